Source: an optimization exercise on an open RTL-to-GDS flow (aim: small area). Production flows keep margins and buffers that such runs may drop.
Function was checked by simulation only, so behaviour that the tests miss may differ from the original.
Order is by start time. A run may have started before the one above it ended, and the first run may already hold edits.
Some runs may be left out. An edit can pass the tests and still lose a function that they never use.

$ cat flow/design.v
module mult_32x32 (a, b, c, clk, en, reset);
input  [31:0] a;
input  [31:0] b;
output [31:0] c;
input  clk;
input  en;
input  reset;
reg [31:0] c;
reg [61:0] temp;
reg        mark;
always @(posedge clk)
begin
  if (!reset) begin
    mark <= 1'b0;
    temp <= 62'd0;
    c    <= 32'd0;
  end else if (!en) begin
    if (a == 32'd0)
      mark <= 1'b0;
    else if (b == 32'd0)
      mark <= 1'b0;
    else
      mark <= a[31] ^ b[31];
    temp <= a[30:0] * b[30:0];
    c    <= {mark, temp[46:16]};
  end
end
endmodule
module Integrator (data_in, data_out, clk, en, reset);
input  [31:0] data_in;
output [31:0] data_out;
input  clk;
input  en;
input  reset;
reg [31:0] data_out;
reg        mark;
reg [30:0] temp;
always @(*)
begin
  if ((data_out[31] ^ data_in[31]) == 1'b0) begin
    mark = data_in[31];
    temp = data_in[30:0] + data_out[30:0];
  end else if (data_in[30:0] > data_out[30:0]) begin
    mark = data_in[31];
    temp = data_in[30:0] - data_out[30:0];
  end else if (data_in[30:0] < data_out[30:0]) begin
    mark = data_out[31];
    temp = data_out[30:0] - data_in[30:0];
  end else begin
    mark = 1'b0;
    temp = 31'd0;
  end
end
always @(posedge clk)
begin
  if (!reset)
    data_out <= 32'd0;
  else if (!en)
    data_out <= {mark, temp};
end
endmodule
module net_state_ctrl(clk,en,reset,en00,en01,en02,en03,en04,
							en05,en06,en07,en08,en09,en10,addder);
input clk,en,reset;
output en00,en01,en02,en03,en04,en05,en06,en07,en08,en09,en10;
output [6:0] addder;
reg [10:0] state;
reg [6:0] addder;
always @ (posedge clk)
begin
	if (!reset)
		addder<=0;
	else if (!en)
		begin
			if(addder==21)
				addder<=1;
			else
				addder<=addder+1'b1;
			end
	else addder<=0;
	end
assign {en00,en01,en02,en03,en04,en05,en06,en07,
		en08,en09,en10}=state;
always @ (addder)
begin
	case (addder)
	7'd1	:	state = 11'b011_111_111_11;
	7'd2, 7'd3	:	state = 11'b101_111_111_11;
	7'd4, 7'd5	:	state = 11'b110_111_111_11;
	7'd6, 7'd7	:	state = 11'b111_011_111_11;
	7'd8, 7'd9, 7'd10	:	state = 11'b111_101_111_11;
	7'd11	:	state = 11'b111_110_111_11;
	7'd12, 7'd13	:	state = 11'b111_111_011_11;
	7'd14, 7'd15	:	state = 11'b111_111_101_11;
	7'd16, 7'd17	:	state = 11'b111_111_110_11;
	7'd18, 7'd19	:	state = 11'b111_111_111_01;
	7'd20, 7'd21	:	state = 11'b111_111_111_10;
	default :	state = 11'b111_111_111_11;
	endcase
end
endmodule
module pdnn_update (clk, reset, en, h, g1, g2, g3, g4, x1, x2, u, v);
input clk;
input reset;
input en;
input  [31:0] h;
input  [31:0] g1, g2, g3, g4;
output [31:0] x1, x2, u, v;
wire en00, en01, en02, en03, en04, en05, en06, en07, en08, en09, en10;
wire [6:0] addder;
wire [31:0] z61, z62, z63, z64;
mult_32x32 m81 (.a(g1), .b(h), .c(z61), .clk(clk), .en(en10), .reset(reset));
mult_32x32 m82 (.a(g2), .b(h), .c(z62), .clk(clk), .en(en10), .reset(reset));
mult_32x32 m83 (.a(g3), .b(h), .c(z63), .clk(clk), .en(en10), .reset(reset));
mult_32x32 m84 (.a(g4), .b(h), .c(z64), .clk(clk), .en(en10), .reset(reset));
Integrator Integrator_1 (.data_in(z61), .data_out(x1), .en(en00), .clk(clk), .reset(reset));
Integrator Integrator_2 (.data_in(z62), .data_out(x2), .en(en00), .clk(clk), .reset(reset));
Integrator Integrator_3 (.data_in(z63), .data_out(u),  .en(en00), .clk(clk), .reset(reset));
Integrator Integrator_4 (.data_in(z64), .data_out(v),  .en(en00), .clk(clk), .reset(reset));
net_state_ctrl ctr1 (.clk(clk), .en(en), .reset(reset), .en00(en00),
	.en01(en01), .en02(en02), .en03(en03), .en04(en04),
	.en05(en05), .en06(en06), .en07(en07), .en08(en08),
	.en09(en09), .en10(en10), .addder(addder));
endmodule
$ cat flow/run.sh
#!/bin/bash
# synth_recipe.tcl (not shown) runs the flow's synth.tcl, then flattens the netlist and writes it again
# the make line also repeats each setting of config.mk as NAME=value (left out here)
make -C /OpenROAD-flow-scripts/flow DESIGN_CONFIG=/design/flow/config.mk WORK_HOME=/design/flow/orfs CLKGATE_MAP_FILE= SYNTH_SCRIPT=/design/flow/synth_recipe.tcl finish
$ cat flow/config.mk
export PLATFORM = sky130hd
export DESIGN_NAME = pdnn_update
export DESIGN_NICKNAME = pdnn_update
export VERILOG_FILES = /design/flow/design.v
export SDC_FILE = /design/flow/constraint.sdc
export NUM_CORES = 4
export LEC_CHECK = 0
export CAP_MARGIN = 20
export CORE_MARGIN = 2
export CORE_UTILIZATION = 40
export SLEW_MARGIN = 20
$ cat flow/constraint.sdc
create_clock -name core_clock -period 20.0 [get_ports {clk}]
set_input_delay 4.0000 -clock core_clock [delete_from_list [all_inputs] [get_ports {clk}]]
set_output_delay 4.0000 -clock core_clock [all_outputs]
set_load 0.01 [all_outputs]
==> run summary, run 1 <==
status = finished clean
drt total wl = 454000 um
Iter 0 DRT Violations = 8943
Die Wd = 587 um
global routing usage on met3 = 5.00%
CP required = 20540 ps
Synth Flop Type = dfxtp_1
share of layout cells above drive strength 1 = 2.87%
Hold EP = m84.c[14]
GRT overflow = 0
Bufs on Longest Clock Path = 3
WS Path Type = in2reg
Netlist cell types = 84
leading area contributor after synthesis = fa_1
Final Cell Area = 0.144 mm2
chip height = 587 um
CP arrival = 12840 ps
post-route ant nets = 0
# resized after CTS = 0
DR vias/cell = 5.40
Fin. Hold Viols = 0
min-delay worst type = reg2reg
Synth Register Bits = 391
fin crit period = 12290 ps
internal reg-to-reg setup slack = 14940 ps
Max Cap Viol = 0
Tcrit/Tclk final = 61.5%
Synth Instances = 15900
Final Setup Violations = 0
vias in the first global route = 113000
DRC = 0
post-route setup TNS = 0 ps
Post-synth EDFFs = 0
critical path launch point type = input pin
synthesized net count = 20000
io pins = 291
Syn Std Cell Area = 0.136 mm2
Initial Utilization = 40.1%
M2 GR Usage = 41.8%
Hold Buf Count CTS = 0
Num CTS Buffers = 54
Worst Hold Launch = m84.temp[30]
FFs w/ async S/R, synth = 0%
post-DP HPWL = 339000 um
first-pass GRT wire length = 699000 um
YS warnings = 3
Routed WL per cell = 22.7 um
initial antenna violation count = 38
met1 Track Usage GR = 36.5%
FP Rows = 214
core area = 0.339 mm2
sequential share of the synthesized area = 5.76%
Initial DRT Pass Iterations = 7
Port Buf Inserts = 290
H-tree Lvls = 2
nets@finish = 19600
Clk Latency, worst-skew pair = 720 ps
Post-CTS Setup Repair Bufs = 0
global placement routability congestion = 0.922
All-Layer GR Usage = 26.4%
busiest grt layer = met2
Max Slew Vio Count = 0
Worst Path Max Fanout = 39
final worst clock skew = 51.8 ps
clk slew on worst S/H paths = 60 ps
Mapped Avg Cell Area = 8.56 um2
reg2reg end = Integrator_3.data_out[19]
CTS tree = yes
Root Buffer = clkbuf_16
largest net degree at the start of global routing = 173
Worst Hold Depth = 2
RSZ-0062 raised after global routing = false
via count = 108000
f_max = 81.3 MHz
worst reg2reg path startpoint = Integrator_3.data_out[3]
Area after DPL = 0.142 mm2
Slew headroom = 24.5%
FF-to-FF path depth = 13
CTS Sinks = 391
Worst Tran Pin Value = 1120 ps
post-synth top area share = 43.4%
CP endpoint kind = flop
P&R area growth vs syn = 6.30%
largest cells by area after synthesis = fa_1 (43%), ha_1 (9.6%), inv_1 (8.6%), and2_1 (7.9%), nand2_1 (6.5%)
die footprint = 0.344 mm2
area by class of cell:
cell class / instances / area, um2
flip-flops and latches: 391 / 7830
multi-input cells: 11300 / 113000
clock inverters: 28 / 435
repair buffers: 526 / 4640
diodes: 8 / 20.0
fillers: 34300 / 195000
clock buffers: 69 / 1500
well taps: 4536 / 5680
inverters: 3132 / 11800
flip-flops by register name, indices dropped and copies added, names as in the netlist, 32 cells and up:
signal	count
Integrator_1.data_out	32
m83.c	32
m81.c	32
m82.c	32
m84.c	32
Integrator_3.data_out	32
Integrator_4.data_out	32
Integrator_2.data_out	32
Yosys cell counts (74+ instances only):
cell      number
a21oi_1      729
clkbuf_1     965
a21o_1       170
fa_1        2948
inv_1       3125
o21ai_0      340
nand4_1       74
nand2_1     2353
nor2_1       363
a221oi_1      94
a211oi_1      91
nand3_1       80
xor2_1       103
and2_1      1711
dfxtp_1      391
ha_1        1043
xnor2_1      273
o21bai_1     116
nor3_1       104
worst max-delay path by stage:
stage / from / endpoint / slack (ps) / cells after the start
6_report: h[23] / m81.temp[40] / 7710 / 28
5_1_grt: h[23] / m81.temp[40] / 7400 / 28
4_1_cts: h[23] / m81.temp[40] / 7860 / 28
3_5_place_dp: h[23] / m81.temp[40] / 7140 / 28
3_3_place_gp: h[23] / m81.temp[40] / 7190 / 28
2_1_floorplan: h[4] / m84.temp[46] / 8180 / 30
worst max-delay path, stage by stage:
cell	delay (ps)
buf_4	460
buf_4	740
buf_4	450
nand2_1	130
fa_1	520
inv_1	50
fa_1	490
inv_1	50
fa_1	530
inv_1	50
fa_1	490
fa_1	540
fa_1	440
fa_1	540
fa_1	430
ha_1	390
a21o_1	190
a21oi_1	150
o22ai_1	100
nor3_1	240
nand2_1	80
nor3_1	510
o31ai_1	260
a221oi_1	420
o21bai_1	100
a21oi_1	180
xor2_1	170
o21ai_0	80
cell families after synthesis:
group	Yosys count	share of synthesized area [%]
AO/OA/AOI/OAI	2045	9.68
buffers and inverters	4143	11.5
flip-flops	391	5.76
adder cells (fa/ha/maj)	3991	53.0
AND/OR/NAND/NOR	4931	17.6
XOR/XNOR	376	2.42
multiplexers	6	0.0442
layer usage:
metal,part of all wire (%),vias up
li1,-,47300
met1,42,55700
met2,45,4464
met3,9.0,751
met4,3.7,28
met5,0.042,-
per-stage QoR:
stage                     std cells  util (%)  hold WS, ps  setup slack, ps
after global routing          20000      42.6          442             7400
final                         20000      42.6          411             7710
after global placement        19900      42.0          435             7190
after CTS                     20000      42.6          399             7860
after floorplan               15900         -          415             8180
after detailed placement      19900      42.0          442             7140
placed cells by master (no fill, tap or decap), types with 20 or more instances in the layout:
cell type / synthesis / routed
inv_1: 3125 / 3125
fa_1: 2948 / 2948
nand2_1: 2353 / 2351
and2_1: 1711 / 1711
ha_1: 1043 / 1043
a21oi_1: 729 / 729
dfxtp_1: 391 / 391
nor2_1: 363 / 359
o21ai_0: 340 / 338
xnor2_1: 273 / 269
buf_4: 1 / 262
clkdlybuf4s50_1: 0 / 252
a21o_1: 170 / 170
o21bai_1: 116 / 116
nor3_1: 104 / 104
xor2_1: 103 / 99
a221oi_1: 94 / 94
a211oi_1: 91 / 91
nand3_1: 80 / 79
nand4_1: 74 / 74
nor4_1: 56 / 56
clkbuf_16: 0 / 55
a31oi_1: 50 / 50
o21a_1: 47 / 47
a221o_1: 47 / 47
o221ai_1: 42 / 42
o22ai_1: 41 / 41
nand2b_1: 40 / 40
o211ai_1: 40 / 40
nor2b_1: 38 / 38
o31ai_1: 32 / 32
or3_1: 31 / 31
and3_1: 26 / 25
a22oi_1: 21 / 21
or2_2: 20 / 20
Power of run 1 is left out: the tool's default activity adds up to more than one toggle a clock period on the data nets, which glitch-free logic cannot reach.
==> run 2, diff against run 1 <==
==> flow/design.v (replaced) <==
module mult_32x32 (a, b, c);
input  [31:0] a;
input  [31:0] b;
output [31:0] c;
wire [46:0] p = a[30:0] * b[30:0];
wire mark = (a == 32'd0 || b == 32'd0) ? 1'b0 : (a[31] ^ b[31]);
assign c = {mark, p[46:16]};
endmodule
module Integrator (c, acc, y);
input  [31:0] c;
input  [31:0] acc;
output [31:0] y;
wire        sub = c[31] ^ acc[31];
wire [31:0] s   = {1'b0, c[30:0]} + {1'b0, acc[30:0] ^ {31{sub}}};
wire [30:0] inc = s[30:0] + 31'd1;
wire        eq  = sub & (&s[30:0]);
assign y = !sub  ? {c[31], s[30:0]} :
           s[31] ? {c[31], inc} :
                   {acc[31] & ~eq, ~s[30:0]};
endmodule
module net_state_ctrl (clk, en, reset, cnt);
input clk, en, reset;
output reg [6:0] cnt;
always @(posedge clk)
begin
  if (!reset)
    cnt <= 7'd0;
  else if (en)
    cnt <= 7'd0;
  else if (cnt == 7'd21)
    cnt <= 7'd1;
  else
    cnt <= cnt + 7'd1;
end
endmodule
module pdnn_update (clk, reset, en, h, g1, g2, g3, g4, x1, x2, u, v);
input clk;
input reset;
input en;
input  [31:0] h;
input  [31:0] g1, g2, g3, g4;
output [31:0] x1, x2, u, v;
localparam IDLE = 4'd0, A1 = 4'd1, A2 = 4'd2, A3 = 4'd3,
           B1 = 4'd4, B2 = 4'd5, B3 = 4'd6, B4 = 4'd7, B5 = 4'd8, B6 = 4'd9;
wire [6:0] cnt;
net_state_ctrl ctr1 (.clk(clk), .en(en), .reset(reset), .cnt(cnt));
wire e20 = (cnt == 7'd20);
wire e21 = (cnt == 7'd21);
wire e01 = (cnt == 7'd1);
reg [3:0]  ph;
reg [31:0] t1, t2, t3, t4, c1, c2, c3, c4, ht, hc;
reg [31:0] a1, a2, a3, a4;
reg        pend4;
reg [31:0] ma, mb;
always @(*)
begin
  ma = t1;
  mb = ht;
  case (ph)
    A1: ma = t2;
    A2: ma = t3;
    A3: ma = t4;
    B1: begin ma = c3; mb = hc; end
    B2: begin ma = c4; mb = hc; end
    B3: ma = t1;
    B4: ma = t2;
    B5: ma = t3;
    B6: ma = t4;
    default: begin ma = g1; mb = h; end
  endcase
end
wire [31:0] mp;
mult_32x32 m81 (.a(ma), .b(mb), .c(mp));
wire [31:0] c3s = (ph == B1) ? mp : c3;
wire [31:0] c4s = (ph == B2) ? mp : c4;
wire [31:0] s1, s2, s3, s4;
Integrator Integrator_1 (.c(c1),  .acc(a1), .y(s1));
Integrator Integrator_2 (.c(c2),  .acc(a2), .y(s2));
Integrator Integrator_3 (.c(c3s), .acc(a3), .y(s3));
Integrator Integrator_4 (.c(c4s), .acc(a4), .y(s4));
assign x1 = a1;
assign x2 = a2;
assign u  = a3;
assign v  = pend4 ? s4 : a4;
always @(posedge clk)
begin
  if (!reset) begin
    ph <= IDLE;
    t1 <= 32'd0; t2 <= 32'd0; t3 <= 32'd0; t4 <= 32'd0;
    c1 <= 32'd0; c2 <= 32'd0; c3 <= 32'd0; c4 <= 32'd0;
    ht <= 32'd0; hc <= 32'd0;
    a1 <= 32'd0; a2 <= 32'd0; a3 <= 32'd0; a4 <= 32'd0;
    pend4 <= 1'b0;
  end else begin
    if (e01) begin
      a1 <= s1; a2 <= s2; a3 <= s3;
    end
    pend4 <= e01;
    if (pend4)
      a4 <= s4;
    if (e20) begin
      c1 <= t1; c2 <= t2; c3 <= t3; c4 <= t4;
      t1 <= mp; t2 <= g2; t3 <= g3; t4 <= g4; ht <= h;
      ph <= A1;
    end else if (e21) begin
      c1 <= t1; c2 <= mp; c3 <= t3; c4 <= t4; hc <= ht;
      t1 <= g1; t2 <= g2; t3 <= g3; t4 <= g4; ht <= h;
      ph <= B1;
    end else begin
      case (ph)
        A1: begin t2 <= mp; ph <= A2; end
        A2: begin t3 <= mp; ph <= A3; end
        A3: begin t4 <= mp; ph <= IDLE; end
        B1: begin c3 <= mp; ph <= B2; end
        B2: begin c4 <= mp; ph <= B3; end
        B3: begin t1 <= mp; ph <= B4; end
        B4: begin t2 <= mp; ph <= B5; end
        B5: begin t3 <= mp; ph <= B6; end
        B6: begin t4 <= mp; ph <= IDLE; end
        default: ph <= IDLE;
      endcase
    end
  end
end
endmodule
==> run 2 against run 1 <==
  * Critical path type is now in2out
  * Setup slack lost 7400 ps
  * Sequential share of layout area increased by 8.3 points
  * Fmax fell by 38%
  * Still clean on timing, DRC and antenna
  * Non-clock buffer count grew 227
  * Largest cell class unchanged
  * Via count fell by 49%
  * Area after synthesis fell by 58%
  * Register-to-register slack got worse by 10000 ps
  * Global-route usage rose by 6.3 points
  * Clock-buffer cell count up 9
==> run summary, run 2 <==
CP max stage cell = a2111o_2 (was buf_4)
Fin. Hold Viols = 0 (unchanged)
Bufs on Longest Clock Path = 3 (unchanged)
io pins = 291 (unchanged)
H-tree Lvls = 2 (unchanged)
Worst Tran Pin Value = 1150 ps (was 1120 ps)
Crit path top cell by count = fa_1 (unchanged)
post-synth top area share = 25.9% (was 43.4%)
first-pass GRT wire length = 355000 um (was 699000 um)
GRT overflow = 0 (unchanged)
clk slew on worst S/H paths = 70 ps (was 60 ps)
drt total wl = 244000 um (was 454000 um)
Final Instance Count excl. Fillers = 9536 (was 20000)
nets@finish = 8790 (was 19600)
via count = 54900 (was 108000)
leading area contributor after synthesis = fa_1 (unchanged)
RSZ-0062 raised after global routing = true (was false)
Iter 0 DRT Violations = 5895 (was 8943)
share of layout cells above drive strength 1 = 9.58% (was 2.87%)
vias in the first global route = 53200 (was 113000)
Die Wd = 381 um (was 587 um)
YS warnings = 2 (was 3)
P&R area growth vs syn = 17.5% (was 6.30%)
complex-gate fraction of the synthesized area = 16.7% (was 9.68%)
largest cells by area after synthesis = fa_1 (26%), dfxtp_1 (16%), nand2_1 (7.6%), ha_1 (6.6%), nor2_1 (5.3%) (was fa_1 (43%), ha_1 (9.6%), inv_1 (8.6%), and2_1 (7.9%), nand2_1 (6.5%))
Slew headroom = 23.3% (was 24.5%)
Synth Flop Type = dfxtp_1 (unchanged)
min-delay worst type = reg2reg (unchanged)
Num CTS Buffers = 55 (was 54)
Worst Path Max Fanout = 12 (was 39)
FP Rows = 138 (was 214)
CP peak stage delay = 630 ps (was 740 ps)
f_max = 50.7 MHz (was 81.3 MHz)
status = finished clean (unchanged)
final worst clock skew = 70.7 ps (was 51.8 ps)
Initial Utilization = 40.3% (was 40.1%)
placed cell count = 9408 (was 19900)
CTS tree = yes (unchanged)
critical path launch point type = input pin (unchanged)
xor and xnor area share after synthesis = 6.20% (was 2.42%)
WS Path Type = in2out (was in2reg)
post-DP HPWL = 194000 um (was 339000 um)
Post-synth EDFFs = 0 (unchanged)
CTS Sinks = 460 (was 391)
core area = 0.141 mm2 (was 0.339 mm2)
CP arrival = 15730 ps (was 12840 ps)
post-route ant nets = 0 (unchanged)
global placement routability congestion = 1.04 (was 0.922)
DRC = 0 (unchanged)
commonest cells after routing, fill and taps aside = nand2_1 (1147), nor2_1 (798), inv_1 (778) (was inv_1 (3125), fa_1 (2948), nand2_1 (2351))
most common cell in the netlist = nand2_1 (was inv_1)
Tcrit/Tclk final = 98.7% (was 61.5%)
synthesized net count = 8425 (was 20000)
All-Layer GR Usage = 32.7% (was 26.4%)
Max Cap Viol = 0 (unchanged)
DR vias/cell = 5.76 (was 5.40)
CP endpoint kind = primary output (was flop)
FFs w/ async S/R, synth = 0% (unchanged)
Initial DRT Pass Iterations = 6 (was 7)
Final Setup Violations = 0 (unchanged)
Clk Latency, worst-skew pair = 680 ps (was 720 ps)
sequential share of the synthesized area = 16.2% (was 5.76%)
largest net degree at the start of global routing = 97 (was 173)
Port Buf Inserts = 290 (unchanged)
Max Slew Vio Count = 0 (unchanged)
initial antenna violation count = 35 (was 38)
Hold Buf Count CTS = 0 (unchanged)
Synth Register Bits = 460 (was 391)
Synth Instances = 7224 (was 15900)
Netlist cell types = 116 (was 84)
die footprint = 0.146 mm2 (was 0.344 mm2)
largest family of logic cells by synthesized area = adder cells (unchanged)
post-synthesis mux area share = 0.773% (was 0.0442%)
Routed WL per cell = 25.5 um (was 22.7 um)
Root Buffer = clkbuf_16 (unchanged)
simple-gate portion of the synthesized area = 19.3% (was 17.6%)
Commonest cells post-synth = nand2_1 (1153), nor2_1 (804), inv_1 (779) (was inv_1 (3125), fa_1 (2948), nand2_1 (2353))
chip height = 381 um (was 587 um)
CP required = 16000 ps (was 20540 ps)
Synth Area in Adders = 32.5% (was 53.0%)
commonest non-fill, non-tap cell in the layout = nand2_1 (was inv_1)
Mapped Avg Cell Area = 7.89 um2 (was 8.56 um2)
Syn Std Cell Area = 0.0570 mm2 (was 0.136 mm2)
fin crit period = 19730 ps (was 12290 ps)
[run 2: path summary, 6_finish.rpt]
path,startpoint,end,slack [ps],cells past startpoint
min,ht[3],hc[3],430,2
max reg2reg,ph[2],a3[28],4760,47
min reg2reg,ht[3],hc[3],430,2
max,g1[25],v[29],270,45
[run 2: layout make-up]
class	count	area, um2
antenna	12	30.0
clock buffer	78	1610
clock inverter	24	384
fill	13900	74400
inverter	783	2950
multi-input combinational	5536	43600
sequential	460	9220
tap	1890	2360
timing repair buffer	753	6850
[run 2: timing repair]
item,in CTS,in global routing
pin swaps,4,27
cloned,0,1
setup endpoints to repair,31,31
resized for setup,21,89
hold endpoints to repair,0,0
setup buffers,1,12
[run 2: per-layer routing]
metal  GRT usage [%]  routed length [um]  part of all wire, %
met5               0                 259                 0.11
met4            14.1               12600                  5.2
met1            44.9               99900                   41
met2            49.1              104000                   43
met3            7.55               26600                   11
[run 2: kinds of logic (layout without fill, tap and decap cells)]
| family | Yosys count | after routing |
|---|---|---|
| other | 0 | 12 |
| AND/OR/NAND/NOR | 2531 | 2531 |
| multiplexers | 42 | 42 |
| XOR/XNOR | 400 | 400 |
| buffers and inverters | 1228 | 1638 |
| flip-flops | 460 | 460 |
| AO/OA/AOI/OAI | 1524 | 1524 |
| adder cells (fa/ha/maj) | 1039 | 1039 |
[run 2: through the flow]
| step | setup WS [ps] | util [%] | instance area, um2 | TNS [ps] | hold slack, ps |
|---|---|---|---|---|---|
| floorplan | 727 | - | 57000 | 0 | 436 |
| global placement | -279 | 45.6 | 64400 | -2540 | 443 |
| detailed placement | -335 | 45.6 | 64400 | -4860 | 447 |
| CTS | -32.2 | 47.0 | 66500 | -32.2 | 420 |
| global route | -142 | 47.4 | 67000 | -314 | 472 |
| finish | 268 | 47.4 | 67000 | 0 | 432 |
[run 2: worst max-delay path: cells and delay by family]
kind,cells,cell delay (ps)
AO/OA/AOI/OAI,16,3490
XOR/XNOR,1,310
adder cells (fa/ha/maj),10,4780
buffers and inverters,10,2220
AND/OR/NAND/NOR,8,880
Power of run 2 is left out for the same reason.
--- run 3: outline of the changes from run 2 ---
flow/design.v: 125 -> 1920 lines; modules unchanged: 1
  mult_32x32: edited, 8 -> 1612 lines, shown in part
  Integrator: edited, 12 -> 19 lines
  Integrator_fast: new, 164 lines
  pdnn_update: edited, 90 -> 110 lines
==> module mult_32x32, changes in run 3, first 36 of 1609 lines <==
@@ -4,3 +4,1607 @@
 output [31:0] c;
-wire [46:0] p = a[30:0] * b[30:0];
+wire one1 = b[0] ^ 1'b0;
+wire two2 = (b[1] & ~b[0] & ~1'b0) | (~b[1] & b[0] & 1'b0);
+wire neg3 = b[1];
+wire pp4 = ((one1 & a[0])) ^ neg3;
+wire pp5 = ((one1 & a[1]) | (two2 & a[0])) ^ neg3;
+wire pp6 = ((one1 & a[2]) | (two2 & a[1])) ^ neg3;
+wire pp7 = ((one1 & a[3]) | (two2 & a[2])) ^ neg3;
+wire pp8 = ((one1 & a[4]) | (two2 & a[3])) ^ neg3;
+wire pp9 = ((one1 & a[5]) | (two2 & a[4])) ^ neg3;
+wire pp10 = ((one1 & a[6]) | (two2 & a[5])) ^ neg3;
+wire pp11 = ((one1 & a[7]) | (two2 & a[6])) ^ neg3;
+wire pp12 = ((one1 & a[8]) | (two2 & a[7])) ^ neg3;
+wire pp13 = ((one1 & a[9]) | (two2 & a[8])) ^ neg3;
+wire pp14 = ((one1 & a[10]) | (two2 & a[9])) ^ neg3;
+wire pp15 = ((one1 & a[11]) | (two2 & a[10])) ^ neg3;
+wire pp16 = ((one1 & a[12]) | (two2 & a[11])) ^ neg3;
+wire pp17 = ((one1 & a[13]) | (two2 & a[12])) ^ neg3;
+wire pp18 = ((one1 & a[14]) | (two2 & a[13])) ^ neg3;
+wire pp19 = ((one1 & a[15]) | (two2 & a[14])) ^ neg3;
+wire pp20 = ((one1 & a[16]) | (two2 & a[15])) ^ neg3;
+wire pp21 = ((one1 & a[17]) | (two2 & a[16])) ^ neg3;
+wire pp22 = ((one1 & a[18]) | (two2 & a[17])) ^ neg3;
+wire pp23 = ((one1 & a[19]) | (two2 & a[18])) ^ neg3;
+wire pp24 = ((one1 & a[20]) | (two2 & a[19])) ^ neg3;
+wire pp25 = ((one1 & a[21]) | (two2 & a[20])) ^ neg3;
+wire pp26 = ((one1 & a[22]) | (two2 & a[21])) ^ neg3;
+wire pp27 = ((one1 & a[23]) | (two2 & a[22])) ^ neg3;
+wire pp28 = ((one1 & a[24]) | (two2 & a[23])) ^ neg3;
+wire pp29 = ((one1 & a[25]) | (two2 & a[24])) ^ neg3;
+wire pp30 = ((one1 & a[26]) | (two2 & a[25])) ^ neg3;
+wire pp31 = ((one1 & a[27]) | (two2 & a[26])) ^ neg3;
+wire pp32 = ((one1 & a[28]) | (two2 & a[27])) ^ neg3;
+wire pp33 = ((one1 & a[29]) | (two2 & a[28])) ^ neg3;
==> module Integrator as of run 3 <==
module Integrator (c, acc, y);
input  [31:0] c;
input  [31:0] acc;
output [31:0] y;
wire sub = c[31] ^ acc[31];
wire [30:0] b = acc[30:0] ^ {31{sub}};
wire [30:0] p = c[30:0] ^ b;
wire [30:0] g = c[30:0] & b;
wire [31:0] k0, pp;
assign k0[0] = 1'b0;
assign pp[0] = 1'b1;
assign k0[31:1] = g | (p & k0[30:0]);
assign pp[31:1] = p & pp[30:0];
wire [30:0] s0 = p ^ k0[30:0];
wire cout = k0[31];
wire eq = sub & ~cout & pp[31];
wire [30:0] fl = {31{sub}} & ({31{~cout}} | (pp[30:0] & ~k0[30:0]));
assign y = {(sub & ~cout) ? (acc[31] & ~eq) : c[31], s0 ^ fl};
endmodule
==> module Integrator_fast as of run 3 <==
module Integrator_fast (c, acc, y);
input  [31:0] c;
input  [31:0] acc;
output [31:0] y;
wire sub = c[31] ^ acc[31];
wire [30:0] b = acc[30:0] ^ {31{sub}};
wire [30:0] p = c[30:0] ^ b;
wire [30:0] g = c[30:0] & b;
wire gg1 = g[1] | (p[1] & g[0]);
wire pp2 = p[1] & p[0];
wire gg3 = g[3] | (p[3] & g[2]);
wire pp4 = p[3] & p[2];
wire gg5 = g[5] | (p[5] & g[4]);
wire pp6 = p[5] & p[4];
wire gg7 = g[7] | (p[7] & g[6]);
wire pp8 = p[7] & p[6];
wire gg9 = g[9] | (p[9] & g[8]);
wire pp10 = p[9] & p[8];
wire gg11 = g[11] | (p[11] & g[10]);
wire pp12 = p[11] & p[10];
wire gg13 = g[13] | (p[13] & g[12]);
wire pp14 = p[13] & p[12];
wire gg15 = g[15] | (p[15] & g[14]);
wire pp16 = p[15] & p[14];
wire gg17 = g[17] | (p[17] & g[16]);
wire pp18 = p[17] & p[16];
wire gg19 = g[19] | (p[19] & g[18]);
wire pp20 = p[19] & p[18];
wire gg21 = g[21] | (p[21] & g[20]);
wire pp22 = p[21] & p[20];
wire gg23 = g[23] | (p[23] & g[22]);
wire pp24 = p[23] & p[22];
wire gg25 = g[25] | (p[25] & g[24]);
wire pp26 = p[25] & p[24];
wire gg27 = g[27] | (p[27] & g[26]);
wire pp28 = p[27] & p[26];
wire gg29 = g[29] | (p[29] & g[28]);
wire pp30 = p[29] & p[28];
wire gg31 = g[2] | (p[2] & gg1);
wire pp32 = p[2] & pp2;
wire gg33 = gg3 | (pp4 & gg1);
wire pp34 = pp4 & pp2;
wire gg35 = g[6] | (p[6] & gg5);
wire pp36 = p[6] & pp6;
wire gg37 = gg7 | (pp8 & gg5);
wire pp38 = pp8 & pp6;
wire gg39 = g[10] | (p[10] & gg9);
wire pp40 = p[10] & pp10;
wire gg41 = gg11 | (pp12 & gg9);
wire pp42 = pp12 & pp10;
wire gg43 = g[14] | (p[14] & gg13);
wire pp44 = p[14] & pp14;
wire gg45 = gg15 | (pp16 & gg13);
wire pp46 = pp16 & pp14;
wire gg47 = g[18] | (p[18] & gg17);
wire pp48 = p[18] & pp18;
wire gg49 = gg19 | (pp20 & gg17);
wire pp50 = pp20 & pp18;
wire gg51 = g[22] | (p[22] & gg21);
wire pp52 = p[22] & pp22;
wire gg53 = gg23 | (pp24 & gg21);
wire pp54 = pp24 & pp22;
wire gg55 = g[26] | (p[26] & gg25);
wire pp56 = p[26] & pp26;
wire gg57 = gg27 | (pp28 & gg25);
wire pp58 = pp28 & pp26;
wire gg59 = g[30] | (p[30] & gg29);
wire pp60 = p[30] & pp30;
wire gg61 = g[4] | (p[4] & gg33);
wire pp62 = p[4] & pp34;
wire gg63 = gg5 | (pp6 & gg33);
wire pp64 = pp6 & pp34;
wire gg65 = gg35 | (pp36 & gg33);
wire pp66 = pp36 & pp34;
wire gg67 = gg37 | (pp38 & gg33);
wire pp68 = pp38 & pp34;
wire gg69 = g[12] | (p[12] & gg41);
wire pp70 = p[12] & pp42;
wire gg71 = gg13 | (pp14 & gg41);
wire pp72 = pp14 & pp42;
wire gg73 = gg43 | (pp44 & gg41);
wire pp74 = pp44 & pp42;
wire gg75 = gg45 | (pp46 & gg41);
wire pp76 = pp46 & pp42;
wire gg77 = g[20] | (p[20] & gg49);
wire pp78 = p[20] & pp50;
wire gg79 = gg21 | (pp22 & gg49);
wire pp80 = pp22 & pp50;
wire gg81 = gg51 | (pp52 & gg49);
wire pp82 = pp52 & pp50;
wire gg83 = gg53 | (pp54 & gg49);
wire pp84 = pp54 & pp50;
wire gg85 = g[28] | (p[28] & gg57);
wire pp86 = p[28] & pp58;
wire gg87 = gg29 | (pp30 & gg57);
wire pp88 = pp30 & pp58;
wire gg89 = gg59 | (pp60 & gg57);
wire pp90 = pp60 & pp58;
wire gg91 = g[8] | (p[8] & gg67);
wire pp92 = p[8] & pp68;
wire gg93 = gg9 | (pp10 & gg67);
wire pp94 = pp10 & pp68;
wire gg95 = gg39 | (pp40 & gg67);
wire pp96 = pp40 & pp68;
wire gg97 = gg41 | (pp42 & gg67);
wire pp98 = pp42 & pp68;
wire gg99 = gg69 | (pp70 & gg67);
wire pp100 = pp70 & pp68;
wire gg101 = gg71 | (pp72 & gg67);
wire pp102 = pp72 & pp68;
wire gg103 = gg73 | (pp74 & gg67);
wire pp104 = pp74 & pp68;
wire gg105 = gg75 | (pp76 & gg67);
wire pp106 = pp76 & pp68;
wire gg107 = g[24] | (p[24] & gg83);
wire pp108 = p[24] & pp84;
wire gg109 = gg25 | (pp26 & gg83);
wire pp110 = pp26 & pp84;
wire gg111 = gg55 | (pp56 & gg83);
wire pp112 = pp56 & pp84;
wire gg113 = gg57 | (pp58 & gg83);
wire pp114 = pp58 & pp84;
wire gg115 = gg85 | (pp86 & gg83);
wire pp116 = pp86 & pp84;
wire gg117 = gg87 | (pp88 & gg83);
wire pp118 = pp88 & pp84;
wire gg119 = gg89 | (pp90 & gg83);
wire pp120 = pp90 & pp84;
wire gg121 = g[16] | (p[16] & gg105);
wire pp122 = p[16] & pp106;
wire gg123 = gg17 | (pp18 & gg105);
wire pp124 = pp18 & pp106;
wire gg125 = gg47 | (pp48 & gg105);
wire pp126 = pp48 & pp106;
wire gg127 = gg49 | (pp50 & gg105);
wire pp128 = pp50 & pp106;
wire gg129 = gg77 | (pp78 & gg105);
wire pp130 = pp78 & pp106;
wire gg131 = gg79 | (pp80 & gg105);
wire pp132 = pp80 & pp106;
wire gg133 = gg81 | (pp82 & gg105);
wire pp134 = pp82 & pp106;
wire gg135 = gg83 | (pp84 & gg105);
wire pp136 = pp84 & pp106;
wire gg137 = gg107 | (pp108 & gg105);
wire pp138 = pp108 & pp106;
wire gg139 = gg109 | (pp110 & gg105);
wire pp140 = pp110 & pp106;
wire gg141 = gg111 | (pp112 & gg105);
wire pp142 = pp112 & pp106;
wire gg143 = gg113 | (pp114 & gg105);
wire pp144 = pp114 & pp106;
wire gg145 = gg115 | (pp116 & gg105);
wire pp146 = pp116 & pp106;
wire gg147 = gg117 | (pp118 & gg105);
wire pp148 = pp118 & pp106;
wire gg149 = gg119 | (pp120 & gg105);
wire pp150 = pp120 & pp106;
wire [30:0] s0 = {p[30] ^ gg147, p[29] ^ gg145, p[28] ^ gg143, p[27] ^ gg141, p[26] ^ gg139, p[25] ^ gg137, p[24] ^ gg135, p[23] ^ gg133, p[22] ^ gg131, p[21] ^ gg129, p[20] ^ gg127, p[19] ^ gg125, p[18] ^ gg123, p[17] ^ gg121, p[16] ^ gg105, p[15] ^ gg103, p[14] ^ gg101, p[13] ^ gg99, p[12] ^ gg97, p[11] ^ gg95, p[10] ^ gg93, p[9] ^ gg91, p[8] ^ gg67, p[7] ^ gg65, p[6] ^ gg63, p[5] ^ gg61, p[4] ^ gg33, p[3] ^ gg31, p[2] ^ gg1, p[1] ^ g[0], p[0]};
wire [30:0] s1 = {p[30] ^ (gg147 | pp148), p[29] ^ (gg145 | pp146), p[28] ^ (gg143 | pp144), p[27] ^ (gg141 | pp142), p[26] ^ (gg139 | pp140), p[25] ^ (gg137 | pp138), p[24] ^ (gg135 | pp136), p[23] ^ (gg133 | pp134), p[22] ^ (gg131 | pp132), p[21] ^ (gg129 | pp130), p[20] ^ (gg127 | pp128), p[19] ^ (gg125 | pp126), p[18] ^ (gg123 | pp124), p[17] ^ (gg121 | pp122), p[16] ^ (gg105 | pp106), p[15] ^ (gg103 | pp104), p[14] ^ (gg101 | pp102), p[13] ^ (gg99 | pp100), p[12] ^ (gg97 | pp98), p[11] ^ (gg95 | pp96), p[10] ^ (gg93 | pp94), p[9] ^ (gg91 | pp92), p[8] ^ (gg67 | pp68), p[7] ^ (gg65 | pp66), p[6] ^ (gg63 | pp64), p[5] ^ (gg61 | pp62), p[4] ^ (gg33 | pp34), p[3] ^ (gg31 | pp32), p[2] ^ (gg1 | pp2), p[1] ^ (g[0] | p[0]), ~p[0]};
wire cout = gg149;
wire eq = sub & pp150;
assign y = !sub ? {c[31], s0} : cout ? {c[31], s1} : {acc[31] & ~eq, ~s0};
endmodule
==> module pdnn_update as of run 3 <==
module pdnn_update (clk, reset, en, h, g1, g2, g3, g4, x1, x2, u, v);
input clk;
input reset;
input en;
input  [31:0] h;
input  [31:0] g1, g2, g3, g4;
output [31:0] x1, x2, u, v;
localparam IDLE = 4'd0, A1 = 4'd1, A2 = 4'd2, A3 = 4'd3,
           B1 = 4'd4, B2 = 4'd5, B3 = 4'd6, B4 = 4'd7, B5 = 4'd8, B6 = 4'd9;
wire [6:0] cnt;
net_state_ctrl ctr1 (.clk(clk), .en(en), .reset(reset), .cnt(cnt));
wire e20 = (cnt == 7'd20);
wire e21 = (cnt == 7'd21);
wire e01 = (cnt == 7'd1);
reg [3:0]  ph;
reg [31:0] t1, t2, t3, t4, c1, c2, c3, c4, ht, hc;
reg [31:0] a1, a2, a3, a4;
reg        pend, zt, zc;
reg [31:0] ma, mb;
always @(*)
begin
  ma = t1;
  mb = ht;
  case (ph)
    A1: ma = t2;
    A2: ma = t3;
    A3: ma = t4;
    B1: begin ma = c3; mb = hc; end
    B2: begin ma = c4; mb = hc; end
    B3: ma = t1;
    B4: ma = t2;
    B5: ma = t3;
    B6: ma = t4;
    default: begin ma = g1; mb = h; end
  endcase
end
wire [31:0] mp;
mult_32x32 m81 (.a(ma), .b(mb), .c(mp));
wire [31:0] c4s = (ph == B2) ? mp : c4;
wire [31:0] sx, sy;
wire [31:0] cx = zc ? 32'd0 : pend ? c3 : c1;
wire [31:0] cy = zc ? 32'd0 : pend ? c4s : c2;
Integrator      Integrator_1 (.c(cx), .acc(pend ? a3 : a1), .y(sx));
Integrator_fast Integrator_2 (.c(cy), .acc(pend ? a4 : a2), .y(sy));
assign x1 = a1;
assign x2 = a2;
assign u  = pend ? sx : a3;
assign v  = pend ? sy : a4;
always @(posedge clk)
begin
  if (!reset) begin
    ph <= IDLE;
    zt <= 1'b1; zc <= 1'b1;
    a1 <= 32'd0; a2 <= 32'd0; a3 <= 32'd0; a4 <= 32'd0;
    pend <= 1'b0;
  end else begin
    pend <= e01;
    if (e01) begin
      a1 <= sx; a2 <= sy;
    end
    if (pend) begin
      a3 <= sx; a4 <= sy;
    end
    if (e20) begin
      zc <= zt; zt <= 1'b0;
    end else if (e21) begin
      zc <= 1'b0;
    end
    if (e20)
      ph <= A1;
    else if (e21)
      ph <= B1;
    else case (ph)
      A1: ph <= A2;
      A2: ph <= A3;
      B1: ph <= B2;
      B2: ph <= B3;
      B3: ph <= B4;
      B4: ph <= B5;
      B5: ph <= B6;
      default: ph <= IDLE;
    endcase
  end
end
always @(posedge clk)
begin
  begin
    if (e20) begin
      c1 <= t1; c2 <= t2; c3 <= t3; c4 <= t4;
      t1 <= mp; t2 <= g2; t3 <= g3; t4 <= g4; ht <= h;
    end else if (e21) begin
      c1 <= t1; c2 <= mp; c3 <= t3; c4 <= t4; hc <= ht;
      t1 <= g1; t2 <= g2; t3 <= g3; t4 <= g4; ht <= h;
    end else begin
      case (ph)
        A1: begin t2 <= mp; end
        A2: begin t3 <= mp; end
        A3: begin t4 <= mp; end
        B1: begin c3 <= mp; end
        B2: begin c4 <= mp; end
        B3: begin t1 <= mp; end
        B4: begin t2 <= mp; end
        B5: begin t3 <= mp; end
        B6: begin t4 <= mp; end
        default: ;
      endcase
    end
  end
end
endmodule
--- a/flow/config.mk
+++ b/flow/config.mk
@@ -7,5 +7,6 @@
 export LEC_CHECK = 0
+export ABC_AREA = 1
 export CAP_MARGIN = 20
 export CORE_MARGIN = 2
-export CORE_UTILIZATION = 40
+export CORE_UTILIZATION = 60
 export SLEW_MARGIN = 20
==> run 3 against run 2 <==
  * Global-route usage grew 11 points
  * Critical endpoint is now u[22]
  * Flip-flop and latch count rose by 2
  * Clock-buffer cell count down 9
  * Cell area decreased by 22%
  * Critical path depth did not move
  * Sequential share of layout area up 9.4 points
  * Synthesized cell count fell by 20%
  * Final cell count is 26% lower
  * Area after synthesis fell by 20%
  * Clock skew is 20 ps lower
  * Die area shrank 46%
  * Critical path type is now reg2out
  * Routed wire length down 30%
==> run summary, run 3 <==
status = finished clean (unchanged)
Worst Path Max Fanout = 11 (was 12)
Root Buffer = clkbuf_16 (unchanged)
via count = 42800 (was 54900)
core area = 0.0758 mm2 (was 0.141 mm2)
reg2reg end = a1[22] (was a3[28])
Bufs on Longest Clock Path = 3 (unchanged)
internal reg-to-reg setup slack = 5320 ps (was 4760 ps)
Initial Utilization = 60.4% (was 40.3%)
P&R area growth vs syn = 14.4% (was 17.5%)
Synth Instances = 5754 (was 7224)
commonest non-fill, non-tap cell in the layout = nand2_1 (unchanged)
CP endpoint kind = primary output (unchanged)
DRC = 0 (unchanged)
crit path to = u[22] (was v[29])
post-route setup TNS = 0 ps (unchanged)
Max Cap Viol = 0 (unchanged)
Crit path top cell by count = fa_2 (was fa_1)
final worst clock skew = 50.5 ps (was 70.7 ps)
DR vias/cell = 6.09 (was 5.76)
Die Wd = 280 um (was 381 um)
share of layout cells above drive strength 1 = 7.99% (was 9.58%)
Mapped Avg Cell Area = 7.96 um2 (was 7.89 um2)
io pins = 291 (unchanged)
WS Path Type = reg2out (was in2out)
Syn Std Cell Area = 0.0458 mm2 (was 0.0570 mm2)
FF-to-FF path depth = 46 (was 47)
post-synth top area share = 18.9% (was 25.9%)
largest net degree at the start of global routing = 141 (was 97)
synthesized net count = 6487 (was 8425)
nets@finish = 6733 (was 8790)
Final Cell Area = 0.0524 mm2 (was 0.0670 mm2)
largest cells by area after synthesis = edfxtp_1 (19%), fa_1 (18%), nand2_1 (9.4%), xor2_1 (9.2%), dfxtp_1 (7.6%) (was fa_1 (26%), dfxtp_1 (16%), nand2_1 (7.6%), ha_1 (6.6%), nor2_1 (5.3%))
Synth Flop Type = edfxtp_1 (was dfxtp_1)
Clk Latency, worst-skew pair = 650 ps (was 680 ps)
fin crit period = 19610 ps (was 19730 ps)
FP Rows = 101 (was 138)
commonest cells after routing, fill and taps aside = nand2_1 (1144), inv_1 (888), xor2_1 (480) (was nand2_1 (1147), nor2_1 (798), inv_1 (778))
drt total wl = 171000 um (was 244000 um)
Commonest cells post-synth = nand2_1 (1149), inv_1 (893), xor2_1 (480) (was nand2_1 (1153), nor2_1 (804), inv_1 (779))
Port Buf Inserts = 290 (unchanged)
Area after DPL = 0.0505 mm2 (was 0.0644 mm2)
post-route ant nets = 0 (unchanged)
Initial DRT Pass Iterations = 8 (was 6)
CP arrival = 15610 ps (was 15730 ps)
vias in the first global route = 41500 (was 53200)
Netlist cell types = 63 (was 116)
f_max = 51.0 MHz (was 50.7 MHz)
GRT overflow = 0 (unchanged)
area occupied by multi-input gates = 0.0289 mm2 (was 0.0436 mm2)
critical path launch point type = flop (was input pin)
chip height = 280 um (was 381 um)
die footprint = 0.0786 mm2 (was 0.146 mm2)
Worst Tran Pin Value = 1120 ps (was 1150 ps)
post-DP HPWL = 125000 um (was 194000 um)
most common cell in the netlist = nand2_1 (unchanged)
All-Layer GR Usage = 43.4% (was 32.7%)
Max Slew Vio Count = 0 (unchanged)
Post-synth EDFFs = 288 (was 0)
CTS tree = yes (unchanged)
RSZ-0062 raised after global routing = false (was true)
CP required = 16000 ps (about the same)
leading area contributor after synthesis = edfxtp_1 (was fa_1)
Fin. Hold Viols = 0 (unchanged)
Iter 0 DRT Violations = 5392 (was 5895)
CP startpoint = pend (was g1[25])
H-tree Lvls = 2 (unchanged)
fillers = 6433 (was 13900)
Num CTS Buffers = 51 (was 55)
min-delay worst type = reg2reg (unchanged)
register area = 0.0121 mm2 (was 0.00922 mm2)
clk slew on worst S/H paths = 60 ps (was 70 ps)
FFs w/ async S/R, synth = 0% (unchanged)
Tcrit/Tclk final = 98.0% (was 98.7%)
Final Setup Violations = 0 (unchanged)
global placement routability congestion = 1.09 (was 1.04)
Slew headroom = 24.7% (was 23.3%)
Synth Register Bits = 462 (was 460)
Routed WL per cell = 24.4 um (was 25.5 um)
CP peak stage delay = 530 ps (was 630 ps)
first-pass GRT wire length = 254000 um (was 355000 um)
initial antenna violation count = 6 (was 35)
worst reg2reg path startpoint = pend (was ph[2])
CP max stage cell = clkdlybuf4s50_1 (was a2111o_2)
YS warnings = 2 (unchanged)
CTS Sinks = 462 (was 460)
sequential share of the synthesized area = 26.5% (was 16.2%)
-- run 3: stage by stage --
stage	hold WS, ps	setup WS, ps	util, %	cells
after floorplan	427	524	-	5754
after global placement	427	210	66.7	6918
after detailed placement	434	63.2	66.7	6918
after CTS	405	41.2	69.0	7018
after global routing	449	5.13	69.2	7021
final	430	394	69.2	7022
-- run 3: layout make-up --
class                           count  area share (%)
Clock inverter                     27           0.573
Multi-Input combinational cell   3998            55.1
Sequential cell                   462            23.1
Tap cell                          978            2.33
Timing Repair inverter              2          0.0239
Clock buffer                       69            2.72
Timing Repair Buffer              559            9.45
Inverter                          926            6.66
Antenna cell                        1         0.00477
-- run 3: what timing repair did --
item	4_1_cts	5_1_grt
pin swaps	3	3
cloned	1	1
setup endpoints to repair	28	60
hold buffers	0	0
gates resized for setup	12	16
buffers inserted	3	1
-- run 3: kinds of logic after synthesis --
group,share of synthesized area [%]
muxes,0.0218
DFF,26.5
and+or+nand+nor,16.0
AOI/OAI and AO/OA,13.6
adders and majority gates,22.4
xor gates and xnor gates,10.7
buffers and inverters,10.8
-- run 3: critical path, delay by kind of cell, from the launching register on --
family                     cells  cell delay (ps)
adders and majority gates     31            12060
buffers and inverters          4              930
AOI/OAI and AO/OA              1               90
xor gates and xnor gates       2              330
DFF                            1              390
and+or+nand+nor                7             1130
-- run 3: worst min path at each step --
stage / from / end / depth (start not counted)
detailed placement: t1[12] / c1[12] / 0
floorplan: t1[16] / c1[16] / 0
global route: ht[21] / hc[21] / 0
global placement: ht[21] / hc[21] / 0
CTS: t1[10] / c1[10] / 0
finish: t1[10] / c1[10] / 0
-- run 3: metal layers --
layer | wire length (um) | part of all wire (%) | vias up | GRT usage (%)
met5 | 56 | 0.033 | - | 0
met4 | 15700 | 9.2 | 10 | 32.4
met3 | 20800 | 12 | 746 | 10.9
met2 | 75100 | 44 | 2868 | 67.9
met1 | 59600 | 35 | 20200 | 51.7
li1 | - | - | 19000 | -
Power of run 3 is left out for the same reason.
==> run 4, diff against run 3 <==
--- a/flow/config.mk
+++ b/flow/config.mk
@@ -8,5 +8,7 @@
 export ABC_AREA = 1
-export CAP_MARGIN = 20
+export CAP_MARGIN = 0
 export CORE_MARGIN = 2
-export CORE_UTILIZATION = 60
-export SLEW_MARGIN = 20
+export CORE_UTILIZATION = 55
+export CTS_BUF_LIST = sky130_fd_sc_hd__clkbuf_8
+export CTS_CLUSTER_SIZE = 20
+export SLEW_MARGIN = 0
==> run 4 against run 3 <==
  * Die area grew 9.0%
  * Non-clock buffer count decreased by 27
  * Synthesized cell count did not move
  * Critical path depth up 1
  * Via count is 1.6% lower
  * First-iteration DRC count decreased by 9.0%
  * Still clean
  * Worst hold slack improved by 10 ps
==> run summary, run 4 <==
status = finished clean (unchanged)
most common cell in the netlist = nand2_1 (unchanged)
Synth Register Bits = 462 (unchanged)
worst reg2reg path startpoint = pend (unchanged)
WP buf/inv = 5 (was 4)
GRT overflow = 0 (unchanged)
P&R area growth vs syn = 14.0% (was 14.4%)
Routed WL per cell = 24.4 um (about the same)
f_max = 51.3 MHz (was 51.0 MHz)
Num CTS Buffers = 82 (was 51)
Root Buffer = clkbuf_8 (was clkbuf_16)
Worst Path Max Fanout = 11 (unchanged)
pre-CTS setup slack = 49.1 ps (was 63.2 ps)
FF-to-FF path depth = 45 (was 46)
Synth Flop Type = edfxtp_1 (unchanged)
Netlist cell types = 63 (unchanged)
post-route ant nets = 0 (unchanged)
largest net degree at the start of global routing = 126 (was 141)
Port Buf Inserts = 290 (unchanged)
Hold EP = c1[16] (was c1[10])
Max Cap Viol = 0 (unchanged)
Final Setup Violations = 0 (unchanged)
final worst clock skew = 40.1 ps (was 50.5 ps)
fin worst setup slack = 492 ps (was 394 ps)
Area after DPL = 0.0505 mm2 (about the same)
post-route setup TNS = 0 ps (unchanged)
WS Path Type = reg2out (unchanged)
FP Rows = 105 (was 101)
register area = 0.0121 mm2 (unchanged)
critical path launch point type = flop (unchanged)
YS warnings = 2 (unchanged)
Initial DRT Pass Iterations = 6 (was 8)
initial antenna violation count = 5 (was 6)
CP endpoint kind = primary output (unchanged)
nets@finish = 6736 (was 6733)
Bufs on Longest Clock Path = 3 (unchanged)
die footprint = 0.0856 mm2 (was 0.0786 mm2)
Clk Latency, worst-skew pair = 710 ps (was 650 ps)
Initial Utilization = 55.7% (was 60.4%)
first-pass GRT wire length = 259000 um (was 254000 um)
Tcrit/Tclk final = 97.5% (was 98.0%)
io pins = 291 (unchanged)
Final Cell Area = 0.0522 mm2 (was 0.0524 mm2)
DR vias/cell = 5.89 (was 6.09)
fin crit period = 19510 ps (was 19610 ps)
Die Wd = 293 um (was 280 um)
chip height = 293 um (was 280 um)
area occupied by multi-input gates = 0.0289 mm2 (about the same)
internal reg-to-reg setup slack = 5580 ps (was 5320 ps)
reg2reg end = a1[23] (was a1[22])
Commonest cells post-synth = nand2_1 (1149), inv_1 (893), xor2_1 (480) (unchanged)
Worst Hold Launch = t1[16] (was t1[10])
sequential share of the synthesized area = 26.5% (unchanged)
H-tree Lvls = 3 (was 2)
post-DP HPWL = 130000 um (was 125000 um)
Hold Buf Count CTS = 0 (unchanged)
Worst Tran Pin Value = 1150 ps (was 1120 ps)
post-synth top area share = 18.9% (unchanged)
commonest non-fill, non-tap cell in the layout = nand2_1 (unchanged)
drt total wl = 174000 um (was 171000 um)
Synth Instances = 5754 (unchanged)
CTS tree = yes (unchanged)
Mapped Avg Cell Area = 7.96 um2 (unchanged)
leading area contributor after synthesis = edfxtp_1 (unchanged)
Max Slew Vio Count = 0 (unchanged)
Slew headroom = 23.2% (was 24.7%)
via count = 42100 (was 42800)
commonest cells after routing, fill and taps aside = nand2_1 (1144), inv_1 (924), xor2_1 (480) (was nand2_1 (1144), inv_1 (888), xor2_1 (480))
CP arrival = 15510 ps (was 15610 ps)
share of layout cells above drive strength 1 = 7.97% (was 7.99%)
clk slew on worst S/H paths = 60 ps (about the same)
DRC = 0 (unchanged)
Core Util, Final = 63.5% (was 69.2%)
CP peak stage delay = 530 ps (about the same)
fillers = 7405 (was 6433)
min-delay worst type = reg2reg (unchanged)
CP max stage cell = clkdlybuf4s50_1 (unchanged)
FFs w/ async S/R, synth = 0% (unchanged)
Iter 0 DRT Violations = 4905 (was 5392)
Syn Std Cell Area = 0.0458 mm2 (unchanged)
largest cells by area after synthesis = edfxtp_1 (19%), fa_1 (18%), nand2_1 (9.4%), xor2_1 (9.2%), dfxtp_1 (7.6%) (unchanged)
All-Layer GR Usage = 40.5% (was 43.4%)
RSZ-0062 raised after global routing = false (unchanged)
vias in the first global route = 41000 (was 41500)
synthesized net count = 6487 (unchanged)
CTS Sinks = 462 (unchanged)
Worst Hold Depth = 0 (unchanged)
global placement routability congestion = 1.06 (was 1.09)
CP delay by family, top = adder cells (unchanged)
Post-synth EDFFs = 288 (unchanged)
core area = 0.0822 mm2 (was 0.0758 mm2)
Fin. Hold Viols = 0 (unchanged)
CP required = 16000 ps (about the same)
==> run 4: timing repair <==
| action | CTS | global route |
|---|---|---|
| gates cloned | 1 | 0 |
| pin swaps | 3 | 1 |
| gates resized for setup | 12 | 14 |
| buffers inserted | 6 | 0 |
| endpoints found under the setup margin | 31 | 62 |
==> run 4: final cells by class <==
cell class	instances	area share (%)
Timing Repair Buffer	532	9.16
Antenna cell	4	0.0192
Multi-Input combinational cell	3998	55.3
Sequential cell	462	23.2
Inverter	926	6.69
Clock inverter	56	0.513
Tap cell	1070	2.56
Clock buffer	95	2.50
Timing Repair inverter	1	0.0144
==> run 4: per-stage QoR <==
step,std cells,hold slack [ps]
2_1_floorplan,5754,427
3_3_place_gp,6982,428
3_5_place_dp,6982,432
4_1_cts,7140,439
5_1_grt,7141,458
6_report,7144,440
==> run 4: layer usage <==
layer	track usage (%)	vias to the layer above	share of wire (%)
li1	-	19000	-
met1	49.5	19900	37
met2	63.9	2525	44
met3	9.79	661	11
met4	27.0	6	8.1
met5	0	-	0.025
==> run 4: logic make-up (layout without fill, tap and decap cells) <==
logic type	after synthesis	count (layout)	synth area share, %
simple gates	1797	1797	16.0
buf+inv	1294	1610	10.8
compound gates	1075	1075	13.6
fa+ha+maj	570	570	22.4
xor+xnor	555	555	10.7
flops	462	462	26.5
mux	1	1	0.0218
other cells	0	4	0
==> run 4: how the worst max path moves through the flow <==
stage	from	end	slack (ps)	cells past startpoint
6_report	pend	u[9]	490	46
3_3_place_gp	pend	u[23]	140	44
3_5_place_dp	pend	u[27]	50	44
2_1_floorplan	pend	u[22]	520	48
4_1_cts	pend	u[9]	7	46
5_1_grt	pend	u[9]	4	46
==> run 4: worst reg2reg max path, delay by kind of cell, from the launching register on <==
family	cells	cell delay (ps)
adders and majority gates	31	12080
and+or+nand+nor	5	810
buffers and inverters	5	560
DFF	1	410
AOI/OAI and AO/OA	2	260
xor gates and xnor gates	2	210
Power of run 4 is left out for the same reason.
==> run 5, diff against run 4 <==
==> flow/flow/run.sh (new file) <==
#!/bin/bash
# The standard layout (standard.sh, with its standard synthesis),
# with two changes: each port gets a sky130_fd_sc_hd__buf_1 as its buffer
# instead of the default clkdlybuf4s50_1, and after global routing the
# resizer downsizes gates off the critical paths (RECOVER_POWER).
set -euo pipefail
export BUFFER_PORTS_ARGS="-buffer_cell sky130_fd_sc_hd__buf_1"
export RECOVER_POWER=100
bash standard.sh finish > standard_flow.log 2>&1
==> flow/standard.sh (new file) <==
#!/bin/bash
# synth_recipe.tcl (not shown) runs the flow's synth.tcl, then flattens the netlist and writes it again
# the make line also repeats each setting of config.mk as NAME=value (left out here)
make -C /OpenROAD-flow-scripts/flow DESIGN_CONFIG=/design/flow/config.mk WORK_HOME=/design/flow/orfs CLKGATE_MAP_FILE= SYNTH_SCRIPT=/design/flow/synth_recipe.tcl "${@:-finish}"
removed: flow/run.sh
==> run 5 against run 4 <==
  * Now fails the layout checks on max-capacitance violations, max-slew violations
  * Worst hold slack lost 16 ps
  * Core utilization is 2.1 points lower
  * Largest cell class unchanged
  * Cell area decreased by 3.4%
  * Non-clock buffer count shrank 1
  * Via count increased by 0.62%
  * Critical endpoint is now u[29]
  * Sequential share of layout area increased by 0.81 points
  * Area after synthesis unchanged
  * Flip-flop and latch count unchanged
  * Global-route usage is 0.65 points higher
  * Die area is the same
  * Critical path depth down 2
  * First-iteration DRC count decreased by 5.1%
==> run summary, run 5 <==
Fin. Hold Viols = 0 (unchanged)
first-pass GRT wire length = 262000 um (was 259000 um)
Synth Instances = 5754 (unchanged)
CTS Sinks = 462 (unchanged)
core area = 0.0822 mm2 (unchanged)
Max Cap Viol = 14 (was 0)
via count = 42400 (was 42100)
H-tree Lvls = 3 (unchanged)
FP Rows = 105 (unchanged)
largest net degree at the start of global routing = 131 (was 126)
area occupied by multi-input gates = 0.0288 mm2 (was 0.0289 mm2)
Syn Std Cell Area = 0.0458 mm2 (unchanged)
Worst Tran Pin Value = 4690 ps (was 1150 ps)
Slew headroom = -214% (was 23.2%)
fin worst setup slack = 500 ps (was 492 ps)
YS warnings = 2 (unchanged)
fillers = 7712 (was 7405)
nets@finish = 6739 (was 6736)
Worst Hold Launch = t1[11] (was t1[16])
Root Buffer = clkbuf_8 (unchanged)
DRC = 0 (unchanged)
leading area contributor after synthesis = edfxtp_1 (unchanged)
GRT overflow = 0 (unchanged)
Tcrit/Tclk final = 97.5% (about the same)
pre-CTS setup slack = 189 ps (was 49.1 ps)
CP endpoint kind = primary output (unchanged)
chip height = 293 um (unchanged)
sequential share of the synthesized area = 26.5% (unchanged)
CP required = 16000 ps (about the same)
most common cell in the netlist = nand2_1 (unchanged)
Worst Path Max Fanout = 20 (was 11)
final worst clock skew = 59.2 ps (was 40.1 ps)
layout check faults = max-capacitance violations, max-slew violations
post-route setup TNS = 0 ps (unchanged)
post-synth top area share = 18.9% (unchanged)
fin crit period = 19500 ps (was 19510 ps)
status = finished with violations (was finished clean)
Crit path top cell by count = fa_1
drt total wl = 176000 um (was 174000 um)
f_max = 51.3 MHz (about the same)
Post-synth EDFFs = 288 (unchanged)
Hold EP = c1[11] (was c1[16])
min-delay worst type = reg2reg (unchanged)
CP max stage cell = fa_1 (was clkdlybuf4s50_1)
FF-to-FF path depth = 43 (was 45)
vias in the first global route = 41400 (was 41000)
CP startpoint = pend (unchanged)
Initial DRT Pass Iterations = 8 (was 6)
Commonest cells post-synth = nand2_1 (1149), inv_1 (893), xor2_1 (480) (unchanged)
RSZ-0062 raised after global routing = false (unchanged)
Routed WL per cell = 24.7 um (was 24.4 um)
post-route ant nets = 0 (unchanged)
Initial Utilization = 55.7% (unchanged)
Iter 0 DRT Violations = 4653 (was 4905)
internal reg-to-reg setup slack = 5060 ps (was 5580 ps)
Final Setup Violations = 0 (unchanged)
All-Layer GR Usage = 41.2% (was 40.5%)
Num CTS Buffers = 86 (was 82)
CP peak stage delay = 430 ps (was 530 ps)
FFs w/ async S/R, synth = 0% (unchanged)
io pins = 291 (unchanged)
commonest non-fill, non-tap cell in the layout = nand2_1 (unchanged)
P&R area growth vs syn = 10.1% (was 14.0%)
post-DP HPWL = 130000 um (about the same)
reg2reg end = a3[29] (was a1[23])
Bufs on Longest Clock Path = 3 (unchanged)
commonest cells after routing, fill and taps aside = nand2_1 (1147), inv_1 (914), xor2_1 (480) (was nand2_1 (1144), inv_1 (924), xor2_1 (480))
Worst Hold Depth = 0 (unchanged)
Mapped Avg Cell Area = 7.96 um2 (unchanged)
critical path launch point type = flop (unchanged)
DR vias/cell = 5.92 (was 5.89)
clk slew on worst S/H paths = 70 ps (was 60 ps)
synthesized net count = 6487 (unchanged)
CP delay by family, top = adder cells (unchanged)
global placement routability congestion = 1.07 (was 1.06)
die footprint = 0.0856 mm2 (unchanged)
WP buf/inv = 5 (unchanged)
Max Slew Vio Count = 705 (was 0)
Synth Flop Type = edfxtp_1 (unchanged)
largest cells by area after synthesis = edfxtp_1 (19%), fa_1 (18%), nand2_1 (9.4%), xor2_1 (9.2%), dfxtp_1 (7.6%) (unchanged)
initial antenna violation count = 6 (was 5)
Netlist cell types = 63 (unchanged)
Die Wd = 293 um (unchanged)
worst reg2reg path startpoint = pend (unchanged)
CTS tree = yes (unchanged)
WS Path Type = reg2out (unchanged)
Port Buf Inserts = 290 (unchanged)
share of layout cells above drive strength 1 = 7.73% (was 7.97%)
Synth Register Bits = 462 (unchanged)
Hold Buf Count CTS = 0 (unchanged)
CP arrival = 15500 ps (was 15510 ps)
Clk Latency, worst-skew pair = 730 ps (was 710 ps)
register area = 0.0121 mm2 (unchanged)
## run 5: cells by family after synthesis
group / count (synthesis) / share of synthesized area [%]
AOI/OAI and AO/OA: 1075 / 13.6
xor gates and xnor gates: 555 / 10.7
adders and majority gates: 570 / 22.4
buffers and inverters: 1294 / 10.8
DFF: 462 / 26.5
muxes: 1 / 0.0218
and+or+nand+nor: 1797 / 16.0
## run 5: metrics by stage
stage	cell area (um2)	instances	hold WS, ps	util [%]
global route	50500	7151	449	61.4
CTS	50500	7148	431	61.5
finish	50500	7153	423	61.4
detailed placement	48700	6979	432	59.2
floorplan	45800	5754	427	-
global placement	48700	6979	429	59.2
## run 5: routing by layer
metal | global-route usage, % | routed length (um)
met4 | 27.5 | 14500
met5 | 0 | 50
met2 | 64.0 | 77100
met1 | 50.8 | 65100
met3 | 10.4 | 19600
## run 5: worst max-delay path by stage
| stage | end | slack, ps | cells past startpoint |
|---|---|---|---|
| detailed placement | u[21] | 190 | 43 |
| global route | v[29] | 10 | 56 |
| finish | u[29] | 500 | 44 |
| CTS | u[21] | 60 | 44 |
| floorplan | u[22] | 520 | 48 |
| global placement | u[23] | 390 | 43 |
## run 5: worst register-to-register path, delay by kind of cell (launching register included)
| family | cells | cell delay, ps |
|---|---|---|
| and+or+nand+nor | 6 | 940 |
| buffers and inverters | 3 | 570 |
| DFF | 1 | 390 |
| adders and majority gates | 31 | 12300 |
| AOI/OAI and AO/OA | 2 | 380 |
| xor gates and xnor gates | 1 | 70 |
## run 5: repair_timing
action                                  CTS  global route
resized for setup                        14             9
endpoints found under the setup margin   26            31
gates cloned                              1             0
setup buffers                             6             2
pin swaps                                 4             4
## run 5: cell type report
| cell class | instances | area share (%) |
|---|---|---|
| multi-input combinational | 3998 | 57.2 |
| timing repair inverter | 1 | 0.00992 |
| clock buffer | 101 | 2.75 |
| inverter | 926 | 6.91 |
| tap | 1070 | 2.65 |
| clock inverter | 61 | 0.784 |
| antenna | 3 | 0.0149 |
| sequential | 462 | 24.0 |
| timing repair buffer | 531 | 5.67 |
Power of run 5 is left out for the same reason.
==> run 6, diff against run 5 <==
--- a/flow/design.v
+++ b/flow/design.v
@@ -1797,3 +1797,3 @@
 input clk, en, reset;
-output reg [6:0] cnt;
+output reg [4:0] cnt;
 always @(posedge clk)
@@ -1801,9 +1801,9 @@
   if (!reset)
-    cnt <= 7'd0;
+    cnt <= 5'd0;
   else if (en)
-    cnt <= 7'd0;
-  else if (cnt == 7'd21)
-    cnt <= 7'd1;
+    cnt <= 5'd0;
+  else if (cnt == 5'd21)
+    cnt <= 5'd1;
   else
-    cnt <= cnt + 7'd1;
+    cnt <= cnt + 5'd1;
 end
@@ -1817,10 +1817,9 @@
 output [31:0] x1, x2, u, v;
-localparam IDLE = 4'd0, A1 = 4'd1, A2 = 4'd2, A3 = 4'd3,
-           B1 = 4'd4, B2 = 4'd5, B3 = 4'd6, B4 = 4'd7, B5 = 4'd8, B6 = 4'd9;
-wire [6:0] cnt;
+localparam A1 = 0, A2 = 1, A3 = 2, B1 = 3, B2 = 4, B3 = 5, B4 = 6, B5 = 7, B6 = 8;
+wire [4:0] cnt;
 net_state_ctrl ctr1 (.clk(clk), .en(en), .reset(reset), .cnt(cnt));
-wire e20 = (cnt == 7'd20);
-wire e21 = (cnt == 7'd21);
-wire e01 = (cnt == 7'd1);
-reg [3:0]  ph;
+wire e20 = (cnt == 5'd20);
+wire e21 = (cnt == 5'd21);
+wire e01 = (cnt == 5'd1);
+reg [8:0]  ph;
 reg [31:0] t1, t2, t3, t4, c1, c2, c3, c4, ht, hc;
@@ -1831,16 +1830,7 @@
 begin
-  ma = t1;
-  mb = ht;
-  case (ph)
-    A1: ma = t2;
-    A2: ma = t3;
-    A3: ma = t4;
-    B1: begin ma = c3; mb = hc; end
-    B2: begin ma = c4; mb = hc; end
-    B3: ma = t1;
-    B4: ma = t2;
-    B5: ma = t3;
-    B6: ma = t4;
-    default: begin ma = g1; mb = h; end
-  endcase
+  ma = ({32{ph[A1] | ph[B4]}} & t2) | ({32{ph[A2] | ph[B5]}} & t3) |
+       ({32{ph[A3] | ph[B6]}} & t4) | ({32{ph[B3]}} & t1) |
+       ({32{ph[B1]}} & c3) | ({32{ph[B2]}} & c4) | ({32{~|ph}} & g1);
+  mb = ({32{|ph[A3:A1] | |ph[B6:B3]}} & ht) | ({32{ph[B1] | ph[B2]}} & hc) |
+       ({32{~|ph}} & h);
 end
@@ -1848,3 +1838,3 @@
 mult_32x32 m81 (.a(ma), .b(mb), .c(mp));
-wire [31:0] c4s = (ph == B2) ? mp : c4;
+wire [31:0] c4s = ph[B2] ? mp : c4;
 wire [31:0] sx, sy;
@@ -1861,3 +1851,3 @@
   if (!reset) begin
-    ph <= IDLE;
+    ph <= 9'd0;
     zt <= 1'b1; zc <= 1'b1;
@@ -1878,16 +1868,3 @@
     end
-    if (e20)
-      ph <= A1;
-    else if (e21)
-      ph <= B1;
-    else case (ph)
-      A1: ph <= A2;
-      A2: ph <= A3;
-      B1: ph <= B2;
-      B2: ph <= B3;
-      B3: ph <= B4;
-      B4: ph <= B5;
-      B5: ph <= B6;
-      default: ph <= IDLE;
-    endcase
+    ph <= {ph[B5:B1], e21, ph[A2], ph[A1] & ~e21, e20};
   end
@@ -1904,14 +1881,8 @@
     end else begin
-      case (ph)
-        A1: begin t2 <= mp; end
-        A2: begin t3 <= mp; end
-        A3: begin t4 <= mp; end
-        B1: begin c3 <= mp; end
-        B2: begin c4 <= mp; end
-        B3: begin t1 <= mp; end
-        B4: begin t2 <= mp; end
-        B5: begin t3 <= mp; end
-        B6: begin t4 <= mp; end
-        default: ;
-      endcase
+      if (ph[A1] | ph[B4]) t2 <= mp;
+      if (ph[A2] | ph[B5]) t3 <= mp;
+      if (ph[A3] | ph[B6]) t4 <= mp;
+      if (ph[B1]) c3 <= mp;
+      if (ph[B2]) c4 <= mp;
+      if (ph[B3]) t1 <= mp;
     end
==> flow/run.sh (new file) <==
#!/bin/bash
# synth_recipe.tcl (not shown) runs the flow's synth.tcl, then flattens the netlist and writes it again
# the make line also repeats each setting of config.mk as NAME=value (left out here)
make -C /OpenROAD-flow-scripts/flow DESIGN_CONFIG=/design/flow/config.mk WORK_HOME=/design/flow/orfs CLKGATE_MAP_FILE= SYNTH_SCRIPT=/design/flow/synth_recipe.tcl finish
removed: flow/flow/run.sh
removed: flow/standard.sh
==> run 6 against run 5 <==
  * The run now finishes clean
  * Core utilization up 2.3 points
  * Via count is 3.2% lower
  * Non-clock buffer count is 9 higher
  * Flip-flop and latch count increased by 3
  * Die area down 1.2%
  * Cell area up 3.0%
  * Global-route usage fell by 2.9 points
  * Clock skew rose by 12 ps
  * Worst hold slack worse by 24 ps
  * Area after synthesis shrank 1.2%
  * Critical endpoint is now u[23]
  * Largest cell class unchanged
  * Highest routed layer unchanged
==> run summary, run 6 <==
CP arrival = 15530 ps (was 15500 ps)
Final Setup Violations = 0 (unchanged)
Synth Instances = 5583 (was 5754)
global placement routability congestion = 1.00 (was 1.07)
Max Slew Vio Count = 0 (was 705)
Clk Latency, worst-skew pair = 730 ps (about the same)
nets@finish = 6572 (was 6739)
Bufs on Longest Clock Path = 3 (unchanged)
final worst clock skew = 70.8 ps (was 59.2 ps)
die footprint = 0.0846 mm2 (was 0.0856 mm2)
DRC = 0 (unchanged)
P&R area growth vs syn = 14.9% (was 10.1%)
Root Buffer = clkbuf_8 (unchanged)
most common cell in the netlist = nand2_1 (unchanged)
fin crit period = 19530 ps (was 19500 ps)
vias in the first global route = 40500 (was 41400)
Post-synth EDFFs = 288 (unchanged)
met1 Track Usage GR = 48.6% (was 50.8%)
min-delay worst type = reg2reg (unchanged)
Die Wd = 291 um (was 293 um)
Tcrit/Tclk final = 97.7% (was 97.5%)
post-DP HPWL = 118000 um (was 130000 um)
Initial Utilization = 55.4% (was 55.7%)
M2 GR Usage = 61.3% (was 64.0%)
Num CTS Buffers = 84 (was 86)
initial antenna violation count = 5 (was 6)
Worst Hold Launch = t1[21] (was t1[11])
Synth Flop Type = edfxtp_1 (unchanged)
via count = 41000 (was 42400)
leading area contributor after synthesis = edfxtp_1 (unchanged)
Commonest cells post-synth = nand2_1 (1170), inv_1 (806), xor2_1 (514) (was nand2_1 (1149), inv_1 (893), xor2_1 (480))
placed cell count = 6817 (was 6979)
CTS tree = yes (unchanged)
internal reg-to-reg setup slack = 5550 ps (was 5060 ps)
CTS Sinks = 465 (was 462)
Iter 0 DRT Violations = 3982 (was 4653)
largest cells by area after synthesis = edfxtp_1 (19%), fa_1 (19%), xor2_1 (9.9%), nand2_1 (9.7%), dfxtp_1 (7.8%) (was edfxtp_1 (19%), fa_1 (18%), nand2_1 (9.4%), xor2_1 (9.2%), dfxtp_1 (7.6%))
Fin. Hold Viols = 0 (unchanged)
first-pass GRT wire length = 246000 um (was 262000 um)
CP endpoint kind = primary output (unchanged)
FF-to-FF path depth = 45 (was 43)
Final Instance Count excl. Fillers = 6981 (was 7153)
drt total wl = 163000 um (was 176000 um)
Max Cap Viol = 0 (was 14)
global routing usage on met3 = 7.79% (was 10.4%)
largest net degree at the start of global routing = 124 (was 131)
Port Buf Inserts = 290 (unchanged)
Worst Hold Depth = 0 (unchanged)
share of layout cells above drive strength 1 = 8.22% (was 7.73%)
H-tree Lvls = 3 (unchanged)
Worst Path Max Fanout = 11 (was 20)
FFs w/ async S/R, synth = 0% (unchanged)
core area = 0.0817 mm2 (was 0.0822 mm2)
commonest non-fill, non-tap cell in the layout = nand2_1 (unchanged)
YS warnings = 2 (unchanged)
CP peak stage delay = 540 ps (was 430 ps)
DR vias/cell = 5.87 (was 5.92)
RSZ-0062 raised after global routing = false (unchanged)
FP Rows = 105 (unchanged)
busiest grt layer = met2 (unchanged)
sequential share of the synthesized area = 26.9% (was 26.5%)
GRT overflow = 0 (unchanged)
All-Layer GR Usage = 38.3% (was 41.2%)
post-synth top area share = 19.1% (was 18.9%)
post-route ant nets = 0 (unchanged)
CP max stage cell = clkdlybuf4s50_1 (was fa_1)
reg2reg end = a1[13] (was a3[29])
worst reg2reg path startpoint = pend (unchanged)
Crit path top cell by count = fa_2 (was fa_1)
commonest cells after routing, fill and taps aside = nand2_1 (1166), inv_1 (839), xor2_1 (514) (was nand2_1 (1147), inv_1 (914), xor2_1 (480))
Hold EP = c1[21] (was c1[11])
Routed WL per cell = 23.4 um (was 24.7 um)
Syn Std Cell Area = 0.0453 mm2 (was 0.0458 mm2)
clk slew on worst S/H paths = 60 ps (was 70 ps)
Mapped Avg Cell Area = 8.11 um2 (was 7.96 um2)
Worst Tran Pin Value = 1230 ps (was 4690 ps)
chip height = 291 um (was 293 um)
synthesized net count = 6316 (was 6487)
Synth Register Bits = 465 (was 462)
Initial DRT Pass Iterations = 6 (was 8)
io pins = 291 (unchanged)
critical path launch point type = flop (unchanged)
WS Path Type = reg2out (unchanged)
f_max = 51.2 MHz (was 51.3 MHz)
Slew headroom = 18.1% (was -214%)
Netlist cell types = 61 (was 63)
status = finished clean (was finished with violations)
CP required = 16000 ps (about the same)
post-route setup TNS = 0 ps (unchanged)
-- run 6: cell count changes after synthesis, moves of 11 or more --
| cell | delta |
|---|---|
| inv_1 | -87 |
| o21ai_0 | -55 |
| nand3_1 | -35 |
| xor2_1 | +34 |
| a21oi_1 | -30 |
| nor3_1 | -25 |
| nand2_1 | +21 |
| o211ai_1 | +19 |
| nand2_2 | -16 |
| or2_2 | -14 |
| a22o_1 | -12 |
| mux2i_1 | +11 |
| xnor2_1 | -11 |
-- run 6: how the worst max path moves through the flow --
stage / start / endpoint / slack (ps) / cells past startpoint
after global routing: pend / u[27] / 40 / 45
final: pend / u[23] / 470 / 45
after detailed placement: pend / u[23] / 110 / 44
after CTS: pend / u[23] / 30 / 45
after global placement: pend / u[23] / 280 / 44
after floorplan: pend / u[11] / 510 / 47
-- run 6: through the flow --
stage | worst slack [ps] | instance area, um2 | utilization, % | hold slack, ps
floorplan | 507 | 45300 | - | 418
global placement | 279 | 50200 | 61.5 | 427
detailed placement | 108 | 50200 | 61.5 | 431
CTS | 29.5 | 51900 | 63.6 | 382
global route | 36.8 | 52000 | 63.6 | 404
finish | 470 | 52000 | 63.6 | 399
-- run 6: cells by family after synthesis --
kind of cell / Yosys count / share of synthesized area, %
AOI/OAI and AO/OA: 1025 / 13.4
xor gates and xnor gates: 577 / 11.2
adders and majority gates: 570 / 22.7
buffers and inverters: 1211 / 10.2
DFF: 465 / 26.9
muxes: 12 / 0.265
and+or+nand+nor: 1723 / 15.2
-- run 6: timing repair --
action / 4_1_cts / 5_1_grt
pin swaps: 2 / 3
hold endpoints to repair: 0 / 0
gates cloned: 1 / 0
hold buffers: 0 / 0
setup buffers: 4 / 1
resized for setup: 12 / 12
setup endpoints to repair: 31 / 35
-- run 6: layer usage --
| layer | up-vias | share of wire (%) | wire length, um |
|---|---|---|---|
| li1 | 18500 | - | - |
| met4 | 8 | 6.3 | 10300 |
| met1 | 19600 | 38 | 62700 |
| met3 | 547 | 9.9 | 16200 |
| met5 | - | 0.033 | 53 |
| met2 | 2361 | 45 | 73800 |
-- run 6: critical path, delay by kind of cell (launching register included) --
kind | cells | cell delay (ps)
AO/OA/AOI/OAI | 1 | 90
XOR/XNOR | 2 | 300
adder cells (fa/ha/maj) | 31 | 12030
buffers and inverters | 4 | 940
flip-flops | 1 | 380
AND/OR/NAND/NOR | 7 | 1070
-- run 6: area by class of cell --
cell class,count,area [um2]
Antenna cell,2,5.00
Multi-Input combinational cell,3907,28800
Tap cell,1070,1340
Clock inverter,62,344
Sequential cell,465,12200
Timing Repair Buffer,540,4880
Clock buffer,94,1290
Fill cell,7361,29700
Inverter,840,3170
Timing Repair inverter,1,7.51
Power of run 6 is left out for the same reason.
==> run 7, diff against run 6 <==
==> flow/flow/run.sh (new file) <==
#!/bin/bash
# The standard layout (standard.sh, with its standard synthesis),
# with two changes: each port gets a sky130_fd_sc_hd__buf_1 as its buffer
# instead of the default clkdlybuf4s50_1, and timing-driven global
# placement does not keep the buffers its internal repair inserts
# (GPL_KEEP_OVERFLOW=0); the later repair steps still fix slew, capacitance
# and timing.
set -euo pipefail
export BUFFER_PORTS_ARGS="-buffer_cell sky130_fd_sc_hd__buf_1"
export GPL_KEEP_OVERFLOW=0
bash standard.sh finish > standard_flow.log 2>&1
==> flow/standard.sh (new file) <==
#!/bin/bash
# synth_recipe.tcl (not shown) runs the flow's synth.tcl, then flattens the netlist and writes it again
# the make line also repeats each setting of config.mk as NAME=value (left out here)
make -C /OpenROAD-flow-scripts/flow DESIGN_CONFIG=/design/flow/config.mk WORK_HOME=/design/flow/orfs CLKGATE_MAP_FILE= SYNTH_SCRIPT=/design/flow/synth_recipe.tcl "${@:-finish}"
removed: flow/run.sh
==> run 7 against run 6 <==
  * Core utilization down 0.86 points
  * Critical endpoint is now v[10]
  * Clock-buffer cell count up 6
  * First-iteration DRC count up 2.6%
  * Area after synthesis unchanged
==> run summary, run 7 <==
share of layout cells above drive strength 1 = 8.17% (was 8.22%)
FF-to-FF path depth = 48 (was 45)
internal reg-to-reg setup slack = 5170 ps (was 5550 ps)
Mapped Avg Cell Area = 8.11 um2 (unchanged)
leading area contributor after synthesis = edfxtp_1 (unchanged)
CP peak stage delay = 1180 ps (was 540 ps)
Hold Buf Count CTS = 0 (unchanged)
Initial Utilization = 55.4% (unchanged)
Final Cell Area = 0.0513 mm2 (was 0.0520 mm2)
Netlist cell types = 61 (unchanged)
Bufs on Longest Clock Path = 3 (unchanged)
io pins = 291 (unchanged)
first-pass GRT wire length = 251000 um (was 246000 um)
post-route ant nets = 0 (unchanged)
Initial DRT Pass Iterations = 8 (was 6)
CP max stage cell = clkinvlp_2 (was clkdlybuf4s50_1)
CTS Sinks = 465 (unchanged)
DRC = 0 (unchanged)
Fin. Hold Viols = 0 (unchanged)
Commonest cells post-synth = nand2_1 (1170), inv_1 (806), xor2_1 (514) (unchanged)
largest net degree at the start of global routing = 101 (was 124)
Synth Register Bits = 465 (unchanged)
min-delay worst type = reg2reg (unchanged)
Hold EP = hc[6] (was c1[21])
global placement routability congestion = 0.925 (was 1.00)
hold slack = 423 ps (was 399 ps)
vias in the first global route = 40200 (was 40500)
f_max = 51.2 MHz (about the same)
Worst Tran Pin Value = 1320 ps (was 1230 ps)
Die Wd = 291 um (unchanged)
post-synth top area share = 19.1% (unchanged)
drt total wl = 168000 um (was 163000 um)
CP endpoint kind = primary output (unchanged)
Tcrit/Tclk final = 97.7% (about the same)
Routed WL per cell = 24.3 um (was 23.4 um)
chip height = 291 um (unchanged)
pre-CTS setup slack = -1860 ps (was 108 ps)
FP Rows = 105 (unchanged)
Syn Std Cell Area = 0.0453 mm2 (unchanged)
Crit path top cell by count = inv_1 (was fa_2)
WS Path Type = in2out (was reg2out)
Port Buf Inserts = 290 (unchanged)
Clk Latency, worst-skew pair = 730 ps (about the same)
most common cell in the netlist = nand2_1 (unchanged)
Root Buffer = clkbuf_8 (unchanged)
via count = 41100 (was 41000)
Area after DPL = 0.0484 mm2 (was 0.0502 mm2)
Worst Hold Launch = ht[6] (was t1[21])
commonest non-fill, non-tap cell in the layout = nand2_1 (unchanged)
final worst clock skew = 49.7 ps (was 70.8 ps)
fillers = 7364 (was 7361)
synthesized net count = 6316 (unchanged)
nets@finish = 6513 (was 6572)
post-DP HPWL = 116000 um (was 118000 um)
CP required = 16000 ps (about the same)
Synth Flop Type = edfxtp_1 (unchanged)
GRT overflow = 0 (unchanged)
YS warnings = 2 (unchanged)
Synth Instances = 5583 (unchanged)
worst reg2reg path startpoint = pend (unchanged)
sequential share of the synthesized area = 26.9% (unchanged)
core area = 0.0817 mm2 (unchanged)
Slew headroom = 12.1% (was 18.1%)
Max Slew Vio Count = 0 (unchanged)
reg2reg end = a1[22] (was a1[13])
fin worst setup slack = 461 ps (was 470 ps)
Post-synth EDFFs = 288 (unchanged)
Worst Hold Depth = 0 (unchanged)
Final Setup Violations = 0 (unchanged)
FFs w/ async S/R, synth = 0% (unchanged)
initial antenna violation count = 8 (was 5)
CTS tree = yes (unchanged)
commonest cells after routing, fill and taps aside = nand2_1 (1153), inv_1 (825), xor2_1 (512) (was nand2_1 (1166), inv_1 (839), xor2_1 (514))
Core Util, Final = 62.8% (was 63.6%)
Max Cap Viol = 0 (unchanged)
critical path launch point type = input pin (was flop)
H-tree Lvls = 3 (unchanged)
P&R area growth vs syn = 13.3% (was 14.9%)
status = finished clean (unchanged)
CP arrival = 15540 ps (was 15530 ps)
clk slew on worst S/H paths = 60 ps (about the same)
largest cells by area after synthesis = edfxtp_1 (19%), fa_1 (19%), xor2_1 (9.9%), nand2_1 (9.7%), dfxtp_1 (7.8%) (unchanged)
Num CTS Buffers = 85 (was 84)
Worst Path Max Fanout = 15 (was 11)
DR vias/cell = 5.93 (was 5.87)
Iter 0 DRT Violations = 4085 (was 3982)
fin crit period = 19540 ps (was 19530 ps)
die footprint = 0.0846 mm2 (unchanged)
All-Layer GR Usage = 39.3% (was 38.3%)
==> run 7: cell counts after synthesis <==
Identical to the previous run, type by type.
==> run 7: kinds of logic (layout without fill, tap and decap cells) <==
family	Yosys count	after routing	synth area share (%)
compound gates	1025	1025	13.4
fa+ha+maj	570	570	22.7
mux	12	12	0.265
flops	465	465	26.9
buf+inv	1211	1481	10.2
other cells	0	7	0
simple gates	1723	1723	15.2
xor+xnor	577	577	11.2
==> run 7: through the flow <==
stage | instances | setup TNS (ps)
floorplan | 5583 | 0
global placement | 6572 | -1704820
detailed placement | 6679 | -85910
CTS | 6873 | 0
global route | 6925 | -4.74
finish | 6930 | 0
==> run 7: timing repair <==
action,in CTS,in global routing
gates cloned,14,4
gates resized for setup,45,48
buffers inserted,20,45
pin swaps,3,6
setup endpoints to repair,62,62
==> run 7: critical path: cells and delay by family <==
family,cells,cell delay (ps)
adders and majority gates,8,3530
buffers and inverters,13,2540
AOI/OAI and AO/OA,9,2830
and+or+nand+nor,13,2230
xor gates and xnor gates,2,390
==> run 7: layer usage <==
metal,vias up,track usage [%],share of wire [%]
met5,-,0,0.020
met3,588,10.3,11
li1,18400,-,-
met2,2448,62.6,46
met1,19700,48.4,37
met4,6,22.6,6.0
==> run 7: how the worst max path moves through the flow <==
| stage | slack [ps] | from | end |
|---|---|---|---|
| 4_1_cts | 5 | pend | u[23] |
| 5_1_grt | -5 | h[13] | v[6] |
| 2_1_floorplan | 510 | pend | u[11] |
| 3_5_place_dp | -1860 | pend | u[27] |
| 3_3_place_gp | -14790 | pend | u[17] |
| 6_report | 460 | h[0] | v[10] |
==> run 7: area by class of cell <==
class	count	area (um2)	share of cell area, %
Multi-Input combinational cell	3907	29000	56.6
Sequential cell	465	12200	23.8
Timing Repair Buffer	470	3680	7.18
Inverter	840	3240	6.32
Clock buffer	100	1380	2.68
Tap cell	1070	1340	2.61
Clock inverter	60	305	0.595
Timing Repair inverter	11	95.1	0.185
Antenna cell	7	17.5	0.0342
Power of run 7 is left out for the same reason.
==> run 8, diff against run 7 <==
==> flow/flow/run.sh (replaced) <==
#!/bin/bash
# The standard layout (standard.sh, with its standard synthesis),
# with one change: each port gets a sky130_fd_sc_hd__buf_1 as its buffer
# instead of the default clkdlybuf4s50_1.
set -euo pipefail
export BUFFER_PORTS_ARGS="-buffer_cell sky130_fd_sc_hd__buf_1"
bash standard.sh finish > standard_flow.log 2>&1
==> run 8 against run 7 <==
  * Critical endpoint is now u[23]
  * Final cell count decreased by 0.12%
  * Clock-buffer cell count shrank 5
  * Setup slack better by 21 ps
  * Via count decreased by 1.3%
  * Routed wire length is 2.8% lower
  * Still clean
  * Synthesized cell count stayed put
  * Flip-flop and latch count is the same
==> run summary, run 8 <==
status = finished clean (unchanged)
H-tree Lvls = 3 (unchanged)
Area after DPL = 0.0479 mm2 (was 0.0484 mm2)
Die Wd = 291 um (unchanged)
min-delay worst type = reg2reg (unchanged)
RSZ-0062 raised after global routing = false
Max Cap Viol = 0 (unchanged)
global placement routability congestion = 0.969 (was 0.925)
Worst Hold Launch = t1[12] (was ht[6])
hold slack = 409 ps (was 423 ps)
worst reg2reg path startpoint = pend (unchanged)
CP arrival = 15520 ps (was 15540 ps)
Final Cell Area = 0.0497 mm2 (was 0.0513 mm2)
Fin. Hold Viols = 0 (unchanged)
Netlist cell types = 61 (unchanged)
via count = 40600 (was 41100)
Commonest cells post-synth = nand2_1 (1170), inv_1 (806), xor2_1 (514) (unchanged)
nets@finish = 6512 (was 6513)
commonest cells after routing, fill and taps aside = nand2_1 (1165), inv_1 (835), xor2_1 (513) (was nand2_1 (1153), inv_1 (825), xor2_1 (512))
placed cell count = 6754 (was 6679)
Max Slew Vio Count = 0 (unchanged)
Slew headroom = 19.6% (was 12.1%)
Synth Flop Type = edfxtp_1 (unchanged)
Final Setup Violations = 0 (unchanged)
core area = 0.0817 mm2 (unchanged)
Crit path top cell by count = fa_1 (was inv_1)
post-route ant nets = 0 (unchanged)
CP peak stage delay = 430 ps (was 1180 ps)
Hold Buf Count CTS = 0 (unchanged)
Root Buffer = clkbuf_8 (unchanged)
fin crit period = 19520 ps (was 19540 ps)
first-pass GRT wire length = 245000 um (was 251000 um)
final worst clock skew = 76.4 ps (was 49.7 ps)
vias in the first global route = 39600 (was 40200)
register area = 0.0122 mm2 (about the same)
FF-to-FF path depth = 46 (was 48)
FFs w/ async S/R, synth = 0% (unchanged)
CP required = 16000 ps (about the same)
sequential share of the synthesized area = 26.9% (unchanged)
YS warnings = 2 (unchanged)
Worst Tran Pin Value = 1200 ps (was 1320 ps)
Worst Path Max Fanout = 11 (was 15)
Synth Instances = 5583 (unchanged)
P&R area growth vs syn = 9.80% (was 13.3%)
post-DP HPWL = 118000 um (was 116000 um)
post-synth top area share = 19.1% (unchanged)
All-Layer GR Usage = 38.4% (was 39.3%)
most common cell in the netlist = nand2_1 (unchanged)
CP max stage cell = fa_1 (was clkinvlp_2)
internal reg-to-reg setup slack = 5080 ps (was 5170 ps)
largest net degree at the start of global routing = 121 (was 101)
DR vias/cell = 5.86 (was 5.93)
CTS tree = yes (unchanged)
Num CTS Buffers = 84 (was 85)
drt total wl = 164000 um (was 168000 um)
Syn Std Cell Area = 0.0453 mm2 (unchanged)
io pins = 291 (unchanged)
Iter 0 DRT Violations = 4350 (was 4085)
initial antenna violation count = 8 (unchanged)
GRT overflow = 0 (unchanged)
leading area contributor after synthesis = edfxtp_1 (unchanged)
Clk Latency, worst-skew pair = 710 ps (was 730 ps)
share of layout cells above drive strength 1 = 7.23% (was 8.17%)
Worst Hold Depth = 0 (unchanged)
clk slew on worst S/H paths = 70 ps (was 60 ps)
Initial Utilization = 55.4% (unchanged)
Synth Register Bits = 465 (unchanged)
FP Rows = 105 (unchanged)
reg2reg end = a1[23] (was a1[22])
fillers = 7658 (was 7364)
Tcrit/Tclk final = 97.6% (was 97.7%)
die footprint = 0.0846 mm2 (unchanged)
Routed WL per cell = 23.7 um (was 24.3 um)
f_max = 51.2 MHz (about the same)
CTS Sinks = 465 (unchanged)
area occupied by multi-input gates = 0.0288 mm2 (was 0.0290 mm2)
critical path launch point type = flop (was input pin)
Final Instance Count excl. Fillers = 6922 (was 6930)
Post-synth EDFFs = 288 (unchanged)
Initial DRT Pass Iterations = 9 (was 8)
Hold EP = c1[12] (was hc[6])
CP endpoint kind = primary output (unchanged)
largest cells by area after synthesis = edfxtp_1 (19%), fa_1 (19%), xor2_1 (9.9%), nand2_1 (9.7%), dfxtp_1 (7.8%) (unchanged)
Bufs on Longest Clock Path = 3 (unchanged)
DRC = 0 (unchanged)
chip height = 291 um (unchanged)
Mapped Avg Cell Area = 8.11 um2 (unchanged)
post-route setup TNS = 0 ps (unchanged)
WS Path Type = reg2out (was in2out)
Port Buf Inserts = 290 (unchanged)
commonest non-fill, non-tap cell in the layout = nand2_1 (unchanged)
synthesized net count = 6316 (unchanged)
==> run 8: cell count changes in the layout (fill, tap and decap cells not counted), moves of 7 or more <==
cell / delta
inv_1: +10
buf_16: -23
buf_8: -28
buf_6: -17
clkinvlp_4: -16
buf_4: +108
bufbuf_16: -7
nand2_2: -9
buf_12: -23
nand2_1: +12
fa_1: +7
fa_2: -7
==> run 8: area by class of cell <==
type | count | area share [%]
Timing Repair Buffer | 480 | 5.15
Inverter | 840 | 6.38
Antenna cell | 5 | 0.0252
Timing Repair inverter | 1 | 0.0151
Sequential cell | 465 | 24.5
Clock buffer | 95 | 2.63
Clock inverter | 59 | 0.692
Tap cell | 1070 | 2.69
Multi-Input combinational cell | 3907 | 57.9
==> run 8: per-stage QoR <==
stage | setup WS (ps) | utilization, %
finish | 481 | 60.8
CTS | 10.9 | 60.7
global route | 16.9 | 60.8
global placement | 366 | 58.6
floorplan | 507 | -
detailed placement | 233 | 58.6
==> run 8: what timing repair did <==
| action | 4_1_cts | 5_1_grt |
|---|---|---|
| cloned | 1 | 0 |
| hold endpoints to repair | 0 | 0 |
| endpoints found under the setup margin | 26 | 31 |
| pin swaps | 3 | 4 |
| resized for setup | 10 | 10 |
| buffers inserted | 5 | 3 |
==> run 8: per-layer routing <==
metal | track usage, % | wire length [um] | vias up
met5 | 0 | 68 | -
met4 | 20.4 | 9840 | 10
met3 | 8.09 | 17100 | 553
met2 | 61.4 | 74000 | 2341
met1 | 49.2 | 62700 | 19300
li1 | - | - | 18400
==> run 8: critical path, delay by kind of cell (launching register included) <==
family                     cells  cell delay (ps)
and+or+nand+nor                7             1090
xor gates and xnor gates       2              330
adders and majority gates     31            12310
AOI/OAI and AO/OA              1               90
DFF                            1              420
buffers and inverters          4              540
==> run 8: kinds of logic (layout without fill, tap and decap cells) <==
| group | count (synthesis) | in the layout | synth area share [%] |
|---|---|---|---|
| xor+xnor | 577 | 577 | 11.2 |
| other cells | 0 | 5 | 0 |
| flops | 465 | 465 | 26.9 |
| simple gates | 1723 | 1723 | 15.2 |
| mux | 12 | 12 | 0.265 |
| buf+inv | 1211 | 1475 | 10.2 |
| compound gates | 1025 | 1025 | 13.4 |
| fa+ha+maj | 570 | 570 | 22.7 |
==> run 8: how the worst max path moves through the flow <==
stage / start / end / slack, ps / cells after the start
2_1_floorplan: pend / u[11] / 510 / 47
3_3_place_gp: pend / u[23] / 370 / 44
3_5_place_dp: pend / u[23] / 230 / 44
4_1_cts: pend / u[23] / 10 / 45
5_1_grt: pend / u[22] / 20 / 45
6_report: pend / u[23] / 480 / 45
Power of run 8 is left out for the same reason.
==> run 9, diff against run 8 <==
--- a/flow/config.mk
+++ b/flow/config.mk
@@ -11,4 +11,5 @@
 export CORE_UTILIZATION = 55
-export CTS_BUF_LIST = sky130_fd_sc_hd__clkbuf_8
-export CTS_CLUSTER_SIZE = 20
+export CTS_BUF_LIST = sky130_fd_sc_hd__clkbuf_16
+export CTS_CLUSTER_DIAMETER = 80
+export CTS_CLUSTER_SIZE = 30
 export SLEW_MARGIN = 0
==> run 9 against run 8 <==
  * Clock skew down 2.2 ps
  * Sequential share of layout area increased by 0.25 points
  * Fmax hardly changed
  * Via count decreased by 1.3%
  * Final cell count shrank 1.5%
  * Area after synthesis is the same
  * Largest cell class unchanged
  * Highest routed layer unchanged
==> run summary, run 9 <==
status = finished clean (unchanged)
Netlist cell types = 61 (unchanged)
DRC = 0 (unchanged)
Num CTS Buffers = 29 (was 84)
share of layout cells above drive strength 1 = 6.38% (was 7.23%)
CP max stage cell = fa_1 (unchanged)
CP required = 16000 ps (about the same)
commonest cells after routing, fill and taps aside = nand2_1 (1165), inv_1 (800), xor2_1 (513) (was nand2_1 (1165), inv_1 (835), xor2_1 (513))
internal reg-to-reg setup slack = 5030 ps (was 5080 ps)
GRT overflow = 0 (unchanged)
min-delay worst type = reg2reg (unchanged)
most common cell in the netlist = nand2_1 (unchanged)
Final Setup Violations = 0 (unchanged)
Post-synth EDFFs = 288 (unchanged)
Commonest cells post-synth = nand2_1 (1170), inv_1 (806), xor2_1 (514) (unchanged)
first-pass GRT wire length = 244000 um (was 245000 um)
largest cells by area after synthesis = edfxtp_1 (19%), fa_1 (19%), xor2_1 (9.9%), nand2_1 (9.7%), dfxtp_1 (7.8%) (unchanged)
Fin. Hold Viols = 0 (unchanged)
Initial DRT Pass Iterations = 8 (was 9)
Max Slew Vio Count = 0 (unchanged)
Mapped Avg Cell Area = 8.11 um2 (unchanged)
io pins = 291 (unchanged)
Worst Path Max Fanout = 120 (was 11)
YS warnings = 2 (unchanged)
post-DP HPWL = 118000 um (unchanged)
CP endpoint kind = primary output (unchanged)
f_max = 51.2 MHz (about the same)
P&R area growth vs syn = 8.69% (was 9.80%)
CP arrival = 15540 ps (was 15520 ps)
vias in the first global route = 39200 (was 39600)
Syn Std Cell Area = 0.0453 mm2 (unchanged)
chip height = 291 um (unchanged)
FFs w/ async S/R, synth = 0% (unchanged)
post-synth top area share = 19.1% (unchanged)
drt total wl = 163000 um (was 164000 um)
Initial Utilization = 55.4% (unchanged)
WS Path Type = reg2out (unchanged)
leading area contributor after synthesis = edfxtp_1 (unchanged)
critical path launch point type = flop (unchanged)
core area = 0.0817 mm2 (unchanged)
CP startpoint = pend (unchanged)
CP peak stage delay = 430 ps (about the same)
Hold Buf Count CTS = 0 (unchanged)
Max Cap Viol = 0 (unchanged)
crit path to = u[23] (unchanged)
sequential share of the synthesized area = 26.9% (unchanged)
Synth Flop Type = edfxtp_1 (unchanged)
largest net degree at the start of global routing = 121 (unchanged)
worst reg2reg path startpoint = pend (unchanged)
global placement routability congestion = 0.969 (unchanged)
All-Layer GR Usage = 38.1% (was 38.4%)
CTS tree = yes (unchanged)
Bufs on Longest Clock Path = 3 (unchanged)
nets@finish = 6458 (was 6512)
Die Wd = 291 um (unchanged)
Synth Register Bits = 465 (unchanged)
fin crit period = 19540 ps (was 19520 ps)
initial antenna violation count = 5 (was 8)
commonest non-fill, non-tap cell in the layout = nand2_1 (unchanged)
reg2reg end = a1[23] (unchanged)
Clk Latency, worst-skew pair = 670 ps (was 710 ps)
synthesized net count = 6316 (unchanged)
Routed WL per cell = 23.9 um (was 23.7 um)
Root Buffer = clkbuf_16 (was clkbuf_8)
Worst Tran Pin Value = 1240 ps (was 1200 ps)
clk slew on worst S/H paths = 120 ps (was 70 ps)
fillers = 7673 (was 7658)
final worst clock skew = 74.2 ps (was 76.4 ps)
die footprint = 0.0846 mm2 (unchanged)
Crit path top cell by count = fa_1 (unchanged)
RSZ-0062 raised after global routing = false (unchanged)
FF-to-FF path depth = 44 (was 46)
FP Rows = 105 (unchanged)
DR vias/cell = 5.87 (was 5.86)
Port Buf Inserts = 290 (unchanged)
post-route setup TNS = 0 ps (unchanged)
Slew headroom = 16.7% (was 19.6%)
via count = 40000 (was 40600)
H-tree Lvls = 1 (was 3)
Synth Instances = 5583 (unchanged)
post-route ant nets = 0 (unchanged)
Tcrit/Tclk final = 97.7% (was 97.6%)
CTS Sinks = 465 (unchanged)
Iter 0 DRT Violations = 4236 (was 4350)
run 9: cell counts after synthesis:
No cell type changed its count.
run 9: area by class of cell:
type	count	area, um2	share of cell area [%]
antenna	3	7.51	0.0153
clock buffer	29	726	1.48
clock inverter	25	424	0.862
inverter	840	3170	6.44
multi-input combinational	3907	28800	58.5
sequential	465	12200	24.8
tap	1070	1340	2.72
timing repair buffer	481	2570	5.22
timing repair inverter	1	7.51	0.0153
run 9: what timing repair did:
| action | CTS | global route |
|---|---|---|
| gates cloned | 1 | 0 |
| setup endpoints to repair | 26 | 31 |
| setup buffers | 5 | 4 |
| pin swaps | 3 | 4 |
| resized for setup | 9 | 10 |
run 9: per-stage QoR:
| stage | cells | utilization, % | hold slack, ps | setup WS, ps | area (um2) |
|---|---|---|---|---|---|
| 5_1_grt | 6819 | 60.2 | 406 | 27.5 | 49200 |
| 3_5_place_dp | 6754 | 58.6 | 428 | 233 | 47900 |
| 2_1_floorplan | 5583 | - | 418 | 507 | 45300 |
| 3_3_place_gp | 6754 | 58.6 | 427 | 366 | 47900 |
| 4_1_cts | 6814 | 60.1 | 418 | 3.19 | 49100 |
| 6_report | 6821 | 60.2 | 415 | 463 | 49200 |
run 9: worst min-delay path by stage:
stage	startpoint	endpoint	slack, ps	depth (start not counted)
2_1_floorplan	ph[1]	ph[2]	420	2
3_3_place_gp	ph[1]	ph[2]	430	2
3_5_place_dp	ph[7]	ph[8]	430	2
4_1_cts	t1[13]	c1[13]	420	0
5_1_grt	t1[24]	c1[24]	410	0
6_report	t1[13]	c1[13]	410	0
run 9: critical path, delay by kind of cell, from the launching register on:
family                     cells  cell delay, ps
AOI/OAI and AO/OA              2             280
xor gates and xnor gates       2             400
buffers and inverters          5             910
and+or+nand+nor                3             400
DFF                            1             390
adders and majority gates     31           12380
run 9: kinds of logic after synthesis:
kind of cell / synth area share (%)
multiplexers: 0.265
adder cells (fa/ha/maj): 22.7
buffers and inverters: 10.2
flip-flops: 26.9
AND/OR/NAND/NOR: 15.2
XOR/XNOR: 11.2
AO/OA/AOI/OAI: 13.4
run 9: metal layers:
| metal | part of all wire [%] | GRT usage [%] | wire [um] | up-vias |
|---|---|---|---|---|
| met5 | 0.034 | 0 | 55 | - |
| met4 | 6.0 | 19.2 | 9720 | 8 |
| met3 | 10 | 7.26 | 16800 | 515 |
| met2 | 45 | 61.4 | 73500 | 2248 |
| met1 | 38 | 49.3 | 62600 | 19000 |
| li1 | - | - | - | 18200 |
Power of run 9 is left out for the same reason.
==> run 10, diff against run 9 <==
--- a/flow/config.mk
+++ b/flow/config.mk
@@ -10,3 +10,3 @@
 export CORE_MARGIN = 2
-export CORE_UTILIZATION = 55
+export CORE_UTILIZATION = 60
 export CTS_BUF_LIST = sky130_fd_sc_hd__clkbuf_16
==> run 10 against run 9 <==
  * Register-to-register slack gained 230 ps
  * Still clean on timing, DRC and antenna
  * Highest routed layer unchanged
  * Largest cell class unchanged
  * Critical path depth grew 2
  * Sequential share of layout area grew 0.14 points
  * Synthesized cell count is the same
==> run summary, run 10 <==
Bufs on Longest Clock Path = 3 (unchanged)
post-DP HPWL = 114000 um (was 118000 um)
share of layout cells above drive strength 1 = 6.25% (was 6.38%)
largest cells by area after synthesis = edfxtp_1 (19%), fa_1 (19%), xor2_1 (9.9%), nand2_1 (9.7%), dfxtp_1 (7.8%) (unchanged)
global placement routability congestion = 1.01 (was 0.969)
DRC = 0 (unchanged)
Routed WL per cell = 23.4 um (was 23.9 um)
post-synth top area share = 19.1% (unchanged)
CTS Sinks = 465 (unchanged)
DR vias/cell = 6.01 (was 5.87)
via count = 40300 (was 40000)
vias in the first global route = 38900 (was 39200)
GRT overflow = 0 (unchanged)
Crit path top cell by count = fa_1 (unchanged)
Die Wd = 279 um (was 291 um)
f_max = 51.5 MHz (was 51.2 MHz)
YS warnings = 2 (unchanged)
post-route ant nets = 0 (unchanged)
commonest cells after routing, fill and taps aside = nand2_1 (1164), inv_1 (801), xor2_1 (514) (was nand2_1 (1165), inv_1 (800), xor2_1 (513))
Netlist cell types = 61 (unchanged)
Slew headroom = 24.5% (was 16.7%)
Max Cap Viol = 0 (unchanged)
Worst Tran Pin Value = 1130 ps (was 1240 ps)
FP Rows = 100 (was 105)
nets@finish = 6452 (was 6458)
Post-synth EDFFs = 288 (unchanged)
P&R area growth vs syn = 8.09% (was 8.69%)
worst reg2reg path startpoint = pend (unchanged)
Iter 0 DRT Violations = 4553 (was 4236)
final worst clock skew = 63.6 ps (was 74.2 ps)
synthesized net count = 6316 (unchanged)
Synth Register Bits = 465 (unchanged)
leading area contributor after synthesis = edfxtp_1 (unchanged)
chip height = 279 um (was 291 um)
Num CTS Buffers = 28 (was 29)
min-delay worst type = reg2reg (unchanged)
io pins = 291 (unchanged)
Worst Path Max Fanout = 11 (was 120)
WS Path Type = reg2out (unchanged)
All-Layer GR Usage = 40.1% (was 38.1%)
Syn Std Cell Area = 0.0453 mm2 (unchanged)
CP required = 16000 ps (about the same)
drt total wl = 157000 um (was 163000 um)
CP endpoint kind = primary output (unchanged)
Root Buffer = clkbuf_16 (unchanged)
CP arrival = 15420 ps (was 15540 ps)
post-route setup TNS = 0 ps (unchanged)
status = finished clean (unchanged)
clk slew on worst S/H paths = 120 ps (about the same)
CTS tree = yes (unchanged)
largest net degree at the start of global routing = 110 (was 121)
core area = 0.0746 mm2 (was 0.0817 mm2)
Commonest cells post-synth = nand2_1 (1170), inv_1 (806), xor2_1 (514) (unchanged)
fillers = 6610 (was 7673)
die footprint = 0.0776 mm2 (was 0.0846 mm2)
fin crit period = 19420 ps (was 19540 ps)
Port Buf Inserts = 290 (unchanged)
Synth Flop Type = edfxtp_1 (unchanged)
sequential share of the synthesized area = 26.9% (unchanged)
Initial Utilization = 60.7% (was 55.4%)
Worst Hold Launch = ph[1] (was t1[13])
CP startpoint = pend (unchanged)
CP max stage cell = fa_1 (unchanged)
Worst Hold Depth = 2 (was 0)
Hold Buf Count CTS = 0 (unchanged)
H-tree Lvls = 1 (unchanged)
reg2reg end = a3[11] (was a1[23])
Final Setup Violations = 0 (unchanged)
Clk Latency, worst-skew pair = 660 ps (was 670 ps)
Hold EP = ph[2] (was c1[13])
Max Slew Vio Count = 0 (unchanged)
Fin. Hold Viols = 0 (unchanged)
Initial DRT Pass Iterations = 7 (was 8)
initial antenna violation count = 5 (unchanged)
FF-to-FF path depth = 44 (unchanged)
commonest non-fill, non-tap cell in the layout = nand2_1 (unchanged)
Mapped Avg Cell Area = 8.11 um2 (unchanged)
first-pass GRT wire length = 236000 um (was 244000 um)
FFs w/ async S/R, synth = 0% (unchanged)
internal reg-to-reg setup slack = 5260 ps (was 5030 ps)
Synth Instances = 5583 (unchanged)
most common cell in the netlist = nand2_1 (unchanged)
RSZ-0062 raised after global routing = false (unchanged)
critical path launch point type = flop (unchanged)
CP peak stage delay = 430 ps (about the same)
Tcrit/Tclk final = 97.1% (was 97.7%)
## run 10: cell types whose count changed in the layout (fill, tap and decap cells not counted), sizes merged
| cell | previous run | this run |
|---|---|---|
| buf | 481 | 475 |
| clkinvlp | 2 | 5 |
| inv | 845 | 842 |
| bufinv | 2 | 1 |
| clkbuf | 29 | 30 |
| clkinv | 17 | 16 |
| diode | 3 | 4 |
## run 10: timing repair
action	CTS	global route
resized for setup	8	11
setup buffers	4	0
endpoints found under the setup margin	26	31
cloned	1	0
pin swaps	2	2
## run 10: cells by family (layout without fill, tap and decap cells)
kind of cell	after synthesis	after routing	share of synthesized area (%)
multiplexers	12	12	0.265
adder cells (fa/ha/maj)	570	570	22.7
buffers and inverters	1211	1369	10.2
AO/OA/AOI/OAI	1025	1025	13.4
flip-flops	465	465	26.9
XOR/XNOR	577	577	11.2
other	0	4	0
AND/OR/NAND/NOR	1723	1723	15.2
## run 10: routing by layer
layer	track usage (%)	vias to the layer above	part of all wire (%)
met5	0	-	0.024
met4	22.2	6	7.0
met3	8.73	564	11
met2	63.0	2456	44
met1	51.7	19100	37
li1	-	18200	-
## run 10: per-stage QoR
step                util, %  instance area, um2  worst slack [ps]  hold WS, ps  instances
floorplan                 -               45300               507          418       5583
finish                 65.6               48900               582          429       6714
detailed placement     64.1               47800               336          429       6653
global route           65.6               48900              22.0          448       6711
CTS                    65.6               48900              49.2          432       6710
global placement       64.1               47800               489          423       6653
## run 10: worst max-delay path: cells and delay by family, from the launching register on
| family | cells | cell delay, ps |
|---|---|---|
| xor+xnor | 2 | 320 |
| fa+ha+maj | 31 | 12380 |
| buf+inv | 4 | 550 |
| compound gates | 1 | 90 |
| simple gates | 7 | 1020 |
| flops | 1 | 410 |
## run 10: worst max-delay path by stage
| stage | end |
|---|---|
| 2_1_floorplan | u[11] |
| 3_3_place_gp | u[27] |
| 3_5_place_dp | u[27] |
| 4_1_cts | u[27] |
| 5_1_grt | u[27] |
| 6_report | u[23] |
## run 10: cell type report
cell class	count	area (um2)	share of cell area (%)
timing repair buffer	476	2530	5.17
sequential	465	12200	24.9
antenna	4	10.0	0.0205
timing repair inverter	1	7.51	0.0153
clock buffer	29	726	1.48
multi-input combinational	3907	28700	58.7
tap	969	1210	2.48
clock inverter	23	329	0.673
inverter	840	3170	6.48
Power of run 10 is left out for the same reason.
==> run 11, diff against run 10 <==
--- a/flow/config.mk
+++ b/flow/config.mk
@@ -10,3 +10,3 @@
 export CORE_MARGIN = 2
-export CORE_UTILIZATION = 60
+export CORE_UTILIZATION = 65
 export CTS_BUF_LIST = sky130_fd_sc_hd__clkbuf_16
==> run 11 against run 10 <==
  * Routed wire length fell by 0.20%
  * Critical path type unchanged
  * Flip-flop and latch count unchanged
  * Clock-buffer cell count fell by 4
  * Critical path depth is 1 higher
  * Synthesized cell count is the same
  * Fmax is 0.68% lower
  * Core utilization increased by 5.1 points
  * Cell area fell by 0.49%
  * Area after synthesis is the same
  * Still clean
==> run summary, run 11 <==
status = finished clean (unchanged)
via count = 41100 (was 40300)
Worst Hold Depth = 2 (unchanged)
critical path launch point type = flop (unchanged)
GRT overflow = 0 (unchanged)
die footprint = 0.0718 mm2 (was 0.0776 mm2)
Iter 0 DRT Violations = 5103 (was 4553)
Worst Path Max Fanout = 7 (was 11)
Die Wd = 268 um (was 279 um)
Mapped Avg Cell Area = 8.11 um2 (unchanged)
core area = 0.0688 mm2 (was 0.0746 mm2)
Clk Latency, worst-skew pair = 640 ps (was 660 ps)
CP required = 16000 ps (about the same)
worst reg2reg path startpoint = pend (unchanged)
Hold Buf Count CTS = 0 (unchanged)
Routed WL per cell = 23.5 um (was 23.4 um)
io pins = 291 (unchanged)
All-Layer GR Usage = 43.6% (was 40.1%)
Max Slew Vio Count = 0 (unchanged)
CP endpoint kind = primary output (unchanged)
nets@finish = 6446 (was 6452)
Final Setup Violations = 0 (unchanged)
leading area contributor after synthesis = edfxtp_1 (unchanged)
Syn Std Cell Area = 0.0453 mm2 (unchanged)
Fin. Hold Viols = 0 (unchanged)
post-synth top area share = 19.1% (unchanged)
Port Buf Inserts = 290 (unchanged)
Tcrit/Tclk final = 97.8% (was 97.1%)
DRC = 0 (unchanged)
Initial Utilization = 65.8% (was 60.7%)
DR vias/cell = 6.17 (was 6.01)
clk slew on worst S/H paths = 120 ps (about the same)
WS Path Type = reg2out (unchanged)
largest cells by area after synthesis = edfxtp_1 (19%), fa_1 (19%), xor2_1 (9.9%), nand2_1 (9.7%), dfxtp_1 (7.8%) (unchanged)
Synth Instances = 5583 (unchanged)
Netlist cell types = 61 (unchanged)
CP arrival = 15550 ps (was 15420 ps)
fin crit period = 19550 ps (was 19420 ps)
H-tree Lvls = 1 (unchanged)
Hold EP = ph[8] (was ph[2])
Final Cell Area = 0.0487 mm2 (was 0.0489 mm2)
min-delay worst type = reg2reg (unchanged)
CP max stage cell = fa_1 (unchanged)
FFs w/ async S/R, synth = 0% (unchanged)
most common cell in the netlist = nand2_1 (unchanged)
internal reg-to-reg setup slack = 5110 ps (was 5260 ps)
P&R area growth vs syn = 7.56% (was 8.09%)
CTS tree = yes (unchanged)
Bufs on Longest Clock Path = 3 (unchanged)
post-DP HPWL = 112000 um (was 114000 um)
final worst clock skew = 52.9 ps (was 63.6 ps)
FF-to-FF path depth = 45 (was 44)
Initial DRT Pass Iterations = 7 (unchanged)
Area after DPL = 0.0477 mm2 (was 0.0478 mm2)
Root Buffer = clkbuf_16 (unchanged)
RSZ-0062 raised after global routing = false (unchanged)
Crit path top cell by count = fa_1 (unchanged)
Worst Tran Pin Value = 1330 ps (was 1130 ps)
reg2reg end = a3[25] (was a3[11])
commonest non-fill, non-tap cell in the layout = nand2_1 (unchanged)
global placement routability congestion = 1.05 (was 1.01)
commonest cells after routing, fill and taps aside = nand2_1 (1165), inv_1 (802), xor2_1 (514) (was nand2_1 (1164), inv_1 (801), xor2_1 (514))
Synth Register Bits = 465 (unchanged)
fillers = 5850 (was 6610)
drt total wl = 157000 um (about the same)
largest net degree at the start of global routing = 144 (was 110)
FP Rows = 96 (was 100)
Commonest cells post-synth = nand2_1 (1170), inv_1 (806), xor2_1 (514) (unchanged)
post-route setup TNS = 0 ps (unchanged)
Slew headroom = 11.0% (was 24.5%)
post-route ant nets = 0 (unchanged)
Num CTS Buffers = 25 (was 28)
sequential share of the synthesized area = 26.9% (unchanged)
CTS Sinks = 465 (unchanged)
Max Cap Viol = 0 (unchanged)
Synth Flop Type = edfxtp_1 (unchanged)
YS warnings = 2 (unchanged)
initial antenna violation count = 6 (was 5)
Post-synth EDFFs = 288 (unchanged)
synthesized net count = 6316 (unchanged)
CP peak stage delay = 440 ps (was 430 ps)
Worst Hold Launch = ph[7] (was ph[1])
vias in the first global route = 40200 (was 38900)
f_max = 51.1 MHz (was 51.5 MHz)
first-pass GRT wire length = 236000 um (about the same)
share of layout cells above drive strength 1 = 6.07% (was 6.25%)
chip height = 268 um (was 279 um)
==> run 11: cell counts after synthesis <==
Identical to the previous run, type by type.
==> run 11: how the worst max path moves through the flow <==
stage	from	end	slack, ps	cells after the start
5_1_grt	pend	u[25]	4	46
3_3_place_gp	pend	u[17]	490	44
6_report	pend	u[26]	450	46
4_1_cts	pend	u[23]	30	45
2_1_floorplan	pend	u[11]	510	47
3_5_place_dp	pend	u[27]	400	44
==> run 11: cells by family after synthesis <==
family	after synthesis	share of synthesized area [%]
AO/OA/AOI/OAI	1025	13.4
XOR/XNOR	577	11.2
adder cells (fa/ha/maj)	570	22.7
buffers and inverters	1211	10.2
flip-flops	465	26.9
multiplexers	12	0.265
AND/OR/NAND/NOR	1723	15.2
==> run 11: final cells by class <==
cell class	instances	area [um2]	area share [%]
antenna	3	7.51	0.0154
clock buffer	25	626	1.29
clock inverter	21	270	0.555
inverter	840	3170	6.51
multi-input combinational	3907	28700	59.0
sequential	465	12200	25.1
tap	931	1160	2.39
timing repair buffer	473	2500	5.14
timing repair inverter	1	7.51	0.0154
==> run 11: per-layer routing <==
metal  global-route usage [%]  share of wire (%)
met5                        0              0.030
met4                     27.5                7.9
met3                     12.0                 13
met2                     68.5                 44
met1                     53.5                 36
==> run 11: timing repair <==
item / CTS / global route
buffers inserted: 4 / 5
pin swaps: 2 / 1
cloned: 1 / 0
gates resized for setup: 7 / 9
endpoints found under the hold margin: 0 / 0
setup endpoints to repair: 21 / 31
==> run 11: stage by stage <==
stage,hold WS [ps],std cells,setup slack (ps),util (%)
2_1_floorplan,418,5583,507,-
3_3_place_gp,426,6607,491,69.2
3_5_place_dp,432,6607,398,69.2
4_1_cts,429,6658,30.5,70.6
5_1_grt,462,6664,3.62,70.7
6_report,439,6666,449,70.7
==> run 11: critical path: cells and delay by family (launching register included) <==
family          cells  cell delay (ps)
simple gates        7              940
xor+xnor            2              270
compound gates      1              120
flops               1              380
fa+ha+maj          31            12460
buf+inv             5              700
Power of run 11 is left out for the same reason.
==> run 12, diff against run 11 <==
--- a/flow/config.mk
+++ b/flow/config.mk
@@ -10,3 +10,3 @@
 export CORE_MARGIN = 2
-export CORE_UTILIZATION = 65
+export CORE_UTILIZATION = 60
 export CTS_BUF_LIST = sky130_fd_sc_hd__clkbuf_16
@@ -14,2 +14,3 @@
 export CTS_CLUSTER_SIZE = 30
+export PLACE_DENSITY = 0.75
 export SLEW_MARGIN = 0
==> run 12 against run 11 <==
  * First-iteration DRC count is 7.8% higher
  * Cell area is 0.20% lower
  * Sequential share of layout area hardly changed
  * Setup slack better by 28 ps
  * Flip-flop and latch count stayed put
  * Clock-buffer cell count is 2 higher
  * Non-clock buffer count is 32 lower
  * Clock skew is 9.7 ps higher
  * Synthesized cell count stayed put
  * Final cell count is 0.17% higher
  * Largest cell class unchanged
  * Highest routed layer unchanged
  * Core utilization is 5.6 points lower
  * Area after synthesis stayed put
==> run summary, run 12 <==
status = finished clean (unchanged)
FP Rows = 100 (was 96)
FF-to-FF path depth = 45 (unchanged)
post-synth top area share = 19.1% (unchanged)
Root Buffer = clkbuf_16 (unchanged)
Bufs on Longest Clock Path = 3 (unchanged)
fin crit period = 19520 ps (was 19550 ps)
Synth Instances = 5583 (unchanged)
Netlist cell types = 61 (unchanged)
DR vias/cell = 6.14 (was 6.17)
Max Slew Vio Count = 0 (unchanged)
WS Path Type = reg2out (unchanged)
final worst clock skew = 62.7 ps (was 52.9 ps)
FFs w/ async S/R, synth = 0% (unchanged)
io pins = 291 (unchanged)
Post-synth EDFFs = 288 (unchanged)
CTS tree = yes (unchanged)
internal reg-to-reg setup slack = 5090 ps (was 5110 ps)
via count = 41000 (was 41100)
CP max stage cell = fa_1 (unchanged)
GRT overflow = 0 (unchanged)
Worst Hold Launch = ht[22] (was ph[7])
core area = 0.0746 mm2 (was 0.0688 mm2)
DRC = 0 (unchanged)
Crit path top cell by count = fa_1 (unchanged)
f_max = 51.2 MHz (was 51.1 MHz)
YS warnings = 2 (unchanged)
reg2reg end = a1[21] (was a3[25])
post-route setup TNS = 0 ps (unchanged)
sequential share of the synthesized area = 26.9% (unchanged)
Fin. Hold Viols = 0 (unchanged)
vias in the first global route = 40000 (was 40200)
nets@finish = 6415 (was 6446)
Slew headroom = 5.18% (was 11.0%)
Die Wd = 279 um (was 268 um)
All-Layer GR Usage = 38.8% (was 43.6%)
Synth Flop Type = edfxtp_1 (unchanged)
CP arrival = 15520 ps (was 15550 ps)
Commonest cells post-synth = nand2_1 (1170), inv_1 (806), xor2_1 (514) (unchanged)
Initial DRT Pass Iterations = 9 (was 7)
H-tree Lvls = 1 (unchanged)
Mapped Avg Cell Area = 8.11 um2 (unchanged)
leading area contributor after synthesis = edfxtp_1 (unchanged)
Iter 0 DRT Violations = 5500 (was 5103)
Syn Std Cell Area = 0.0453 mm2 (unchanged)
Num CTS Buffers = 26 (was 25)
post-route ant nets = 0 (unchanged)
Routed WL per cell = 22.9 um (was 23.5 um)
largest net degree at the start of global routing = 89 (was 144)
post-DP HPWL = 110000 um (was 112000 um)
commonest non-fill, non-tap cell in the layout = nand2_1 (unchanged)
clk slew on worst S/H paths = 110 ps (was 120 ps)
CP required = 16000 ps (about the same)
worst reg2reg path startpoint = pend (unchanged)
Initial Utilization = 60.7% (was 65.8%)
CTS Sinks = 465 (unchanged)
WP buf/inv = 4 (was 5)
CP delay by family, top = adder cells (unchanged)
most common cell in the netlist = nand2_1 (unchanged)
commonest cells after routing, fill and taps aside = nand2_1 (1166), inv_1 (802), xor2_1 (514) (was nand2_1 (1165), inv_1 (802), xor2_1 (514))
Synth Register Bits = 465 (unchanged)
critical path launch point type = flop (unchanged)
P&R area growth vs syn = 7.34% (was 7.56%)
min-delay worst type = reg2reg (unchanged)
RSZ-0062 raised after global routing = false (unchanged)
Worst Tran Pin Value = 1420 ps (was 1330 ps)
share of layout cells above drive strength 1 = 5.54% (was 6.07%)
Hold EP = hc[22] (was ph[8])
Clk Latency, worst-skew pair = 650 ps (was 640 ps)
die footprint = 0.0776 mm2 (was 0.0718 mm2)
largest cells by area after synthesis = edfxtp_1 (19%), fa_1 (19%), xor2_1 (9.9%), nand2_1 (9.7%), dfxtp_1 (7.8%) (unchanged)
chip height = 279 um (was 268 um)
CP peak stage delay = 430 ps (was 440 ps)
global placement routability congestion = 1.01 (was 1.05)
fillers = 6300 (was 5850)
Worst Path Max Fanout = 13 (was 7)
initial antenna violation count = 7 (was 6)
CP endpoint kind = primary output (unchanged)
Port Buf Inserts = 290 (unchanged)
Tcrit/Tclk final = 97.6% (was 97.8%)
drt total wl = 153000 um (was 157000 um)
synthesized net count = 6316 (unchanged)
Final Setup Violations = 0 (unchanged)
Worst Hold Depth = 0 (was 2)
first-pass GRT wire length = 232000 um (was 236000 um)
Max Cap Viol = 0 (unchanged)
run 12: cell counts after synthesis:
Identical to the previous run, type by type.
run 12: logic make-up (layout without fill, tap and decap cells):
logic type	count (synthesis)	count (layout)	synth area share, %
simple gates	1723	1723	15.2
buf+inv	1211	1330	10.2
compound gates	1025	1025	13.4
xor+xnor	577	577	11.2
fa+ha+maj	570	570	22.7
flops	465	465	26.9
mux	12	12	0.265
other cells	0	6	0
run 12: layout make-up:
cell class | instances | area, um2 | area share (%)
diodes | 6 | 15.0 | 0.0309
clock buffers | 27 | 676 | 1.39
clock inverters | 21 | 330 | 0.680
inverters | 840 | 3170 | 6.52
multi-input cells | 3907 | 28700 | 59.2
flip-flops and latches | 465 | 12200 | 25.1
well taps | 969 | 1210 | 2.50
repair buffers | 441 | 2230 | 4.60
repair inverters | 1 | 7.51 | 0.0155
run 12: how the worst max path moves through the flow:
stage	startpoint	end	cells past startpoint
floorplan	pend	u[11]	47
global route	pend	u[19]	45
global placement	pend	u[27]	44
finish	pend	u[21]	45
detailed placement	pend	u[22]	44
CTS	pend	u[21]	45
run 12: stage by stage:
stage | util [%] | worst slack, ps | cell area, um2 | instances | hold WS [ps]
2_1_floorplan | - | 507 | 45300 | 5583 | 418
3_3_place_gp | 63.6 | 419 | 47400 | 6615 | 425
3_5_place_dp | 63.6 | 230 | 47400 | 6615 | 432
4_1_cts | 65.1 | 21.8 | 48500 | 6670 | 435
5_1_grt | 65.1 | 11.7 | 48600 | 6671 | 443
6_report | 65.2 | 477 | 48600 | 6677 | 436
run 12: layer usage:
| metal | GRT usage [%] | vias up | share of wire [%] |
|---|---|---|---|
| met3 | 9.45 | 750 | 13 |
| met5 | 0 | - | 0.10 |
| met1 | 48.6 | 19200 | 36 |
| met4 | 22.5 | 6 | 7.2 |
| li1 | - | 18100 | - |
| met2 | 61.5 | 2943 | 44 |
run 12: timing repair:
action	4_1_cts	5_1_grt
endpoints found under the setup margin	26	31
resized for setup	8	10
hold endpoints to repair	0	0
pin swaps	3	3
cloned	1	0
buffers inserted	6	1
hold buffers	0	0
Power of run 12 is left out for the same reason.

## re-timing with driven ports
No port has a modelled driver above. Below, the same layouts with a new extraction and two added sets of constraints.
Step 1: set_driving_cell puts a clkbuf_16 on clk and a buf_2 on each other input, an assumption about the parent block.
Step 2 adds t to the input delays and takes it off the output delays; t is the mean of the earliest and latest rising clock arrival at the registers after step 1. Input paths then give back, and output paths get back, about the clock's delay inside the block.
Slacks: ideal ports / drivers / drivers and shift; pairs: ideal ports / drivers.
run	t, ns	setup WS [ns]	worst hold slack (ns)	worst register clock-pin slew, ns	cell pins on the clock port's net
run 1	0.779	7.705 / 7.760 / 6.981	0.411 / 0.411 / 0.411	0.07 / 0.07	1
run 2	0.707	0.268 / 0.196 / 0.196	0.432 / 0.432 / 0.432	0.08 / 0.08	1
run 3	0.697	0.394 / 0.321 / 0.427	0.430 / 0.430 / 0.430	0.06 / 0.06	1
run 4	0.761	0.492 / 0.421 / 0.650	0.440 / 0.440 / 0.440	0.07 / 0.07	1
run 5	0.772	0.500 / 0.428 / 0.616	0.423 / 0.423 / 0.423	0.07 / 0.07	1
run 6	0.765	0.470 / 0.398 / 0.628	0.399 / 0.399 / 0.399	0.07 / 0.07	1
run 7	0.768	0.461 / 0.416 / 0.416	0.423 / 0.423 / 0.423	0.07 / 0.07	1
run 8	0.742	0.481 / 0.411 / 1.093	0.409 / 0.409 / 0.409	0.07 / 0.07	1
run 9	0.705	0.463 / 0.394 / 1.028	0.415 / 0.415 / 0.415	0.12 / 0.12	1
run 10	0.703	0.582 / 0.512 / 0.976	0.429 / 0.429 / 0.429	0.12 / 0.12	1
run 11	0.677	0.449 / 0.383 / 0.806	0.439 / 0.439 / 0.439	0.12 / 0.12	1
run 12	0.688	0.477 / 0.410 / 1.097	0.436 / 0.436 / 0.436	0.12 / 0.12	1
The setup slack of run 1, which loses most, moves by +0.055 ns with the drivers and by -0.724 ns with both steps.
